Context: an optimization exercise on an open-source flow, tuned for small area, a short achievable clock period and few clock cycles. The choices shown serve that exercise and are no tape-out recipe.
Where RTL was checked, it was by simulation tests only, not by an equivalence proof against the original.
The runs stand in the order in which they began. Some may have run side by side, so a run need not build on the results above it, and the first need not be the original design.
The series may have gaps, and a smaller design here may also do less where the tests do not look.
For runs 1 to 4, only the layout was checked, not whether the RTL still works.
No activity file was given, so power comes from the tool's default toggle rates.

--- flow/design.v ---
module PC
	#(parameter PC_width = 32)
(clk, rst_n, pc_in, pc_write, pc_out);
	input clk, rst_n, pc_write;
	input [PC_width-1:0] pc_in;
	output reg[PC_width-1:0] pc_out;
	always@(posedge clk or negedge rst_n) begin
		if(!rst_n)
			pc_out <= 0;
		else if(pc_write == 1'b1)
			pc_out <= pc_in;
		else
			pc_out <= pc_out;
	end
endmodule
module IFID
	#(parameter PC_width = 32, inst_width = 32, num_width = 5)
(clk, rst_n, flush, hazard, PC_in, PC4_in, inst_in,rd_num1_in, rd_num2_in, wr_num_in,
PC_out, PC4_out, inst_out, rd_num1_out, rd_num2_out, wr_num_out);
	input clk, rst_n, flush, hazard;
	input [PC_width-1:0] PC_in, PC4_in;
	input [inst_width-1:0] inst_in;
	input [num_width-1:0] rd_num1_in, rd_num2_in, wr_num_in;
	output reg [PC_width-1:0] PC_out, PC4_out;
	output reg [inst_width-1:0] inst_out;
	output reg [num_width-1:0] rd_num1_out, rd_num2_out, wr_num_out;
	wire zero = ~rst_n | flush;
	always@(posedge clk) begin
		if(zero) begin
			PC_out <= 0;
			PC4_out <= 0;
			inst_out <= 0;
			rd_num1_out <= 0;
			rd_num2_out <= 0;
			wr_num_out <= 0;
		end else if(hazard) begin
			PC_out <= PC_out;
			PC4_out <= PC4_out;
			inst_out <= inst_out;
			rd_num1_out <= rd_num1_out;
			rd_num2_out <= rd_num2_out;
			wr_num_out <= wr_num_out;
		end else begin
			PC_out <= PC_in;
			PC4_out <= PC4_in;
			inst_out <= inst_in;
			rd_num1_out <= rd_num1_in;
			rd_num2_out <= rd_num2_in;
			wr_num_out <= wr_num_in;
		end
	end
endmodule
module regnumDecoder
	#(parameter inst_width = 32, num_width = 5)
(instruction, rs1, rs2, rd);
	input [inst_width-1:0] instruction;
	output [num_width-1:0] rs1, rs2, rd;
	assign rs1 = instruction[19:15];
	assign rs2 = instruction[24:20];
	assign rd = instruction[11:7];
endmodule
module regFile
	#(parameter reg_num = 32, reg_addrwidth = 5, reg_dwidth = 32)
(rst_n, clk, rd_num1, rd_num2, rd_data1, rd_data2, wr_num, wr_data, wr_en);
	input clk, rst_n;
	input [reg_addrwidth-1:0] rd_num1, rd_num2;
	output [reg_dwidth-1:0] rd_data1, rd_data2;
	input [reg_addrwidth-1:0] wr_num;
	input [reg_dwidth-1:0] wr_data;
	input wr_en;
	reg [reg_dwidth-1:0] registers [0:reg_num-1];
	assign rd_data1 = registers[rd_num1];
	assign rd_data2 = registers[rd_num2];
	always@(negedge clk or negedge rst_n) begin : write_to_reg
		integer i;
		if(!rst_n) begin	 
			for(i=0; i<reg_num; i=i+1)
				registers[i] <= 0;
		end else begin
			if(wr_en) begin
				if(wr_num == 0)
					registers[wr_num] <= 0;
				else
					registers[wr_num] <= wr_data;
			end else
				registers[wr_num] <= registers[wr_num];
		end
	end
endmodule
module control
	#(parameter inst_width = 32, inst_op_width = 17)
(inst_in, AB_relation, 
read1_src, reg_write, ALU_src, comp_unsigned, ALU_out, sb_w,
memory_rd, memory_wr, lb_w, reg_wr_src, PC_src);
	input [inst_width-1:0] inst_in;
	input AB_relation;
	output reg read1_src;   
	output reg reg_write;   
	output reg ALU_src;   
	output reg comp_unsigned;   
	output reg ALU_out;   
	output reg sb_w;   
	output reg memory_rd;   
	output reg memory_wr;   
	output reg lb_w;   
	output reg [1:0] reg_wr_src;   
	output reg [1:0] PC_src;   
	wire[inst_op_width-1:0] operation;
	assign operation = {inst_in[6:0], inst_in[14:12], inst_in[31:25]};
	always@(operation) begin
		casex(operation)
			17'b0110111_xxx_xxxxxxx: read1_src <= 1'b1;
			default: read1_src <= 1'b0;
		endcase
	end
	always@(operation) begin
		casex(operation)
			17'b0110011_000_0000000, 17'b0110011_000_0100000, 17'b0110011_111_0000000, 17'b0110011_110_0000000, 17'b0110011_100_0000000, 17'b0110011_010_0000000, 17'b0110011_011_0000000, 17'b0110011_101_0100000,
			17'b0110011_101_0000000, 17'b0110011_001_0000000, 17'b0010011_000_xxxxxxx, 17'b0010011_111_xxxxxxx, 17'b0010011_110_xxxxxxx, 17'b0010011_100_xxxxxxx, 17'b0010011_010_xxxxxxx, 17'b0010011_011_xxxxxxx,
			17'b0010011_101_0100000, 17'b0010011_101_0000000, 17'b0010011_001_0000000, 17'b1100111_000_xxxxxxx, 17'b0000011_010_xxxxxxx, 17'b0000011_000_xxxxxxx, 17'b0110111_xxx_xxxxxxx, 17'b1101111_xxx_xxxxxxx:
			reg_write <= 1'b1;
			default: reg_write <= 1'b0;
		endcase
	end
	always@(operation) begin
		casex(operation)
			17'b0010011_000_xxxxxxx, 17'b0010011_111_xxxxxxx, 17'b0010011_110_xxxxxxx, 17'b0010011_100_xxxxxxx, 17'b0010011_010_xxxxxxx, 17'b0010011_011_xxxxxxx, 17'b0010011_101_0100000, 
			17'b0010011_101_0000000, 17'b0010011_001_0000000, 17'b1100111_000_xxxxxxx, 17'b0000011_010_xxxxxxx, 17'b0000011_000_xxxxxxx, 17'b0110111_xxx_xxxxxxx, 17'b0100011_000_xxxxxxx, 17'b0100011_010_xxxxxxx:
			ALU_src <= 1'b1;
			default: ALU_src <= 1'b0;
		endcase
	end
	always@(operation) begin
		casex(operation)
			17'b0110011_011_0000000, 17'b0010011_011_xxxxxxx, 17'b1100011_110_xxxxxxx, 17'b1100011_111_xxxxxxx:
			comp_unsigned <= 1'b1;
			default: comp_unsigned <= 1'b0;
		endcase
	end
	always@(operation) begin
		casex(operation)
			17'b0110011_010_0000000, 17'b0110011_011_0000000, 17'b0010011_010_xxxxxxx, 17'b0010011_011_xxxxxxx, 17'b1100011_100_xxxxxxx, 17'b1100011_101_xxxxxxx, 17'b1100011_110_xxxxxxx, 17'b1100011_111_xxxxxxx:
			 ALU_out <= 1'b1;
			default: ALU_out <= 1'b0;
		endcase
	end
	always@(operation) begin
		casex(operation)
			17'b0100011_000_xxxxxxx: sb_w <= 1'b1;
			default: sb_w <= 1'b0;
		endcase
	end
	always@(operation) begin
		casex(operation)
			17'b0000011_000_xxxxxxx, 17'b0000011_010_xxxxxxx: memory_rd <= 1'b1;
			default: memory_rd <= 1'b0;
		endcase
	end
	always@(operation) begin
		casex(operation)
			17'b0100011_000_xxxxxxx, 17'b0100011_010_xxxxxxx: memory_wr <= 1'b1;
			default: memory_wr <= 1'b0;
		endcase
	end
	always@(operation) begin
		casex(operation)
			17'b0000011_000_xxxxxxx: lb_w <= 1'b1;
			default: lb_w <= 1'b0;
		endcase
	end
	always@(operation) begin
		casex(operation)
			17'b1100111_000_xxxxxxx, 17'b1101111_xxx_xxxxxxx: reg_wr_src <= 2'b11;
			17'b0000011_010_xxxxxxx, 17'b0000011_000_xxxxxxx: reg_wr_src <= 2'b10;
			default: reg_wr_src <= 2'b00;
		endcase
	end
	always@(operation, AB_relation) begin
		casex(operation)
			17'b1100111_000_xxxxxxx: PC_src <= 2'b10;
			17'b0010111_xxx_xxxxxxx, 17'b1101111_xxx_xxxxxxx: PC_src <= 2'b11;
			17'b1100011_000_xxxxxxx, 17'b1100011_001_xxxxxxx, 17'b1100011_100_xxxxxxx, 17'b1100011_110_xxxxxxx: begin  
			if(AB_relation == 1'b1)
				PC_src <= 2'b11;
			else
				PC_src <= 2'b00;
			end
			17'b1100011_101_xxxxxxx, 17'b1100011_111_xxxxxxx: begin  
			if(AB_relation == 1'b1)
				PC_src <= 2'b00;
			else
				PC_src <= 2'b11;
			end
			default:  PC_src <= 2'b00;
		endcase
	end
endmodule
module ALUctl
	#(parameter inst_width = 32, ALUop_width=4, inst_op_width=17)
(inst_in, ALUop_out);
	input [inst_width-1:0] inst_in;
	output reg[ALUop_width-1:0] ALUop_out;
	wire[inst_op_width-1:0] operation;
	assign operation = {inst_in[6:0], inst_in[14:12], inst_in[31:25]};
	always@(operation) begin
		casex(operation)
			17'b0110011_000_0000000, 17'b0010011_000_xxxxxxx, 17'b1100111_000_xxxxxxx, 17'b0000011_010_xxxxxxx, 17'b0000011_000_xxxxxxx, 17'b0110111_xxx_xxxxxxx, 17'b0100011_010_xxxxxxx, 17'b0100011_000_xxxxxxx: ALUop_out <= 4'b100x;
			17'b0110011_000_0100000: ALUop_out <= 4'b110x;
			17'b0110011_111_0000000, 17'b0010011_111_xxxxxxx: ALUop_out <= 4'b0011;
			17'b0110011_110_0000000, 17'b0010011_110_xxxxxxx: ALUop_out <= 4'b0001;
			17'b0110011_100_0000000, 17'b0010011_100_xxxxxxx: ALUop_out <= 4'b0111;
			17'b0110011_101_0100000, 17'b0010011_101_0100000: ALUop_out <= 4'b1111;
			17'b0110011_101_0000000, 17'b0010011_101_0000000: ALUop_out <= 4'b1110;
			17'b0110011_001_0000000, 17'b0010011_001_0000000: ALUop_out <= 4'b101x;
			17'b1100011_000_xxxxxxx: ALUop_out <= 4'b0010;
			17'b1100011_001_xxxxxxx: ALUop_out <= 4'b0000;
			default: ALUop_out <= 0;
		endcase
	end
endmodule
module immGen
	#(parameter inst_width = 32, imm_width = 32)
(inst_in, imm_out);
	input [inst_width-1:0] inst_in;
	output reg[imm_width-1:0] imm_out;
	reg [2:0] inst_type;
	always@(inst_in[6:0]) begin
		case(inst_in[6:0])
			7'b0110011: inst_type <= 3'b000;
			7'b0010011, 7'b1100111, 7'b0000011: inst_type <= 3'b001;
			7'b0010111, 7'b0110111: inst_type <= 3'b010;
			7'b1101111: inst_type <= 3'b011;
			7'b1100011: inst_type <= 3'b100;
			7'b0100011: inst_type <= 3'b101;
			default: inst_type <= 3'b000; 
		endcase
	end
	always@(inst_type, inst_in) begin
		case(inst_type)
			3'd0: imm_out <= 0;
			3'd1: imm_out <= {{20{inst_in[31]}}, inst_in[31:20]};
			3'd2: imm_out <= {inst_in[31:12], 12'b0};
			3'd3: imm_out <= {{11{inst_in[31]}}, inst_in[31], inst_in[19:12], inst_in[20], inst_in[30:21], 1'b0};
			3'd4: imm_out <= {{19{inst_in[31]}}, inst_in[31], inst_in[7], inst_in[30:25], inst_in[11:8] , 1'b0};
			3'd5: imm_out <= {{20{inst_in[31]}}, inst_in[31:25], inst_in[11:7]};
		default: imm_out <= 0;
		endcase
	end
endmodule
module hazardDetect
	#(parameter num_width = 5)
(ID_rs1, ID_rs2, EX_rd, EX_memread, hazard);
	input [num_width-1:0] ID_rs1, ID_rs2, EX_rd;   
	input EX_memread;   
	output reg hazard;
	always@(ID_rs1, ID_rs2, EX_rd, EX_memread) begin
		if(EX_memread == 1'b1 && (EX_rd == ID_rs1 || EX_rd == ID_rs2))
			hazard <= 1'b1;
		else
			hazard <= 1'b0;
	end
endmodule
module IDEX
	#(parameter PC_width = 32, inst_width = 32, num_width = 5, operand_width = 32, ALUop_width = 4)
( 
clk, rst_n, flush, rd_after_ld, PC_in, PC4_in, inst_in, rd_num1_in, rd_num2_in, wr_num_in,
rs1_in, rs2_in, imm_in, ALUop_in, ALUsrc_in, comp_unsigned_in, ALU_out_in, sb_w_in, memory_rd_in, memory_wr_in, lb_w_in,
reg_write_in, reg_wr_src_in,
PC_out, PC4_out, inst_out, rd_num1_out, rd_num2_out, wr_num_out,
rs1_out, rs2_out, imm_out, ALUop_out, ALUsrc_out ,comp_unsigned_out, ALU_out_out, sb_w_out, memory_rd_out, memory_wr_out, lb_w_out,
reg_write_out, reg_wr_src_out
);
	input clk, rst_n, flush, rd_after_ld;
	input [PC_width-1:0] PC_in, PC4_in;
	input [inst_width-1:0] inst_in;
	input [num_width-1:0] rd_num1_in, rd_num2_in, wr_num_in;
	input [operand_width-1:0] rs1_in, rs2_in, imm_in;
	input [ALUop_width-1:0] ALUop_in;
	input ALUsrc_in, comp_unsigned_in, ALU_out_in, sb_w_in, memory_rd_in, memory_wr_in, lb_w_in,
	      reg_write_in;
	input [1:0] reg_wr_src_in;
	output reg [PC_width-1:0] PC_out, PC4_out;
	output reg [inst_width-1:0] inst_out;
	output reg [num_width-1:0] rd_num1_out, rd_num2_out, wr_num_out;
	output reg [operand_width-1:0] rs1_out, rs2_out, imm_out;
	output reg [ALUop_width-1:0] ALUop_out;
	output reg ALUsrc_out, comp_unsigned_out, ALU_out_out, sb_w_out, memory_rd_out, memory_wr_out, lb_w_out,
	      reg_write_out;
	output reg [1:0] reg_wr_src_out;
	wire zero = ~rst_n | flush | rd_after_ld;
	always@(posedge clk) begin
		if(zero) begin
			PC_out <= 0;
			PC4_out <= 0;
			inst_out <= 0;
			rd_num1_out <= 0;
			rd_num2_out <= 0;
			wr_num_out <= 0;
			rs1_out <= 0;
			rs2_out <= 0;
			imm_out <= 0;
			ALUop_out <= 0;
			ALUsrc_out <= 0;
			comp_unsigned_out <= 0; 
			ALU_out_out <= 0; 
			sb_w_out <= 0; 
			memory_rd_out <= 0;
			memory_wr_out <= 0; 
			lb_w_out <= 0;
	      reg_write_out <= 0;
			reg_wr_src_out <= 0;
		end else begin
			PC_out <= PC_in;
			PC4_out <= PC4_in;
			inst_out <= inst_in;
			rd_num1_out <= rd_num1_in;
			rd_num2_out <= rd_num2_in;
			wr_num_out <= wr_num_in;
			rs1_out <= rs1_in;
			rs2_out <= rs2_in;
			imm_out <= imm_in;
			ALUop_out <= ALUop_in;
			ALUsrc_out <= ALUsrc_in;
			comp_unsigned_out <= comp_unsigned_in;
			ALU_out_out <= ALU_out_in;
			sb_w_out <= sb_w_in;
			memory_rd_out <= memory_rd_in;
			memory_wr_out <= memory_wr_in;
			lb_w_out <= lb_w_in;
	      reg_write_out <= reg_write_in;
			reg_wr_src_out <= reg_wr_src_in;
		end
	end
endmodule
module foward
	#(parameter num_width = 5)
(EX_rs1, EX_rs2, MEM_rd, MEM_regwr, WB_rd, WB_regwr, EX_rs1src, EX_rs2src);
	input [num_width-1:0] EX_rs1, EX_rs2, MEM_rd, WB_rd;
	input MEM_regwr, WB_regwr;   
	output reg [1:0] EX_rs1src, EX_rs2src;   
	always@(EX_rs1, EX_rs2, MEM_rd, MEM_regwr, WB_rd, WB_regwr) begin
		if(MEM_rd == EX_rs1 && EX_rs1 != 0 && MEM_regwr == 1'b1) begin
			if(MEM_regwr == 1'b1)
				EX_rs1src <= 2'b10;
			else
				EX_rs1src <= 2'b00;
		end else if(WB_rd == EX_rs1 && EX_rs1 != 0) begin
			if(WB_regwr == 1'b1)
				EX_rs1src <= 2'b11;
			else
				EX_rs1src <= 2'b00;
		end else
			EX_rs1src <= 2'b00;
		if(MEM_rd == EX_rs2 && EX_rs2 != 0 && MEM_regwr == 1'b1) begin
			if(MEM_regwr == 1'b1)
				EX_rs2src <= 2'b10;
			else
				EX_rs2src <= 2'b00;
		end else if(WB_rd == EX_rs2 && EX_rs2 != 0) begin
			if(WB_regwr == 1'b1)
				EX_rs2src <= 2'b11;
			else
				EX_rs2src <= 2'b00;
		end else
			EX_rs2src <= 2'b00;
	end
endmodule
module mul2t1
	#(parameter data_width = 32)
(d1_in, d2_in, sel_in, d_out);
	input [data_width-1:0] d1_in, d2_in;
	input sel_in;   
	output reg [data_width-1:0] d_out;
	always@(d1_in, d2_in, sel_in) begin
		if(sel_in)
			d_out <= d2_in;
		else
			d_out <= d1_in;
	end
endmodule
module mul3t1
	#(parameter data_width = 32)
(d1_in, d2_in, d3_in, sel_in, d_out);
	input [data_width-1:0] d1_in, d2_in, d3_in;
	input [1:0] sel_in;   
	output reg [data_width-1:0] d_out;
	always@(d1_in, d2_in, d3_in, sel_in) begin
		case(sel_in)
			2'b00: d_out <= d1_in;
			2'b10: d_out <= d2_in;
			2'b11: d_out <= d3_in;
			default: d_out <= d1_in;
		endcase
	end
endmodule
module ALU
	#(parameter opcode_width = 4, Sa_width = 5, operand_width = 32)
(ALUop, Sa, A, B, C, V);
	input [opcode_width-1:0] ALUop;
	input [Sa_width-1:0] Sa;
	input signed [operand_width-1:0] A, B;
	output V;
	output reg signed [operand_width-1:0] C;
	assign V = ((ALUop[opcode_width-1:opcode_width-3] == 3'b100 || ALUop[opcode_width-1:opcode_width-3] == 3'b110) && 
	(A[operand_width-1] == B[operand_width-1]) && (A[operand_width-1] != C[operand_width-1]))?1'b1:1'b0;
	always@(ALUop, A, B, Sa) begin
		casex(ALUop)
			4'b0001: C <= A | B;
			4'b0101: C <= ~(A | B);
			4'b0011: C <= A & B;
			4'b0111: C <= A ^ B;
			4'b0010: C <= (A==B)?{{(operand_width-1){1'd0}}, 1'b1}:{{(operand_width-1){1'd0}}, 1'b0};
			4'b0000: C <= (A==B)?{{(operand_width-1){1'd0}}, 1'b0}:{{(operand_width-1){1'd0}}, 1'b1};
			4'b0100: C <= (A<=0)?{{(operand_width-1){1'd0}}, 1'b1}:{{(operand_width-1){1'd0}}, 1'b0};
			4'b0110: C <= (A<=0)?{{(operand_width-1){1'd0}}, 1'b0}:{{(operand_width-1){1'd0}}, 1'b1};
			4'b100x: C <= A + B;
			4'b110x: C <= A - B;
			4'b101x: C <= A << Sa;
			4'b1110: C <= A >> Sa;
			4'b1111: C <= A >>> Sa;
			default C <= {operand_width{1'b0}};
		endcase
	end
endmodule
module ALUSaGen
	#(parameter operand_width = 32, Sa_width = 5)
(ALU_src_in, Sa_out);
	input [operand_width-1:0] ALU_src_in;
	output [Sa_width-1:0] Sa_out;
	assign Sa_out = ALU_src_in[Sa_width-1:0];
endmodule
module comparator
	#(parameter in_width = 32, out_width = 32)
(comp_A, comp_B, comp_unsigned, C);
	input [in_width-1:0] comp_A, comp_B;
	input comp_unsigned;
	output reg [out_width-1:0] C;
	reg [in_width-1:0] A, B;
	always@(comp_A, comp_B, comp_unsigned) begin
		if(comp_unsigned) begin
			if($unsigned(comp_A) < $unsigned(comp_B))
				C <= 1;
			else
				C <= 0;
		end else begin
			if($signed(comp_A) < $signed(comp_B))
				C <= 1;
			else
				C <= 0;
		end
	end
endmodule
module LSBextract
	#(parameter in_dwidth = 32)
(data_input, lsb);
	input [in_dwidth-1:0] data_input;
	output lsb;
	assign lsb = data_input[0];
endmodule
module branchHandler
	#(parameter inst_width = 32, inst_op_width = 17)
(inst_in, AB_relation, PC_src, flush);
	input [inst_width-1:0] inst_in;
	input AB_relation;
	output reg [1:0] PC_src;
	output reg flush;
	wire[inst_op_width-1:0] operation;
	assign operation = {inst_in[6:0], inst_in[14:12], inst_in[31:25]};
	always@(operation, AB_relation) begin
		casex(operation)
			17'b1100111_000_xxxxxxx: PC_src <= 2'b10;
			17'b0010111_xxx_xxxxxxx, 17'b1101111_xxx_xxxxxxx: PC_src <= 2'b11;
			17'b1100011_000_xxxxxxx, 17'b1100011_001_xxxxxxx, 17'b1100011_100_xxxxxxx, 17'b1100011_110_xxxxxxx: begin  
			if(AB_relation == 1'b1)
				PC_src <= 2'b11;
			else
				PC_src <= 2'b00;
			end
			17'b1100011_101_xxxxxxx, 17'b1100011_111_xxxxxxx: begin  
			if(AB_relation == 1'b1)
				PC_src <= 2'b00;
			else
				PC_src <= 2'b11;
			end
			default:  PC_src <= 2'b00;
		endcase
	end
	always@(PC_src) begin
		if(PC_src == 2'b00)
			flush <= 1'b0;
		else
			flush <= 1'b1;
	end
endmodule
module adder
	#(parameter operand_width = 32)
(PC_in, offset_in, C);
	input signed [operand_width-1:0] PC_in, offset_in;
	output reg signed [operand_width-1:0] C;
	always@(PC_in, offset_in) C <= PC_in + offset_in;
endmodule
module EXMEM
	#(parameter PC_width = 32, num_width = 5, operand_width = 32, ALUop_width = 4)
( 
clk, rst_n, PC4_in, wr_num_in, rs2_in, sb_w_in, 
memory_rd_in, memory_wr_in, lb_w_in, reg_write_in, reg_wr_src_in,
ALU_result_in,
wr_num_out, rs2_out, sb_w_out, memory_rd_out, memory_wr_out, lb_w_out,
reg_write_out, reg_wr_src_out,
ALU_result_out
);
	input clk, rst_n;
	input [PC_width-1:0] PC4_in;
	input [num_width-1:0] wr_num_in;
	input [operand_width-1:0] rs2_in, ALU_result_in;
	input sb_w_in, memory_rd_in, memory_wr_in, lb_w_in, reg_write_in;
	input [1:0] reg_wr_src_in;
	output reg [num_width-1:0] wr_num_out;
	output reg [operand_width-1:0] rs2_out, ALU_result_out;
	output reg sb_w_out, memory_rd_out, memory_wr_out, lb_w_out, reg_write_out;
	output reg [1:0] reg_wr_src_out;
	always@(posedge clk) begin
		if(!rst_n) begin
			wr_num_out <= 0;
			rs2_out <= 0;
			ALU_result_out <= 0;
			sb_w_out <= 0; 
			memory_rd_out <= 0;
			memory_wr_out <= 0; 
			lb_w_out <= 0;
	      reg_write_out <= 0;
			reg_wr_src_out <= 0;
		end else begin
			wr_num_out <= wr_num_in;
			sb_w_out <= sb_w_in;
			memory_rd_out <= memory_rd_in;
			memory_wr_out <= memory_wr_in;
			lb_w_out <= lb_w_in;
	      reg_write_out <= reg_write_in;
			reg_wr_src_out <= reg_wr_src_in;
			rs2_out <= rs2_in;
			if(reg_wr_src_in == 2'b11)
				ALU_result_out <= PC4_in;
			else
				ALU_result_out <= ALU_result_in;
		end
	end
endmodule
module dataModifier
	#(parameter mem_dwidth = 32)
(data_in, lb_w, data_out);
	input [mem_dwidth-1:0] data_in;
	input lb_w;
	output reg [mem_dwidth-1:0] data_out;
	always@(data_in, lb_w) begin
		if(lb_w)
			data_out <= {24'b0, data_in[31:24]};
		else
			data_out <= data_in;
	end
endmodule
module MEMWB
	#(parameter num_width = 5, operand_width = 32, ALUop_width = 4)
( 
clk, rst_n, wr_num_in, reg_write_in, reg_wr_src_in,
ALU_result_in, memory_data_in,
wr_num_out, reg_write_out, wr_data_out
);
	input clk, rst_n;
	input [num_width-1:0] wr_num_in;
	input [operand_width-1:0] ALU_result_in, memory_data_in;
	input reg_write_in;
	input [1:0] reg_wr_src_in;
	output reg [num_width-1:0] wr_num_out;
	output reg [operand_width-1:0] wr_data_out;
	output reg reg_write_out;
	always@(posedge clk) begin
		if(!rst_n) begin
			wr_num_out <= 0;
			wr_data_out <= 0;
	      reg_write_out <= 0;
		end else begin
			wr_num_out <= wr_num_in;
	      reg_write_out <= reg_write_in;
			if(reg_wr_src_in == 2'b10)
				wr_data_out <= memory_data_in;
			else
				wr_data_out <= ALU_result_in;
		end
	end
endmodule
module pipeline(
	clk,
	rst_n,
	imem_addr,
	imem_rdata,
	dmem_addr,
	dmem_wdata,
	dmem_we,
	dmem_byte,
	dmem_rdata
);
input wire	clk;
input wire	rst_n;
output wire	[31:0] imem_addr;
input wire	[31:0] imem_rdata;
output wire	[31:0] dmem_addr;
output wire	[31:0] dmem_wdata;
output wire	dmem_we;
output wire	dmem_byte;
input wire	[31:0] dmem_rdata;
wire	[31:0] const_4 = 32'd4;
wire	[4:0] zero = 5'd0;
wire	[3:0] EX_ALUop;
wire	EX_ALUout;
wire	[31:0] EX_ALUresult;
wire	EX_comp;
wire	EX_flush;
wire	EX_lbw;
wire	EX_memread;
wire	EX_memwr;
wire	[31:0] EX_PC4;
wire	[31:0] EX_PCimm;
wire	[1:0] EX_PCsrc;
wire	[4:0] EX_rdnum1;
wire	[4:0] EX_rdnum2;
wire	EX_regwr;
wire	[1:0] EX_regwsrc;
wire	EX_sbw;
wire	[4:0] EX_wrnum;
wire	[1:0] foward_A;
wire	[1:0] foward_B;
wire	hazard;
wire	[31:0] ID_inst;
wire	[31:0] ID_PC4_;
wire	[31:0] ID_PC_;
wire	[4:0] ID_rnum1;
wire	[4:0] ID_rnum2;
wire	[4:0] ID_wrnum;
wire	[31:0] MEM_ALUresult;
wire	MEM_regwr;
wire	[1:0] MEM_regwsrc;
wire	[4:0] MEM_wrnum;
wire	WB_regwr;
wire	[31:0] WB_wrdata;
wire	[4:0] WB_wrnum;
wire	SYNTHESIZED_WIRE_0;
wire	[31:0] SYNTHESIZED_WIRE_1;
wire	[31:0] SYNTHESIZED_WIRE_52;
wire	SYNTHESIZED_WIRE_3;
wire	SYNTHESIZED_WIRE_4;
wire	SYNTHESIZED_WIRE_5;
wire	SYNTHESIZED_WIRE_6;
wire	SYNTHESIZED_WIRE_7;
wire	SYNTHESIZED_WIRE_8;
wire	SYNTHESIZED_WIRE_9;
wire	SYNTHESIZED_WIRE_10;
wire	SYNTHESIZED_WIRE_11;
wire	[3:0] SYNTHESIZED_WIRE_12;
wire	[31:0] SYNTHESIZED_WIRE_13;
wire	[1:0] SYNTHESIZED_WIRE_14;
wire	[31:0] SYNTHESIZED_WIRE_15;
wire	[31:0] SYNTHESIZED_WIRE_16;
wire	[31:0] SYNTHESIZED_WIRE_53;
wire	[31:0] SYNTHESIZED_WIRE_54;
wire	[4:0] SYNTHESIZED_WIRE_19;
wire	SYNTHESIZED_WIRE_20;
wire	[31:0] SYNTHESIZED_WIRE_21;
wire	[31:0] SYNTHESIZED_WIRE_55;
wire	[31:0] SYNTHESIZED_WIRE_25;
wire	[31:0] SYNTHESIZED_WIRE_56;
wire	[31:0] SYNTHESIZED_WIRE_57;
wire	[4:0] SYNTHESIZED_WIRE_29;
wire	[4:0] SYNTHESIZED_WIRE_30;
wire	[4:0] SYNTHESIZED_WIRE_31;
wire	[31:0] SYNTHESIZED_WIRE_33;
wire	[31:0] SYNTHESIZED_WIRE_34;
wire	SYNTHESIZED_WIRE_35;
wire	[31:0] SYNTHESIZED_WIRE_58;
wire	[31:0] SYNTHESIZED_WIRE_38;
wire	[31:0] SYNTHESIZED_WIRE_39;
wire	SYNTHESIZED_WIRE_42;
wire	SYNTHESIZED_WIRE_43;
wire	SYNTHESIZED_WIRE_44;
wire	[31:0] SYNTHESIZED_WIRE_45;
wire	SYNTHESIZED_WIRE_46;
wire	[31:0] SYNTHESIZED_WIRE_47;
wire	[31:0] SYNTHESIZED_WIRE_48;
wire	[4:0] SYNTHESIZED_WIRE_51;
PC	b2v_inst(
	.clk(clk),
	.rst_n(rst_n),
	.pc_write(SYNTHESIZED_WIRE_0),
	.pc_in(SYNTHESIZED_WIRE_1),
	.pc_out(SYNTHESIZED_WIRE_52));
	defparam	b2v_inst.PC_width = 32;
assign	imem_addr = SYNTHESIZED_WIRE_52;
assign	SYNTHESIZED_WIRE_56 = imem_rdata;
mul2t1	b2v_inst10(
	.sel_in(SYNTHESIZED_WIRE_3),
	.d1_in(ID_rnum1),
	.d2_in(zero),
	.d_out(SYNTHESIZED_WIRE_51));
	defparam	b2v_inst10.data_width = 5;
ALUctl	b2v_inst11(
	.inst_in(ID_inst),
	.ALUop_out(SYNTHESIZED_WIRE_12));
	defparam	b2v_inst11.ALUop_width = 4;
	defparam	b2v_inst11.inst_op_width = 17;
	defparam	b2v_inst11.inst_width = 32;
control	b2v_inst12(
	.inst_in(ID_inst),
	.read1_src(SYNTHESIZED_WIRE_3),
	.reg_write(SYNTHESIZED_WIRE_11),
	.ALU_src(SYNTHESIZED_WIRE_4),
	.comp_unsigned(SYNTHESIZED_WIRE_5),
	.ALU_out(SYNTHESIZED_WIRE_6),
	.sb_w(SYNTHESIZED_WIRE_7),
	.memory_rd(SYNTHESIZED_WIRE_8),
	.memory_wr(SYNTHESIZED_WIRE_9),
	.lb_w(SYNTHESIZED_WIRE_10),
	.reg_wr_src(SYNTHESIZED_WIRE_14));
	defparam	b2v_inst12.inst_op_width = 17;
	defparam	b2v_inst12.inst_width = 32;
IDEX	b2v_inst14(
	.clk(clk),
	.rst_n(rst_n),
	.flush(EX_flush),
	.rd_after_ld(hazard),
	.ALUsrc_in(SYNTHESIZED_WIRE_4),
	.comp_unsigned_in(SYNTHESIZED_WIRE_5),
	.ALU_out_in(SYNTHESIZED_WIRE_6),
	.sb_w_in(SYNTHESIZED_WIRE_7),
	.memory_rd_in(SYNTHESIZED_WIRE_8),
	.memory_wr_in(SYNTHESIZED_WIRE_9),
	.lb_w_in(SYNTHESIZED_WIRE_10),
	.reg_write_in(SYNTHESIZED_WIRE_11),
	.ALUop_in(SYNTHESIZED_WIRE_12),
	.imm_in(SYNTHESIZED_WIRE_13),
	.inst_in(ID_inst),
	.PC4_in(ID_PC4_),
	.PC_in(ID_PC_),
	.rd_num1_in(SYNTHESIZED_WIRE_51),
	.rd_num2_in(ID_rnum2),
	.reg_wr_src_in(SYNTHESIZED_WIRE_14),
	.rs1_in(SYNTHESIZED_WIRE_15),
	.rs2_in(SYNTHESIZED_WIRE_16),
	.wr_num_in(ID_wrnum),
	.ALUsrc_out(SYNTHESIZED_WIRE_35),
	.comp_unsigned_out(EX_comp),
	.ALU_out_out(EX_ALUout),
	.sb_w_out(EX_sbw),
	.memory_rd_out(EX_memread),
	.memory_wr_out(EX_memwr),
	.lb_w_out(EX_lbw),
	.reg_write_out(EX_regwr),
	.ALUop_out(EX_ALUop),
	.imm_out(SYNTHESIZED_WIRE_55),
	.inst_out(SYNTHESIZED_WIRE_21),
	.PC4_out(EX_PC4),
	.PC_out(SYNTHESIZED_WIRE_25),
	.rd_num1_out(EX_rdnum1),
	.rd_num2_out(EX_rdnum2),
	.reg_wr_src_out(EX_regwsrc),
	.rs1_out(SYNTHESIZED_WIRE_34),
	.rs2_out(SYNTHESIZED_WIRE_33),
	.wr_num_out(EX_wrnum));
	defparam	b2v_inst14.ALUop_width = 4;
	defparam	b2v_inst14.inst_width = 32;
	defparam	b2v_inst14.num_width = 5;
	defparam	b2v_inst14.operand_width = 32;
	defparam	b2v_inst14.PC_width = 32;
ALU	b2v_inst15(
	.A(SYNTHESIZED_WIRE_53),
	.ALUop(EX_ALUop),
	.B(SYNTHESIZED_WIRE_54),
	.Sa(SYNTHESIZED_WIRE_19),
	.C(SYNTHESIZED_WIRE_38));
	defparam	b2v_inst15.opcode_width = 4;
	defparam	b2v_inst15.operand_width = 32;
	defparam	b2v_inst15.Sa_width = 5;
branchHandler	b2v_inst16(
	.AB_relation(SYNTHESIZED_WIRE_20),
	.inst_in(SYNTHESIZED_WIRE_21),
	.flush(EX_flush),
	.PC_src(EX_PCsrc));
	defparam	b2v_inst16.inst_op_width = 17;
	defparam	b2v_inst16.inst_width = 32;
comparator	b2v_inst17(
	.comp_unsigned(EX_comp),
	.comp_A(SYNTHESIZED_WIRE_53),
	.comp_B(SYNTHESIZED_WIRE_54),
	.C(SYNTHESIZED_WIRE_39));
	defparam	b2v_inst17.in_width = 32;
	defparam	b2v_inst17.out_width = 32;
adder	b2v_inst18(
	.offset_in(SYNTHESIZED_WIRE_55),
	.PC_in(SYNTHESIZED_WIRE_25),
	.C(EX_PCimm));
	defparam	b2v_inst18.operand_width = 32;
LSBextract	b2v_inst19(
	.data_input(EX_ALUresult),
	.lsb(SYNTHESIZED_WIRE_20));
	defparam	b2v_inst19.in_dwidth = 32;
IFID	b2v_inst2(
	.clk(clk),
	.rst_n(rst_n),
	.flush(EX_flush),
	.hazard(hazard),
	.inst_in(SYNTHESIZED_WIRE_56),
	.PC4_in(SYNTHESIZED_WIRE_57),
	.PC_in(SYNTHESIZED_WIRE_52),
	.rd_num1_in(SYNTHESIZED_WIRE_29),
	.rd_num2_in(SYNTHESIZED_WIRE_30),
	.wr_num_in(SYNTHESIZED_WIRE_31),
	.inst_out(ID_inst),
	.PC4_out(ID_PC4_),
	.PC_out(ID_PC_),
	.rd_num1_out(ID_rnum1),
	.rd_num2_out(ID_rnum2),
	.wr_num_out(ID_wrnum));
	defparam	b2v_inst2.inst_width = 32;
	defparam	b2v_inst2.num_width = 5;
	defparam	b2v_inst2.PC_width = 32;
ALUSaGen	b2v_inst20(
	.ALU_src_in(SYNTHESIZED_WIRE_54),
	.Sa_out(SYNTHESIZED_WIRE_19));
	defparam	b2v_inst20.operand_width = 32;
	defparam	b2v_inst20.Sa_width = 5;
mul3t1	b2v_inst22(
	.d1_in(SYNTHESIZED_WIRE_33),
	.d2_in(MEM_ALUresult),
	.d3_in(WB_wrdata),
	.sel_in(foward_B),
	.d_out(SYNTHESIZED_WIRE_58));
	defparam	b2v_inst22.data_width = 32;
mul3t1	b2v_inst23(
	.d1_in(SYNTHESIZED_WIRE_34),
	.d2_in(MEM_ALUresult),
	.d3_in(WB_wrdata),
	.sel_in(foward_A),
	.d_out(SYNTHESIZED_WIRE_53));
	defparam	b2v_inst23.data_width = 32;
mul2t1	b2v_inst24(
	.sel_in(SYNTHESIZED_WIRE_35),
	.d1_in(SYNTHESIZED_WIRE_58),
	.d2_in(SYNTHESIZED_WIRE_55),
	.d_out(SYNTHESIZED_WIRE_54));
	defparam	b2v_inst24.data_width = 32;
mul2t1	b2v_inst25(
	.sel_in(EX_ALUout),
	.d1_in(SYNTHESIZED_WIRE_38),
	.d2_in(SYNTHESIZED_WIRE_39),
	.d_out(EX_ALUresult));
	defparam	b2v_inst25.data_width = 32;
EXMEM	b2v_inst26(
	.clk(clk),
	.rst_n(rst_n),
	.sb_w_in(EX_sbw),
	.memory_rd_in(EX_memread),
	.memory_wr_in(EX_memwr),
	.lb_w_in(EX_lbw),
	.reg_write_in(EX_regwr),
	.ALU_result_in(EX_ALUresult),
	.PC4_in(EX_PC4),
	.reg_wr_src_in(EX_regwsrc),
	.rs2_in(SYNTHESIZED_WIRE_58),
	.wr_num_in(EX_wrnum),
	.sb_w_out(SYNTHESIZED_WIRE_42),
	.memory_rd_out(SYNTHESIZED_WIRE_43),
	.memory_wr_out(SYNTHESIZED_WIRE_44),
	.lb_w_out(SYNTHESIZED_WIRE_46),
	.reg_write_out(MEM_regwr),
	.ALU_result_out(MEM_ALUresult),
	.reg_wr_src_out(MEM_regwsrc),
	.rs2_out(SYNTHESIZED_WIRE_45),
	.wr_num_out(MEM_wrnum));
	defparam	b2v_inst26.ALUop_width = 4;
	defparam	b2v_inst26.num_width = 5;
	defparam	b2v_inst26.operand_width = 32;
	defparam	b2v_inst26.PC_width = 32;
mul3t1	b2v_inst27(
	.d1_in(SYNTHESIZED_WIRE_57),
	.d2_in(EX_ALUresult),
	.d3_in(EX_PCimm),
	.sel_in(EX_PCsrc),
	.d_out(SYNTHESIZED_WIRE_1));
	defparam	b2v_inst27.data_width = 32;
assign	dmem_addr = MEM_ALUresult;
assign	dmem_wdata = SYNTHESIZED_WIRE_45;
assign	dmem_we = SYNTHESIZED_WIRE_44;
assign	dmem_byte = SYNTHESIZED_WIRE_42;
assign	SYNTHESIZED_WIRE_47 = (SYNTHESIZED_WIRE_43 && !SYNTHESIZED_WIRE_44) ? dmem_rdata : 32'd0;
dataModifier	b2v_inst29(
	.lb_w(SYNTHESIZED_WIRE_46),
	.data_in(SYNTHESIZED_WIRE_47),
	.data_out(SYNTHESIZED_WIRE_48));
	defparam	b2v_inst29.mem_dwidth = 32;
MEMWB	b2v_inst30(
	.clk(clk),
	.rst_n(rst_n),
	.reg_write_in(MEM_regwr),
	.ALU_result_in(MEM_ALUresult),
	.memory_data_in(SYNTHESIZED_WIRE_48),
	.reg_wr_src_in(MEM_regwsrc),
	.wr_num_in(MEM_wrnum),
	.reg_write_out(WB_regwr),
	.wr_data_out(WB_wrdata),
	.wr_num_out(WB_wrnum));
	defparam	b2v_inst30.ALUop_width = 4;
	defparam	b2v_inst30.num_width = 5;
	defparam	b2v_inst30.operand_width = 32;
foward	b2v_inst31(
	.MEM_regwr(MEM_regwr),
	.WB_regwr(WB_regwr),
	.EX_rs1(EX_rdnum1),
	.EX_rs2(EX_rdnum2),
	.MEM_rd(MEM_wrnum),
	.WB_rd(WB_wrnum),
	.EX_rs1src(foward_A),
	.EX_rs2src(foward_B));
	defparam	b2v_inst31.num_width = 5;
hazardDetect	b2v_inst32(
	.EX_memread(EX_memread),
	.EX_rd(EX_wrnum),
	.ID_rs1(ID_rnum1),
	.ID_rs2(ID_rnum2),
	.hazard(hazard));
	defparam	b2v_inst32.num_width = 5;
assign	SYNTHESIZED_WIRE_0 =  ~hazard;
regnumDecoder	b2v_inst6(
	.instruction(SYNTHESIZED_WIRE_56),
	.rd(SYNTHESIZED_WIRE_31),
	.rs1(SYNTHESIZED_WIRE_29),
	.rs2(SYNTHESIZED_WIRE_30));
	defparam	b2v_inst6.inst_width = 32;
	defparam	b2v_inst6.num_width = 5;
adder	b2v_inst7(
	.offset_in(const_4),
	.PC_in(SYNTHESIZED_WIRE_52),
	.C(SYNTHESIZED_WIRE_57));
	defparam	b2v_inst7.operand_width = 32;
regFile	b2v_inst8(
	.rst_n(rst_n),
	.clk(clk),
	.wr_en(WB_regwr),
	.rd_num1(SYNTHESIZED_WIRE_51),
	.rd_num2(ID_rnum2),
	.wr_data(WB_wrdata),
	.wr_num(WB_wrnum),
	.rd_data1(SYNTHESIZED_WIRE_15),
	.rd_data2(SYNTHESIZED_WIRE_16));
	defparam	b2v_inst8.reg_addrwidth = 5;
	defparam	b2v_inst8.reg_dwidth = 32;
	defparam	b2v_inst8.reg_num = 32;
immGen	b2v_inst9(
	.inst_in(ID_inst),
	.imm_out(SYNTHESIZED_WIRE_13));
	defparam	b2v_inst9.imm_width = 32;
	defparam	b2v_inst9.inst_width = 32;
endmodule
--- flow/run.sh ---
#!/bin/bash
# synth_recipe.tcl (not shown) runs the flow's synth.tcl, then flattens the netlist and writes it again
# the make line also repeats each setting of config.mk as NAME=value (left out here)
make -C /OpenROAD-flow-scripts/flow DESIGN_CONFIG=/design/flow/config.mk WORK_HOME=/design/flow/orfs CLKGATE_MAP_FILE= SYNTH_SCRIPT=/design/flow/synth_recipe.tcl finish
--- flow/config.mk ---
export PLATFORM = sky130hd
export DESIGN_NAME = pipeline
export DESIGN_NICKNAME = pipeline
export VERILOG_FILES = /design/flow/design.v
export SDC_FILE = /design/flow/constraint.sdc
export NUM_CORES = 8
export LEC_CHECK = 0
export CAP_MARGIN = 20
export CELL_PAD_IN_SITES_DETAIL_PLACEMENT = 2
export CELL_PAD_IN_SITES_GLOBAL_PLACEMENT = 2
export CORE_MARGIN = 2
export CORE_UTILIZATION = 35
export SLEW_MARGIN = 20
--- flow/constraint.sdc ---
create_clock -name core_clock -period 10.0 [get_ports {clk}]
set_input_delay 2.0000 -clock core_clock [delete_from_list [all_inputs] [get_ports {clk}]]
set_output_delay 2.0000 -clock core_clock [all_outputs]
set_load 0.01 [all_outputs]
==> reports/results.tsv, run 1 <==
stage	metric	value	unit
status	status	no timing/DRC/antenna violations	
detailed_routing	Wirelength per Cell	47.6	µm
synthesis	mux contribution to synthesized area	1.82	%
timing	Post-Route Setup TNS	0	ns
timing	RSZ-0062 raised after global routing	false	
placement	Cell Area, Placed	88400	µm²
synthesis	Mapped Avg Cell Area	8.53	µm²
synthesis	synthesized instance count	9553	
synthesis	Post-synth ARST share	72.3	%
grt	number of global-route vias before repair	93300	
synthesis	Yosys warnings	20	
die	Ports	164	
detailed_routing	WL met3	76.6	mm
critical_path	endpoint type of the worst setup path	flip-flop	
detailed_routing	vias	95800	
synthesis	Post-Synth Adder-Cell Area	2.19	%
die	Die ar.	237000	µm²
critical_path	Reg2Reg Setup Slack	0.53	ns
final_layout	P&R area growth vs syn	16.3	%
die	Initial Util	35.1	%
die	Die Y	487	µm
synthesis	synth unique cells	105	
synthesis	xor and xnor area share after synthesis	1.29	%
pwr	maximum vdd drop	141	µV
timing	worst slew pin tran	1.43	ns
final_layout	Layout Nets	9645	
die	core area	232000	µm²
pwr	leakage power	37.6	nW
synthesis	Post-synth top flop	dfrtn_1	
placement	PortBufs	163	
final_layout	most common cell after layout, fill and taps aside	nand2_1	
final_layout	layout cells sized above 1	10.9	%
final_layout	final non-filler cell total	12700	
placement	Detailed Place HPWL	395	mm
synthesis	#FFs+latches synth	1461	
grt	global-route wire length before repair	817	mm
detailed_routing	Final ANT Viol Nets	0	
detailed_routing	met2 WL post-DR	246	mm
detailed_routing	total wire length	605	mm
grt	antenna violations before repair	68	
synthesis	Mapped Area	81500	µm²
min_path	worst min-delay path class	reg -> reg	
critical_path	critical path startpoint category	flip-flop	
clocking	clk sinks	1461	
timing	final hold violation count	0	
synthesis	Synth area leader	dfrtn_1	
placement	dpl cells	12300	
synthesis	largest family of logic cells by synthesized area	compound AO/OA/AOI/OAI gates	
detailed_routing	Vias/cell	7.54	
pwr	pwr/cell area	157	nW/µm²
clocking	Reg clk slew, reported paths	0.06	ns
synthesis	Post-Syn Nets	9760	
detailed_routing	DR top layer	met5	
synthesis	compound-cell area share of the yosys netlist	30.8	%
critical_path	CP Data Required Time	5.75	ns
pwr	Tot Pwr	14.9	mW
timing	Worst slew margin	4.69	%
detailed_routing	Met1 Routed Length	222	mm
final_layout	most frequent cells in the layout	nand2_1, o21ai_0, dfrtn_1	
grt	largest net degree at the start of global routing	89	
clocking	CTS tree	done	
clocking	cts repair resizes	0	
detailed_routing	DRC viols	0	
timing	Worst Skew	0.121	ns
grt	GR Util All Layers	49.7	%
clocking	Hold-fix buffers, CTS	0	
die	num rows	177	
clocking	H-tree levels	4	
clocking	Root Driver	clkbuf_16	
synthesis	sequential element share of the synthesized area	42.4	%
clocking	Clk Latency, worst-skew pair	0.88	ns
die	Chip Width	487	µm
synthesis	Yosys top cell area share	31.4	%
synthesis	post-synthesis simple-gate area fraction	16.6	%
flow_run	max-cap violation count	0	
final_layout	Final Instance Area	94800	µm²
critical_path	Arr. time, crit path	5.22	ns
detailed_routing	drt pass-1 iters	14	
synthesis	most area-consuming cells after synthesis	dfrtn_1, dfxtp_1, o21ai_0, nand2_1, a22oi_1	
synthesis	Post-synth EDFFs	0	
clocking	postcts setup bufs	0	
placement	RePlAce Congestion	1.04	
clocking	clock buffer count from CTS	171	
timing	endpoints failing setup	0	
grt	Congestion Overflow GR	0	
detailed_routing	Starting DRT DRC Count	14400	
critical_path	Setup CP Type	reg -> reg	
critical_path	worst-path fanout max	31	
clocking	clock buffer depth	3	
timing	Slew Limit Fails	0	
flip-flops by register name, summed over array words and instances (netlist names), 20 cells and up:
name	flops
b2v_inst2.PC_out	32
b2v_inst26.rs2_out	32
b2v_inst30.wr_data_out	32
b2v_inst14.rs2_out	32
b2v_inst2.inst_out	20
b2v_inst14.imm_out	32
b2v_inst8.registers	1024
b2v_inst14.PC_out	32
b2v_inst14.PC4_out	30
b2v_inst.pc_out	32
b2v_inst26.ALU_result_out	32
b2v_inst14.rs1_out	32
b2v_inst2.PC4_out	30
final timing paths:
path / startpoint / end / cells past startpoint
hold / removal: b2v_inst2.PC_out[28] / b2v_inst14.PC_out[28] / 1
setup / recovery: b2v_inst30.wr_num_out[3] / b2v_inst8.registers[24][19] / 11
hold reg to reg: b2v_inst2.PC_out[28] / b2v_inst14.PC_out[28] / 1
setup reg to reg: b2v_inst30.wr_num_out[3] / b2v_inst8.registers[24][19] / 11
max in group asynchronous: rst_n / b2v_inst8.registers[23][19] / 2
min in group asynchronous: rst_n / b2v_inst.pc_out[29] / 3
per-stage QoR:
step	hold slack [ns]	setup WS, ns	utilization (%)
5_1_grt	0.470	0.487	40.8
4_1_cts	0.428	0.785	40.7
3_3_place_gp	0.433	0.982	38.1
2_1_floorplan	0.412	2.21	-
6_report	0.425	0.530	40.9
3_5_place_dp	0.445	0.920	38.1
area by class of cell:
| cell class | count | area (µm²) |
|---|---|---|
| fillers | 25300 | 137000 |
| well taps | 3043 | 3810 |
| multi-input cells | 7079 | 44300 |
| clock buffers | 243 | 5060 |
| inverters | 115 | 432 |
| clock inverters | 71 | 907 |
| repair buffers | 610 | 5620 |
| diodes | 84 | 210 |
| flip-flops and latches | 1461 | 34500 |
synth_stat cells (40+ instances only):
master / instances
nand2_1: 1484
o21ai_0: 1261
dfrtn_1: 1024
clkbuf_1: 735
a22oi_1: 639
a221oi_1: 454
nor2_1: 442
a22o_1: 438
dfxtp_1: 405
a21oi_1: 350
nand3_1: 235
nand4_1: 205
nor3_1: 164
and2_1: 146
ha_1: 138
inv_1: 107
mux2i_1: 101
nor2b_1: 95
buf_2: 80
xnor2_1: 80
a211oi_1: 69
buf_1: 60
a31oi_1: 58
nor4_1: 44
nand2b_1: 40
o32ai_1: 40
xor2_1: 40
worst max-delay path: stages, from the launching register on:
cell and delay, ns:
dfxtp_1 0.68, or3b_2 0.63, nor2_4 1.05, buf_4 0.55, a22o_1 0.24, a221oi_1 0.06, nand4_1 0.13, nor3_1 0.05
nor3_1 0.26, a21oi_2 0.06, buf_4 0.27, o21ai_0 0.29
logic make-up (layout without fill, tap and decap cells):
group,count (synthesis),after routing
buffers and inverters,1013,1039
multiplexers,137,137
AND/OR/NAND/NOR,2992,2992
XOR/XNOR,120,120
adder cells (fa/ha/maj),141,141
flip-flops,1461,1461
other,0,84
AO/OA/AOI/OAI,3689,3689
routing by layer:
| metal | track usage [%] | vias up |
|---|---|---|
| met4 | 38.8 | 50 |
| met2 | 69.9 | 8535 |
| li1 | - | 35500 |
| met3 | 21.6 | 3245 |
| met5 | 1.12 | - |
| met1 | 59.0 | 48500 |
power breakdown:
group          leakage (nW)  switching (mW)  internal, mW
sequential             17.9           0.294          6.10
combinational          16.7            1.23         0.492
clock                  2.93            2.86          3.93
total                  37.6            4.38          10.5
==> inputs of run 2 (changes only) <==
==> flow/design.v (replaced) <==
module pipeline (
	input  wire        clk,
	input  wire        rst_n,
	output wire [31:0] imem_addr,
	input  wire [31:0] imem_rdata,
	output reg  [31:0] dmem_addr,
	output reg  [31:0] dmem_wdata,
	output reg         dmem_we,
	output reg         dmem_byte,
	input  wire [31:0] dmem_rdata
);
	reg  [31:0] pc;
	reg         e_wen, e_load, e_store, e_br, e_jalr, e_link, e_pred;
	reg         e_alu, e_sub, e_sra, e_byte;
	reg  [2:0]  e_f3;
	reg  [4:0]  e_rd;
	reg  [31:0] e_a, e_b, e_aux;
	reg         w_wen, w_load, w_lb;
	reg  [4:0]  w_rd;
	reg  [31:0] rf [1:31];
	assign imem_addr = pc;
	wire [31:0] inst = imem_rdata;
	wire [4:0]  rs1 = inst[19:15];
	wire [4:0]  rs2 = inst[24:20];
	wire [4:0]  rd  = inst[11:7];
	wire [2:0]  f3  = inst[14:12];
	wire d_jal   = inst[3];
	wire d_jalr  = inst[6] & inst[2] & ~inst[3];
	wire d_br    = inst[6] & ~inst[2];
	wire d_lui   = ~inst[6] & inst[2];
	wire d_load  = ~inst[5] & ~inst[4];
	wire d_store = ~inst[6] & inst[5] & ~inst[4];
	wire d_opimm = ~inst[5] & inst[4];
	wire d_op    = inst[5] & inst[4] & ~inst[2];
	wire d_use1  = ~d_lui & ~d_jal;
	wire d_use2  = d_op | d_br | d_store;
	wire d_wr    = d_op | d_opimm | d_load | d_lui | d_jal | d_jalr;
	wire d_wen   = d_wr & (rd != 5'd0);
	wire d_alu   = d_op | d_opimm;
	wire d_sub   = d_br | (d_alu & ~f3[2] & f3[1]) | (d_op & inst[30] & (f3 == 3'b000));
	wire [31:0] e_bx  = e_b ^ {32{e_sub}};
	wire [31:0] e_sum = e_a + e_bx + {31'd0, e_sub};
	wire        e_sd  = e_a[31] ^ e_b[31];
	wire        e_lt  = e_sd ? e_a[31] : e_sum[31];
	wire        e_ltu = e_sd ? e_b[31] : e_sum[31];
	wire        e_eq  = (e_a == e_b);
	wire [2:0]  e_rsel = e_alu ? e_f3 : 3'b000;
	wire        e_left = ~e_f3[2];
	wire [4:0]  e_sh   = e_b[4:0];
	reg  [31:0] e_srev;
	integer k;
	always @(*) for (k = 0; k < 32; k = k + 1) e_srev[k] = e_a[31 - k];
	wire [31:0] e_sin  = e_left ? e_srev : e_a;
	wire        e_fill = e_sra & e_a[31] & ~e_left;
	wire [31:0] e_sr   = $signed({e_fill, e_sin}) >>> e_sh;
	reg  [31:0] e_srr;
	always @(*) for (k = 0; k < 32; k = k + 1) e_srr[k] = e_sr[31 - k];
	wire [31:0] e_shift = e_left ? e_srr : e_sr;
	reg  [31:0] e_alu_out;
	always @(*) begin
		case (e_rsel)
			3'b000: e_alu_out = e_sum;
			3'b001: e_alu_out = e_shift;
			3'b010: e_alu_out = {31'd0, e_lt};
			3'b011: e_alu_out = {31'd0, e_ltu};
			3'b100: e_alu_out = e_a ^ e_b;
			3'b101: e_alu_out = e_shift;
			3'b110: e_alu_out = e_a | e_b;
			default: e_alu_out = e_a & e_b;
		endcase
	end
	wire [31:0] e_res = e_link ? e_aux : e_alu_out;
	wire e_cond  = e_f3[2] ? (e_f3[1] ? e_ltu : e_lt) : e_eq;
	wire e_taken = e_cond ^ e_f3[0];
	wire redirect = e_jalr | (e_br & (e_taken ^ e_pred));
	wire [31:0] e_target = e_jalr ? {e_sum[31:1], 1'b0} : e_aux;
	wire [31:0] w_data = w_load ? (w_lb ? {24'd0, dmem_rdata[31:24]} : dmem_rdata) : dmem_addr;
	wire fe1 = e_wen & (e_rd == rs1);
	wire fw1 = w_wen & (w_rd == rs1);
	wire fe2 = e_wen & (e_rd == rs2);
	wire fw2 = w_wen & (w_rd == rs2);
	wire [31:0] rf1 = (rs1 == 5'd0) ? 32'd0 : rf[rs1];
	wire [31:0] rf2 = (rs2 == 5'd0) ? 32'd0 : rf[rs2];
	wire [31:0] rs1v = fe1 ? e_res : fw1 ? w_data : rf1;
	wire [31:0] rs2v = fe2 ? e_res : fw2 ? w_data : rf2;
	wire stall = e_load & e_wen & ((d_use1 & (e_rd == rs1)) | (d_use2 & (e_rd == rs2)));
	wire go    = ~redirect & ~stall;
	wire [31:0] imm_b_op = d_lui ? {inst[31:12], 12'd0}
	                             : {{20{inst[31]}}, inst[31:25], d_store ? inst[11:7] : inst[24:20]};
	wire [31:0] imm_jb = d_jal ? {{12{inst[31]}}, inst[19:12], inst[20], inst[30:21], 1'b0}
	                           : {{20{inst[31]}}, inst[7], inst[30:25], inst[11:8], 1'b0};
	wire [31:0] pc_tgt = pc + imm_jb;
	wire [31:0] pc_4   = pc + 32'd4;
	wire        d_pred = d_jal | (d_br & inst[31]);
	always @(posedge clk or negedge rst_n) begin
		if (!rst_n) begin
			pc <= 32'd0;
			e_wen <= 1'b0; e_load <= 1'b0; e_store <= 1'b0; e_br <= 1'b0; e_jalr <= 1'b0;
			dmem_we <= 1'b0; w_wen <= 1'b0;
		end else begin
			if (redirect)    pc <= e_target;
			else if (!stall) pc <= d_pred ? pc_tgt : pc_4;
			e_wen   <= go & d_wen;
			e_load  <= go & d_load;
			e_store <= go & d_store;
			e_br    <= go & d_br;
			e_jalr  <= go & d_jalr;
			dmem_we <= e_store;
			w_wen   <= e_wen;
		end
	end
	always @(posedge clk) begin
		e_link <= d_jal | d_jalr;
		e_pred <= d_pred;
		e_alu  <= d_alu;
		e_sub  <= d_sub;
		e_sra  <= inst[30];
		e_byte <= ~f3[1];
		e_f3   <= f3;
		e_rd   <= rd;
		e_a    <= d_lui ? 32'd0 : rs1v;
		e_b    <= (d_op | d_br) ? rs2v : imm_b_op;
		e_aux  <= d_store ? rs2v : (d_br & ~inst[31]) ? pc_tgt : pc_4;
		dmem_addr  <= e_res;
		dmem_wdata <= e_aux;
		dmem_byte  <= e_byte;
		w_rd   <= e_rd;
		w_load <= e_load;
		w_lb   <= e_byte;
		if (w_wen) rf[w_rd] <= w_data;
	end
endmodule
==> run 2 against run 1 <==
Still clean; non-clock buffer count shrank 305; via count shrank 55%; routed wire length shrank 56%; clock-buffer cell count shrank 64; synthesized cell count shrank 54%; setup slack gained 3.3 ns; synthesized area shrank 21%; critical path depth grew 2; die area shrank 21%.
==> reports/results.tsv, run 2 <==
stage	metric	value	unit	change
synthesis	Yosys warnings	1		-95%
detailed_routing	vias	43400		-55%
synthesis	synth unique cells	82		-22%
die	Chip Width	432	µm	-11%
detailed_routing	DRC viols	0		unchanged
pwr	leakage power	24.9	nW	-34%
clocking	H-tree levels	4		unchanged
timing	period utilisation layout	61.5	%	
synthesis	Mapped Avg Cell Area	14.5	µm²	+70%
detailed_routing	Final ANT Viol Nets	0		unchanged
status	status	no timing/DRC/antenna violations		
placement	Cell Area, Placed	69000	µm²	-22%
placement	RePlAce Congestion	0.879		-15%
clocking	clock buffer depth	3		unchanged
critical_path	R2R cell count	13		+2
critical_path	FF-to-FF Start	e_b[3]		
synthesis	Synth area leader	edfxtp_1		
detailed_routing	Met1 Routed Length	106	mm	-52%
critical_path	worst-path fanout max	64		+110%
critical_path	endpoint of the worst register-to-register path	pc[9]		
synthesis	sequential element share of the synthesized area	53.6	%	+11 points
timing	final setup margin	3.85	ns	+3.32 ns
placement	PortBufs	161		-1.2%
final_layout	Filler Cells Inserted	17800		-30%
grt	largest net degree at the start of global routing	122		+37%
clocking	Root Driver	clkbuf_16		
synthesis	synthesized instance count	4423		-54%
die	Die ar.	187000	µm²	-21%
synthesis	commonest cells in the netlist	edfxtp_1, mux4_2, nor2_1		
placement	dpl cells	6782		-45%
critical_path	endpoint type of the worst setup path	flip-flop		
critical_path	critical path startpoint category	flip-flop		
clocking	Hold-fix buffers, CTS	0		unchanged
synthesis	#FFs+latches synth	1212		-17%
critical_path	Reg2Reg Setup Slack	3.85	ns	+3.32 ns
clocking	CTS tree	done		
timing	endpoints failing setup	0		unchanged
detailed_routing	DR top layer	met5		
grt	antenna violations before repair	15		-78%
synthesis	Mapped Area	64100	µm²	-21%
critical_path	CP Data Required Time	10.72	ns	+4.97 ns
detailed_routing	met2 WL post-DR	133	mm	-46%
die	num rows	157		-11%
critical_path	Setup crit start	e_b[3]		
timing	Slew Limit Fails	0		unchanged
final_layout	Layout Nets	4734		-51%
critical_path	Arr. time, crit path	6.87	ns	+1.65 ns
die	Ports	164		unchanged
timing	worst slew pin tran	1.20	ns	-0.227 ns
die	Die Y	432	µm	-11%
clocking	clock buffer count from CTS	141		-18%
pwr	maximum vdd drop	156	µV	+11%
timing	fin crit period	6.15	ns	
synthesis	Post-synth ARST share	3.22	%	-69 points
flow_run	max-cap violation count	0		unchanged
min_path	worst min-delay path class	reg -> reg		
synthesis	Yosys top cell area share	46.4	%	+15 points
clocking	Clk Latency, worst-skew pair	0.83	ns	-0.05 ns
detailed_routing	Starting DRT DRC Count	3868		-73%
synthesis	most frequent cell after synthesis	edfxtp_1		
clocking	Reg clk slew, reported paths	0.06	ns	about the same
clocking	postcts setup bufs	0		unchanged
synthesis	Post-synth top flop	edfxtp_1		
final_layout	most common cell after layout, fill and taps aside	edfxtp_1		
final_layout	Final Instance Area	73700	µm²	-22%
die	core area	182000	µm²	-21%
final_layout	most frequent cells in the layout	edfxtp_1, mux4_2, nor2_1		
final_layout	largest reg by FF count	rf		
detailed_routing	total wire length	265	mm	-56%
detailed_routing	Wirelength per Cell	37.7	µm	-21%
detailed_routing	drt pass-1 iters	5		-9
final_layout	final non-filler cell total	7042		-45%
detailed_routing	WL met3	13.5	mm	-82%
placement	Detailed Place HPWL	173	mm	-56%
final_layout	P&R area growth vs syn	14.9	%	
grt	Congestion Overflow GR	0		unchanged
synthesis	Post-synth EDFFs	992		+992
timing	final hold violation count	0		unchanged
placement	pre-CTS WS	3.26	ns	+2.34 ns
pwr	pwr/cell area	230	nW/µm²	+47%
die	Initial Util	35.1	%	about the same
critical_path	Worst Setup EP	pc[9]		
timing	Worst slew margin	17.8	%	+13 points
clocking	cts repair resizes	0		unchanged
critical_path	Setup CP Type	reg -> reg		
timing	Max Freq	163	MHz	
detailed_routing	Vias/cell	6.16		-18%
grt	number of global-route vias before repair	46100		-51%
synthesis	most area-consuming cells after synthesis	edfxtp_1, mux4_2, dfxtp_1, mux2i_1, ha_1		
clocking	clk sinks	1212		-17%
final_layout	max reg flops	992		-3.1%
timing	Worst Skew	0.0639	ns	-0.0572 ns
timing	Post-Route Setup TNS	0	ns	unchanged
synthesis	Post-Syn Nets	4616		-53%
grt	global-route wire length before repair	370	mm	-55%
grt	GR Util All Layers	28.4	%	-21 points
final_layout	layout cells sized above 1	24.1	%	+13 points
timing	RSZ-0062 raised after global routing	false		
[run 2: cell types whose count changed in the layout (fill, tap and decap cells not counted), moves of 436 or more]
| cell | previous run | this run |
|---|---|---|
| a221oi_1 | 450 | 14 |
| a22oi_1 | 639 | 2 |
| dfrtn_1 | 1024 | 0 |
| edfxtp_1 | 0 | 992 |
| mux4_2 | 6 | 633 |
| nand2_1 | 1455 | 229 |
| o21ai_0 | 1241 | 186 |
[run 2: power by group]
part           total (mW)  internal [mW]  switching [mW]
clock network        5.28           2.99            2.29
registers            6.90           6.27           0.626
logic                4.80           1.74            3.06
[run 2: per-stage QoR]
stage / hold slack [ns] / util (%) / power, mW
6_report: 0.341 / 40.4 / 17.0
4_1_cts: 0.344 / 40.4 / 17.1
5_1_grt: 0.360 / 40.4 / 17.6
3_3_place_gp: 0.315 / 37.8 / 11.7
2_1_floorplan: 0.310 / - / 9.30
3_5_place_dp: 0.331 / 37.8 / 11.8
[run 2: worst min path at each step]
stage,startpoint,end,slack [ns],cells past startpoint
global placement,e_byte,w_lb,0.32,0
detailed placement,e_byte,w_lb,0.33,0
finish,e_byte,w_lb,0.34,0
global route,e_byte,w_lb,0.36,0
CTS,e_byte,w_lb,0.34,0
floorplan,e_byte,w_lb,0.31,0
[run 2: final cells by class]
type | count | area, µm² | share of cell area (%)
diodes | 7 | 17.5 | 0.0238
clock buffers | 179 | 3770 | 5.12
clock inverters | 73 | 890 | 1.21
inverters | 132 | 495 | 0.672
multi-input cells | 2749 | 28400 | 38.5
flip-flops and latches | 1212 | 34400 | 46.7
well taps | 2385 | 2980 | 4.05
repair buffers | 305 | 2760 | 3.74
[run 2: per-layer routing]
metal	track usage, %	vias up
met4	12.4	4
met1	35.8	23700
met2	48.6	1399
li1	-	17900
met5	0	-
met3	4.00	422
[run 2: critical path: stages (launching register included)]
cell and delay (ns):
dfxtp_1 0.31, buf_4 0.23, inv_1 0.73, ha_1 0.41
nor4_1 0.60, nand4_1 0.17, nor3_1 0.42, nor2_1 0.12
nor4_2 0.71, mux2i_4 0.33, buf_4 0.61, or3_2 0.83
a211oi_1 0.15, a211o_1 0.32
[run 2: cell families (layout without fill, tap and decap cells)]
kind of cell	Yosys count	after routing	synth area share, %
adders and majority gates	127	127	2.50
and+or+nand+nor	830	830	5.79
AOI/OAI and AO/OA	815	815	7.88
other	0	7	0
muxes	841	841	25.5
buffers and inverters	462	689	2.82
xor gates and xnor gates	136	136	1.86
DFF	1212	1212	53.6
==> inputs of run 3 (changes only) <==
--- a/flow/config.mk
+++ b/flow/config.mk
@@ -12,2 +12,3 @@
 export CORE_UTILIZATION = 35
+export SETUP_SLACK_MARGIN = 5
 export SLEW_MARGIN = 20
==> run 3 against run 2 <==
Via count fell by 0.13%; clock skew rose by 0.010 ns; critical path type unchanged; combinational power rose by 2%; largest cell class unchanged; still clean on timing, DRC and antenna.
==> reports/results.tsv, run 3 <==
stage	metric	value	unit	change
detailed_routing	Starting DRT DRC Count	4024		+4.0%
die	num rows	157		unchanged
final_layout	Filler Cells Inserted	17800		+0.10%
die	Die ar.	187000	µm²	unchanged
synthesis	Post-Syn Nets	4616		unchanged
synthesis	sequential element share of the synthesized area	53.6	%	unchanged
synthesis	Synth area leader	edfxtp_1		
detailed_routing	DRC viols	0		unchanged
synthesis	Post-synth EDFFs	992		unchanged
critical_path	Setup CP Type	reg -> reg		
clocking	CTS tree	done		
synthesis	#FFs+latches synth	1212		unchanged
pwr	leakage power	25.1	nW	+0.55%
synthesis	Yosys warnings	1		unchanged
final_layout	max reg flops	992		unchanged
min_path	worst min-delay path class	reg -> reg		
clocking	clock buffer count from CTS	141		unchanged
timing	WHS	0.339	ns	-0.00198 ns
die	Die Y	432	µm	unchanged
detailed_routing	Vias/cell	6.14		-0.35%
detailed_routing	Wirelength per Cell	37.5	µm	-0.57%
timing	final hold violation count	0		unchanged
clocking	Hold-fix buffers, CTS	0		unchanged
timing	endpoints failing setup	0		unchanged
detailed_routing	drt pass-1 iters	5		unchanged
flow_run	max-cap violation count	0		unchanged
clocking	H-tree levels	4		unchanged
final_layout	largest reg by FF count	rf		
critical_path	CP Data Required Time	10.54	ns	-0.18 ns
critical_path	critical path startpoint category	flip-flop		
timing	Post-Route Setup TNS	0	ns	unchanged
die	Chip Width	432	µm	unchanged
synthesis	synth unique cells	82		unchanged
synthesis	Yosys top cell area share	46.4	%	unchanged
timing	worst slew pin tran	1.23	ns	+0.0317 ns
clocking	Reg clk slew, reported paths	0.06	ns	about the same
synthesis	most frequent cell after synthesis	edfxtp_1		
final_layout	layout cells sized above 1	25.2	%	+1.1 points
final_layout	P&R area growth vs syn	15.7	%	
critical_path	worst-path fanout max	44		-31%
timing	fin crit period	4.99	ns	-1.17 ns
placement	Detailed Place HPWL	174	mm	+0.79%
grt	number of global-route vias before repair	46400		+0.64%
die	core area	182000	µm²	unchanged
detailed_routing	Final ANT Viol Nets	0		unchanged
synthesis	Post-synth top flop	edfxtp_1		
timing	period utilisation layout	49.9	%	-12 points
detailed_routing	vias	43400		-0.13%
placement	PortBufs	161		unchanged
placement	RePlAce Congestion	0.891		+1.3%
synthesis	Post-synth ARST share	3.22	%	unchanged
detailed_routing	total wire length	264	mm	-0.35%
timing	Slew Limit Fails	0		unchanged
grt	Congestion Overflow GR	0		unchanged
die	Ports	164		unchanged
final_layout	most frequent cells in the layout	edfxtp_1, mux4_2, nor2_1		
clocking	Clk Latency, worst-skew pair	0.81	ns	-0.02 ns
grt	GR Util All Layers	28.2	%	-0.12 points
synthesis	Mapped Area	64100	µm²	unchanged
synthesis	Mapped Avg Cell Area	14.5	µm²	unchanged
timing	Worst slew margin	17.4	%	-0.46 points
clocking	Root Driver	clkbuf_16		
clocking	clock buffer depth	3		unchanged
synthesis	commonest cells in the netlist	edfxtp_1, mux4_2, nor2_1		
synthesis	synthesized instance count	4423		unchanged
grt	largest net degree at the start of global routing	90		-26%
status	status	no timing/DRC/antenna violations		
critical_path	Arr. time, crit path	5.53	ns	-1.34 ns
die	Initial Util	35.1	%	unchanged
grt	global-route wire length before repair	369	mm	-0.31%
timing	Max Freq	201	MHz	+23%
pwr	maximum vdd drop	145	µV	-7.0%
synthesis	most area-consuming cells after synthesis	edfxtp_1, mux4_2, dfxtp_1, mux2i_1, ha_1		
pwr	pwr/cell area	229	nW/µm²	-0.45%
timing	Worst Skew	0.0741	ns	+0.0103 ns
timing	RSZ-0062 raised after global routing	true		
final_layout	most common cell after layout, fill and taps aside	edfxtp_1		
clocking	clk sinks	1212		unchanged
final_layout	Layout Nets	4756		+0.46%
critical_path	endpoint type of the worst setup path	flip-flop		
grt	antenna violations before repair	13		-2
## run 3: cell types whose count changed in the layout (fill, tap and decap cells not counted), sizes merged
| cell | delta |
|---|---|
| clkdlybuf4s50 | -4 |
| clkinv | -1 |
| bufinv | -1 |
| clkbuf | +3 |
| dlymetal6s2s | +1 |
| inv | -3 |
| clkinvlp | +4 |
| diode | -6 |
| buf | +20 |
| dlygate4sd2 | +3 |
## run 3: layout make-up
type | instances | area [µm²] | area share, %
well taps | 2385 | 2980 | 4.02
flip-flops and latches | 1212 | 34400 | 46.4
multi-input cells | 2749 | 28600 | 38.6
clock inverters | 71 | 851 | 1.15
repair buffers | 326 | 3070 | 4.14
repair inverters | 1 | 5.00 | 0.00675
diodes | 1 | 2.50 | 0.00337
inverters | 132 | 503 | 0.678
clock buffers | 181 | 3740 | 5.04
## run 3: what timing repair did
action	4_1_cts	5_1_grt
pin swaps	10	1
cloned	1	0
resized for setup	50	33
buffers inserted	11	2
endpoints found under the setup margin	101	66
## run 3: final timing paths
| check | startpoint | to | slack, ns | cells past startpoint |
|---|---|---|---|---|
| max | e_f3[2] | e_b[3] | 5.01 | 10 |
| min | e_byte | w_lb | 0.34 | 0 |
| max reg2reg | e_f3[2] | e_b[3] | 5.01 | 10 |
| min reg2reg | e_byte | w_lb | 0.34 | 0 |
| max in group asynchronous | rst_n | e_jalr | 8.15 | 2 |
| min in group asynchronous | rst_n | pc[29] | 1.33 | 2 |
## run 3: cells by family (layout without fill, tap and decap cells)
| logic type | count (synthesis) | count (layout) | share of synthesized area [%] |
|---|---|---|---|
| flops | 1212 | 1212 | 53.6 |
| mux | 841 | 841 | 25.5 |
| simple gates | 830 | 830 | 5.79 |
| compound gates | 815 | 815 | 7.88 |
| buf+inv | 462 | 711 | 2.82 |
| xor+xnor | 136 | 136 | 1.86 |
| fa+ha+maj | 127 | 127 | 2.50 |
| other cells | 0 | 1 | 0 |
## run 3: worst max-delay path, stage by stage, from the launching register on
cell      delay, ns
dfxtp_2        0.64
buf_8          0.41
mux4_2         0.64
mux2_2         0.32
mux4_2         0.51
o211ai_1       0.19
a21oi_1        0.09
o22ai_1        0.45
o21ai_0        0.52
mux2i_2        0.53
o21ai_0        0.34
## run 3: report_power, final
part | leakage, nW | switching [mW] | internal [mW]
sequential | 11.0 | 0.637 | 6.27
combinational | 11.9 | 3.09 | 1.81
clock | 2.21 | 2.26 | 2.94
## run 3: routing by layer
layer | share of wire, % | vias to the layer above | global-route usage [%]
met5 | 0.016 | - | 0
met1 | 40 | 23600 | 35.7
met3 | 4.6 | 420 | 3.50
met4 | 4.7 | 6 | 12.1
met2 | 51 | 1426 | 48.7
li1 | - | 17900 | -
## run 3: per-stage QoR
step | utilization [%] | cell area (µm²) | instances | worst slack, ns | power, mW
final | 40.7 | 74200 | 7058 | 5.01 | 17.0
after global routing | 40.7 | 74200 | 7057 | 4.88 | 17.6
after CTS | 40.6 | 74000 | 7055 | 4.74 | 17.1
after detailed placement | 37.9 | 69100 | 6791 | 3.61 | 11.8
after global placement | 37.9 | 69100 | 6790 | 3.62 | 11.7
after floorplan | - | 64400 | 4423 | 4.83 | 9.34
==> inputs of run 4 (changes only) <==
--- a/flow/config.mk
+++ b/flow/config.mk
@@ -8,6 +8,6 @@
 export CAP_MARGIN = 20
-export CELL_PAD_IN_SITES_DETAIL_PLACEMENT = 2
-export CELL_PAD_IN_SITES_GLOBAL_PLACEMENT = 2
+export CELL_PAD_IN_SITES_DETAIL_PLACEMENT = 1
+export CELL_PAD_IN_SITES_GLOBAL_PLACEMENT = 1
 export CORE_MARGIN = 2
-export CORE_UTILIZATION = 35
+export CORE_UTILIZATION = 55
 export SETUP_SLACK_MARGIN = 5
==> run 4 against run 3 <==
Critical path depth decreased by 2; synthesized area unchanged; non-clock buffer count decreased by 26; first-iteration DRC count increased by 43%; sequential share of layout area increased by 1.1 points; setup slack got worse by 0.095 ns; sequential cell count unchanged.
==> reports/results.tsv, run 4 <==
stage	metric	value	unit	change
critical_path	critical path startpoint category	primary input		
synthesis	Post-Syn Nets	4616		unchanged
critical_path	CP bufs+invs	2		+1
synthesis	Mapped Avg Cell Area	14.5	µm²	unchanged
critical_path	endpoint type of the worst setup path	flip-flop		
synthesis	synthesized instance count	4423		unchanged
critical_path	CP peak stage delay	0.72	ns	+0.08 ns
min_path	worst min-delay path class	reg -> reg		
timing	RSZ-0062 raised after global routing	false		
synthesis	most frequent cell after synthesis	edfxtp_1		
timing	WHS	0.329	ns	-0.0101 ns
grt	antenna violations before repair	17		+4
timing	Post-Route Setup TNS	0	ns	unchanged
critical_path	Setup CP Type	in -> reg		
critical_path	crit-path most repeated cell	o21ai_0		
placement	pre-CTS WS	3.59	ns	-0.0235 ns
critical_path	CP Data Required Time	10.58	ns	+0.04 ns
detailed_routing	Wirelength per Cell	38.6	µm	+2.9%
critical_path	Critical-path top delay cell	buf_4		
timing	period utilisation layout	50.8	%	+0.95 points
synthesis	Synth area leader	edfxtp_1		
clocking	Clk Latency, worst-skew pair	0.77	ns	-0.04 ns
placement	Detailed Place HPWL	152	mm	-13%
final_layout	largest reg by FF count	rf		
final_layout	register area	34400	µm²	about the same
detailed_routing	Starting DRT DRC Count	5756		+43%
final_layout	Layout Nets	4719		-0.78%
grt	GR Util All Layers	39.9	%	+12 points
critical_path	worst-path fanout max	88		+100%
clocking	clock buffer count from CTS	131		-7.1%
grt	global-route wire length before repair	338	mm	-8.4%
timing	final hold violation count	0		unchanged
grt	largest net degree at the start of global routing	93		+3.3%
final_layout	most common cell after layout, fill and taps aside	edfxtp_1		
status	status	no timing/DRC/antenna violations		
timing	Slew Limit Fails	0		unchanged
die	Chip Width	345	µm	-20%
detailed_routing	total wire length	238	mm	-10%
die	core area	116000	µm²	-36%
timing	worst slew pin tran	1.30	ns	+0.0702 ns
synthesis	most area-consuming cells after synthesis	edfxtp_1, mux4_2, dfxtp_1, mux2i_1, ha_1		
synthesis	Yosys warnings	1		unchanged
synthesis	synth unique cells	82		unchanged
timing	Worst slew margin	12.4	%	-5.0 points
die	Ports	164		unchanged
pwr	leakage power	24.8	nW	-0.99%
detailed_routing	Vias/cell	7.29		+19%
pwr	maximum vdd drop	182	µV	+25%
clocking	clk sinks	1212		unchanged
synthesis	commonest cells in the netlist	edfxtp_1, mux4_2, nor2_1		
synthesis	Yosys top cell area share	46.4	%	unchanged
die	Die Y	345	µm	-20%
pwr	pwr/cell area	227	nW/µm²	-1.2%
critical_path	delay-heaviest family, CP	multiplexers		
detailed_routing	drt pass-1 iters	5		unchanged
grt	number of global-route vias before repair	45800		-1.2%
final_layout	layout cells sized above 1	24.4	%	-0.76 points
final_layout	P&R area growth vs syn	13.0	%	
clocking	Reg clk slew, reported paths	0.06	ns	about the same
synthesis	Post-synth top flop	edfxtp_1		
critical_path	Arr. time, crit path	5.66	ns	+0.13 ns
die	num rows	125		-20%
timing	Worst Skew	0.0440	ns	-0.0301 ns
final_layout	max reg flops	992		unchanged
detailed_routing	DRC viols	0		unchanged
synthesis	sequential element share of the synthesized area	53.6	%	unchanged
timing	fin crit period	5.08	ns	+0.0950 ns
placement	PortBufs	161		unchanged
detailed_routing	Final ANT Viol Nets	0		unchanged
clocking	Hold-fix buffers, CTS	0		unchanged
grt	Congestion Overflow GR	0		unchanged
detailed_routing	vias	45000		+3.7%
synthesis	#FFs+latches synth	1212		unchanged
flow_run	max-cap violation count	0		unchanged
die	Initial Util	55.3	%	+20 points
final_layout	multi-input logic area	28600	µm²	-0.28%
clocking	H-tree levels	4		unchanged
timing	final setup margin	4.92	ns	-0.0950 ns
timing	endpoints failing setup	0		unchanged
final_layout	most frequent cells in the layout	edfxtp_1, mux4_2, nor2_1		
clocking	CTS tree	done		
synthesis	Post-synth ARST share	3.22	%	unchanged
critical_path	critical path, cell by cell	buf_12 -> buf_4 -> mux4_2 -> mux4_2 -> mux2i_1 -> o21ai_0 -> o21ai_0 -> o21ai_0		
placement	RePlAce Congestion	1.07		+20%
timing	Max Freq	197	MHz	-1.9%
synthesis	Post-synth EDFFs	992		unchanged
clocking	Root Driver	clkbuf_16		
die	Die ar.	119000	µm²	-36%
clocking	clock buffer depth	3		unchanged
final_layout	Filler Cells Inserted	10600		-41%
synthesis	Mapped Area	64100	µm²	unchanged
==> run 4: cell counts after synthesis <==
No cell type changed its count.
==> run 4: repair_timing <==
| action | CTS | global route |
|---|---|---|
| pin swaps | 1 | 4 |
| endpoints found under the setup margin | 62 | 48 |
| setup buffers | 0 | 3 |
| gates resized for setup | 21 | 41 |
| cloned | 1 | 1 |
==> run 4: metrics by stage <==
stage,instance area [µm²],util [%],power [mW],cells
detailed placement,67900,58.6,11.5,5912
floorplan,64400,-,9.34,4423
CTS,72300,62.4,16.3,6154
global placement,67900,58.6,11.4,5912
finish,72500,62.5,16.4,6165
global route,72500,62.5,16.9,6161
==> run 4: cell type report <==
class,instances,share of cell area [%]
clock buffers,170,5.01
inverters,132,0.689
clock inverters,71,0.858
well taps,1524,2.63
diodes,7,0.0242
repair buffers,300,3.92
multi-input cells,2749,39.4
flip-flops and latches,1212,47.5
==> run 4: kinds of logic (layout without fill, tap and decap cells) <==
group | after synthesis | count (layout) | share of synthesized area, %
AOI/OAI and AO/OA | 815 | 815 | 7.88
and+or+nand+nor | 830 | 830 | 5.79
buffers and inverters | 462 | 673 | 2.82
DFF | 1212 | 1212 | 53.6
xor gates and xnor gates | 136 | 136 | 1.86
other | 0 | 7 | 0
muxes | 841 | 841 | 25.5
adders and majority gates | 127 | 127 | 2.50
==> run 4: per-layer routing <==
layer	GRT usage, %	vias to the layer above	routed length [µm]
met3	9.48	651	25000
li1	-	17900	-
met4	21.2	12	14100
met2	62.4	2904	112000
met1	52.1	23500	86600
met5	0	-	66
==> run 4: final timing paths <==
| check | start | endpoint | slack [ns] | cells past startpoint |
|---|---|---|---|---|
| max in group asynchronous | rst_n | e_jalr | 8.17 | 2 |
| min in group asynchronous | rst_n | pc[6] | 1.35 | 2 |
| worst min-delay path | e_byte | w_lb | 0.33 | 0 |
| worst max register to register | e_b[0] | e_b[30] | 5.10 | 13 |
| worst max-delay path | imem_rdata[21] | e_b[12] | 4.92 | 8 |
| worst min register to register | e_byte | w_lb | 0.33 | 0 |
==> run 4: report_power, final <==
part / switching, mW / internal [mW] / total, mW
combinational: 2.99 / 1.77 / 4.75
clock: 2.12 / 2.72 / 4.84
sequential: 0.551 / 6.27 / 6.82
total: 5.66 / 10.8 / 16.4
==> inputs of run 5 (changes only) <==
--- a/flow/design.v
+++ b/flow/design.v
@@ -81,4 +81,12 @@
 	wire fw2 = w_wen & (w_rd == rs2);
-	wire [31:0] rf1 = (rs1 == 5'd0) ? 32'd0 : rf[rs1];
-	wire [31:0] rf2 = (rs2 == 5'd0) ? 32'd0 : rf[rs2];
+	reg  [31:0] rf1, rf2;
+	integer r;
+	always @(*) begin
+		rf1 = 32'd0;
+		rf2 = 32'd0;
+		for (r = 1; r < 32; r = r + 1) begin
+			rf1 = rf1 | (rf[r] & {32{rs1 == r}});
+			rf2 = rf2 | (rf[r] & {32{rs2 == r}});
+		end
+	end
 	wire [31:0] rs1v = fe1 ? e_res : fw1 ? w_data : rf1;
--- a/flow/config.mk
+++ b/flow/config.mk
@@ -8,6 +8,6 @@
 export CAP_MARGIN = 20
-export CELL_PAD_IN_SITES_DETAIL_PLACEMENT = 1
-export CELL_PAD_IN_SITES_GLOBAL_PLACEMENT = 1
+export CELL_PAD_IN_SITES_DETAIL_PLACEMENT = 2
+export CELL_PAD_IN_SITES_GLOBAL_PLACEMENT = 2
 export CORE_MARGIN = 2
-export CORE_UTILIZATION = 55
+export CORE_UTILIZATION = 35
 export SETUP_SLACK_MARGIN = 5
==> run 5 against run 4 <==
Via count is 22% higher; critical path depth up 4; clock power is 15% higher; hold slack improved by 0.0040 ns; final cell count up 24%; synthesized area is 7.3% lower; clock-buffer cell count up 6; setup slack got worse by 0.018 ns; sequential cell count did not move; global-route usage is 2.0 points higher; clock skew rose by 0.012 ns.
==> reports/results.tsv, run 5 <==
stage	metric	value	unit	change
detailed_routing	total wire length	372	mm	+57%
pwr	Tot Pwr	17.3	mW	+5.6%
timing	Worst Skew	0.0561	ns	+0.0121 ns
die	Die ar.	173000	µm²	+45%
grt	number of global-route vias before repair	54200		+18%
critical_path	endpoint type of the worst setup path	flip-flop		
critical_path	critical path startpoint category	primary input		
critical_path	Arr. time, crit path	5.84	ns	+0.18 ns
pwr	pwr/cell area	245	nW/µm²	+7.9%
synthesis	sequential element share of the synthesized area	57.8	%	+4.2 points
clocking	H-tree levels	4		unchanged
critical_path	critical path, cell by cell	clkdlybuf4s50_1 -> buf_4 -> nand3_1 -> nor2_4 -> buf_4 -> buf_4 -> a22o_1 -> a221oi_1 -> nand4_1 -> o22ai_1 -> mux2_2 -> nor2_1		
grt	Congestion Overflow GR	0		unchanged
synthesis	Post-synth EDFFs	992		unchanged
grt	antenna violations before repair	16		-1
synthesis	Post-Syn Nets	5255		+14%
min_path	worst hold path cell count	0		unchanged
status	status	no timing/DRC/antenna violations		
flow_run	max-cap violation count	0		unchanged
grt	Top Usage Layer GRT	met2		
detailed_routing	drt pass-1 iters	9		+4
clocking	Root Driver	clkbuf_16		
timing	Post-Route Setup TNS	0	ns	unchanged
placement	Cell Area, Placed	65400	µm²	-3.7%
timing	final setup margin	4.90	ns	-0.0175 ns
synthesis	Mapped Area	59500	µm²	-7.3%
timing	Worst slew margin	18.8	%	+6.4 points
synthesis	Mapped Avg Cell Area	11.8	µm²	-19%
placement	RePlAce Congestion	0.927		-14%
timing	endpoints failing setup	0		unchanged
pwr	Int Pwr	11.0	mW	+2.5%
timing	worst slew pin tran	1.22	ns	-0.0821 ns
timing	period utilisation layout	51.0	%	+0.18 points
die	Die Y	416	µm	+20%
critical_path	CP Data Required Time	10.74	ns	+0.16 ns
final_layout	layout cells sized above 1	15.1	%	-9.4 points
final_layout	most frequent cells in the layout	edfxtp_1, a22oi_1, nand2_1		
pwr	combinational share of power	28.0	%	-1.0 points
final_layout	final non-filler cell total	7626		+24%
die	Initial Util	35.2	%	-20 points
synthesis	#FFs+latches synth	1212		unchanged
detailed_routing	Vias/cell	7.20		-1.2%
synthesis	synth unique cells	91		+11%
synthesis	most frequent cell after synthesis	edfxtp_1		
timing	Max Freq	196	MHz	-0.34%
timing	RSZ-0062 raised after global routing	false		
critical_path	Setup CP Type	in -> reg		
pwr	maximum vdd drop	198	µV	+8.9%
final_layout	Filler Cells Inserted	17100		+62%
critical_path	endpoint of the worst register-to-register path	e_aux[9]		
grt	GRT met1 Usage	50.7	%	-1.4 points
clocking	Reg clk slew, reported paths	0.06	ns	about the same
critical_path	CP bufs+invs	4		+2
synthesis	most area-consuming cells after synthesis	edfxtp_1, a22oi_1, dfxtp_1, ha_1, nand2_1		
synthesis	Synth area leader	edfxtp_1		
detailed_routing	Starting DRT DRC Count	9196		+60%
clocking	Clk Latency, worst-skew pair	0.85	ns	+0.08 ns
critical_path	worst-path fanout max	18		-80%
final_layout	largest reg by FF count	rf		
grt	met2 Use GR	65.3	%	+2.9 points
die	Chip Width	416	µm	+20%
synthesis	Yosys warnings	1		unchanged
critical_path	CP peak stage delay	0.62	ns	-0.10 ns
min_path	worst min-delay path class	reg -> reg		
grt	met3 Resource Use GR	10.9	%	+1.5 points
grt	global-route wire length before repair	494	mm	+46%
detailed_routing	Final ANT Viol Nets	0		unchanged
critical_path	FF-to-FF Start	e_sub		
clocking	clk sinks	1212		unchanged
min_path	WHS Endpoint	w_lb		
pwr	Seq pwr share	39.9	%	-1.7 points
clocking	clock buffer depth	3		unchanged
pwr	leakage power	24.5	nW	-1.3%
detailed_routing	vias	54900		+22%
pwr	sw frac	36.4	%	+1.9 points
final_layout	most common cell after layout, fill and taps aside	edfxtp_1		
placement	PortBufs	161		unchanged
synthesis	Post-synth top flop	edfxtp_1		
grt	GR Util All Layers	41.9	%	+2.0 points
timing	fin crit period	5.10	ns	+0.0175 ns
clocking	Hold-fix buffers, CTS	0		unchanged
pwr	NetSw	6.31	mW	+12%
timing	final hold violation count	0		unchanged
final_layout	Layout Nets	5472		+16%
critical_path	crit-path most repeated cell	buf_4		
placement	Detailed Place HPWL	233	mm	+53%
critical_path	Reg2Reg Setup Slack	5.15	ns	+0.05 ns
final_layout	Final Instance Area	70900	µm²	-2.1%
critical_path	R2R cell count	12		-1
synthesis	Yosys top cell area share	50.1	%	+3.6 points
die	Ports	164		unchanged
die	core area	169000	µm²	+46%
pwr	Clock Power Share	32.1	%	+2.6 points
die	num rows	151		+21%
timing	Slew Limit Fails	0		unchanged
detailed_routing	Wirelength per Cell	48.8	µm	+27%
grt	largest net degree at the start of global routing	47		-49%
synthesis	Post-synth ARST share	3.22	%	unchanged
placement	dpl cells	7322		+24%
final_layout	max reg flops	992		unchanged
critical_path	delay-heaviest family, CP	buffers and inverters		
synthesis	commonest cells in the netlist	edfxtp_1, a22oi_1, nand2_1		
synthesis	synthesized instance count	5062		+14%
clocking	clock buffer count from CTS	143		+9.2%
placement	pre-CTS WS	2.87	ns	-0.722 ns
clocking	CTS tree	done		
min_path	Hold Path Origin	e_byte		
critical_path	Critical-path top delay cell	buf_4		
detailed_routing	DRC viols	0		unchanged
final_layout	P&R area growth vs syn	19.2	%	
[run 5: cell count changes in the layout (fill, tap and decap cells not counted), moves of 64 or more]
cell and change:
mux4_2 -581, a221oi_1 +144, a22o_1 +123, buf_4 +123, a22oi_1 +650, nor2_1 -69
nand2_1 +143, nand4_1 +104, a21oi_1 -71, a222oi_1 +64, mux2i_1 -125, nand3_1 +127
[run 5: stage by stage]
stage	hold WS, ns	utilization, %
final	0.332	41.9
after global routing	0.346	41.9
after CTS	0.336	41.7
after detailed placement	0.314	38.7
after global placement	0.316	38.7
after floorplan	0.310	-
[run 5: logic make-up (layout without fill, tap and decap cells)]
logic type	after synthesis	count (layout)	share of synthesized area (%)
DFF	1212	1212	57.8
and+or+nand+nor	1258	1258	9.86
other	0	12	0
buffers and inverters	504	838	3.32
xor gates and xnor gates	135	135	1.99
adders and majority gates	127	127	2.70
AOI/OAI and AO/OA	1701	1701	21.1
muxes	125	125	3.25
[run 5: worst reg2reg max path, delay by kind of cell, from the launching register on]
family,cells,cell delay [ns]
compound gates,5,1.68
flops,1,0.32
xor+xnor,1,0.16
fa+ha+maj,1,0.37
simple gates,4,1.82
buf+inv,1,0.39
[run 5: metal layers]
layer  up-vias  share of wire [%]
met2      4332                 45
met1     28600                 35
li1      20700                  -
met4         8                8.6
met3      1242                 11
met5         -              0.012
[run 5: area by class of cell]
cell class	instances	area [µm²]	area share (%)
sequential	1212	34400	48.5
multi-input combinational	3346	24300	34.3
timing repair buffer	438	3940	5.55
clock buffer	176	3820	5.39
tap	2218	2780	3.91
clock inverter	86	1100	1.55
inverter	138	523	0.737
antenna	12	30.0	0.0423
[run 5: timing repair]
item,in CTS,in global routing
pin swaps,7,10
resized for setup,71,41
buffers inserted,12,16
endpoints found under the setup margin,133,67
[run 5: worst max path at each step]
stage,start,endpoint,slack [ns],depth (start not counted)
2_1_floorplan,imem_rdata[3],pc[28],4.99,15
3_3_place_gp,imem_rdata[24],e_b[0],3.02,11
3_5_place_dp,imem_rdata[24],e_b[0],2.87,11
4_1_cts,imem_rdata[20],e_b[0],4.85,11
5_1_grt,imem_rdata[31],pc[28],5.00,15
6_report,imem_rdata[16],e_a[6],4.90,12
[run 5: power by group through the flow]
stage / Sequential [mW] / Combinational [mW] / Clock [mW]
6_report: 6.92 / 4.86 / 5.56
5_1_grt: 6.93 / 5.07 / 5.77
3_5_place_dp: 7.02 / 4.67 / 0
4_1_cts: 6.91 / 4.73 / 5.59
2_1_floorplan: 6.75 / 2.31 / 0
3_3_place_gp: 7.01 / 4.59 / 0
Testbench counts for the RTL of run 5, summed over its fixed seeds: cycles 89,122.
==> inputs of run 6 (changes only) <==
--- a/flow/design.v
+++ b/flow/design.v
@@ -12,3 +12,3 @@
 	reg  [31:0] pc;
-	reg         e_wen, e_load, e_store, e_br, e_jalr, e_link, e_pred;
+	reg         e_wen, e_load, e_store, e_br, e_jalr, e_link, e_pred, e_jal4;
 	reg         e_alu, e_sub, e_sra, e_byte;
@@ -97,10 +97,13 @@
 	                             : {{20{inst[31]}}, inst[31:25], d_store ? inst[11:7] : inst[24:20]};
-	wire [31:0] imm_jb = d_jal ? {{12{inst[31]}}, inst[19:12], inst[20], inst[30:21], 1'b0}
-	                           : {{20{inst[31]}}, inst[7], inst[30:25], inst[11:8], 1'b0};
-	wire [31:0] pc_tgt = pc + imm_jb;
+	wire [31:0] imm_pc = d_jal  ? {{12{inst[31]}}, inst[19:12], inst[20], inst[30:21], 1'b0}
+	                   : d_jalr ? {{20{inst[31]}}, inst[31:20]}
+	                   :          {{20{inst[31]}}, inst[7], inst[30:25], inst[11:8], 1'b0};
+	wire [31:0] pc_tgt = pc + imm_pc;
 	wire [31:0] pc_4   = pc + 32'd4;
-	wire        d_pred = d_jal | (d_br & inst[31]);
+	wire        d_jalr_k = d_jalr & e_jal4 & (e_rd == rs1);
+	wire        d_pred = d_jal | (d_br & inst[31]) | d_jalr_k;
+	wire        d_jal4 = d_jal & (inst[31:12] == 20'h00400);
 	always @(posedge clk or negedge rst_n) begin
 		if (!rst_n) begin
-			pc <= 32'd0;
+			pc <= 32'd0; e_jal4 <= 1'b0;
 			e_wen <= 1'b0; e_load <= 1'b0; e_store <= 1'b0; e_br <= 1'b0; e_jalr <= 1'b0;
@@ -109,3 +112,3 @@
 			if (redirect)    pc <= e_target;
-			else if (!stall) pc <= d_pred ? pc_tgt : pc_4;
+			else if (!stall) pc <= d_pred ? {pc_tgt[31:1], pc_tgt[0] & ~d_jalr} : pc_4;
 			e_wen   <= go & d_wen;
@@ -114,3 +117,4 @@
 			e_br    <= go & d_br;
-			e_jalr  <= go & d_jalr;
+			e_jalr  <= go & d_jalr & ~d_jalr_k;
+			e_jal4  <= go & d_jal4 & d_wen;
 			dmem_we <= e_store;
==> flow/flow/run.sh (new file) <==
#!/bin/bash
set -euo pipefail
export SETUP_SLACK_MARGIN=5.5
export BUFFER_PORTS_ARGS="-buffer_cell sky130_fd_sc_hd__buf_2"
bash standard.sh > standard_flow.log 2>&1
==> flow/standard.sh (new file) <==
#!/bin/bash
# synth_recipe.tcl (not shown) runs the flow's synth.tcl, then flattens the netlist and writes it again
# the make line also repeats each setting of config.mk as NAME=value (left out here)
make -C /OpenROAD-flow-scripts/flow DESIGN_CONFIG=/design/flow/config.mk WORK_HOME=/design/flow/orfs CLKGATE_MAP_FILE= SYNTH_SCRIPT=/design/flow/synth_recipe.tcl "${@:-finish}"
--- a/flow/config.mk
+++ b/flow/config.mk
@@ -12,3 +12,4 @@
 export CORE_UTILIZATION = 35
-export SETUP_SLACK_MARGIN = 5
+export CTS_CLUSTER_DIAMETER = 100
+export CTS_CLUSTER_SIZE = 24
 export SLEW_MARGIN = 20
removed: flow/run.sh
==> run 6 against run 5 <==
Critical endpoint is now e_a[20]; total power down 12%; sequential power barely moved; non-clock buffer count increased by 73; highest routed layer unchanged; register-to-register slack improved by 0.37 ns; clock-buffer cell count decreased by 97; synthesized area up 0.58%; die area is 0.57% higher.
==> reports/results.tsv, run 6 <==
stage	metric	value	unit	change
status	status	no timing/DRC/antenna violations		
grt	largest net degree at the start of global routing	54		+15%
grt	number of global-route vias before repair	53800		-0.72%
grt	global-route wire length before repair	486	mm	-1.5%
clocking	Reg clk slew, reported paths	0.10	ns	+0.04 ns
critical_path	Worst Setup EP	e_a[20]		
synthesis	Yosys warnings	1		unchanged
pwr	NetSw	6.09	mW	-3.5%
die	Chip Width	417	µm	+0.29%
placement	pre-CTS WS	3.84	ns	+0.972 ns
synthesis	Post-synth ARST share	3.30	%	+0.080 points
final_layout	most frequent cells in the layout	edfxtp_1, a22oi_1, nand2_1		
critical_path	Setup crit start	imem_rdata[17]		
synthesis	#FFs+latches synth	1213		+0.083%
timing	WHS	0.353	ns	+0.0206 ns
final_layout	Layout Nets	5494		+0.40%
clocking	Clk Latency, worst-skew pair	0.73	ns	-0.12 ns
timing	worst slew pin tran	1.22	ns	+0.000907 ns
synthesis	Mapped Avg Cell Area	11.7	µm²	-0.21%
synthesis	Post-synth EDFFs	992		unchanged
clocking	CTS tree	done		
final_layout	max reg flops	992		unchanged
detailed_routing	Vias/cell	7.22		+0.30%
final_layout	post-layout util	40.6	%	-1.3 points
timing	Worst Skew	0.0612	ns	+0.00516 ns
synthesis	Synth area leader	edfxtp_1		
clocking	Hold-fix buffers, CTS	0		unchanged
timing	Worst slew margin	18.7	%	-0.061 points
synthesis	synthesized instance count	5102		+0.79%
grt	GR Util All Layers	40.9	%	-0.98 points
clocking	clock buffer count from CTS	66		-54%
critical_path	CP Data Required Time	10.63	ns	-0.11 ns
critical_path	endpoint type of the worst setup path	flip-flop		
critical_path	endpoint of the worst register-to-register path	e_b[11]		
critical_path	critical path startpoint category	primary input		
final_layout	most common cell after layout, fill and taps aside	edfxtp_1		
placement	RePlAce Congestion	0.938		+1.2%
synthesis	most area-consuming cells after synthesis	edfxtp_1, a22oi_1, dfxtp_1, ha_1, nand2_1		
timing	fin crit period	4.70	ns	-0.395 ns
critical_path	Setup CP Type	in -> reg		
pwr	Seq pwr share	45.2	%	+5.3 points
placement	dpl cells	7335		+0.18%
pwr	Clock Power Share	20.8	%	-11 points
final_layout	P&R area growth vs syn	15.3	%	
grt	antenna violations before repair	20		+4
synthesis	Mapped Area	59800	µm²	+0.58%
critical_path	Arr. time, crit path	5.33	ns	-0.51 ns
synthesis	Yosys top cell area share	49.8	%	-0.29 points
synthesis	most frequent cell after synthesis	edfxtp_1		
timing	final setup margin	5.30	ns	+0.395 ns
detailed_routing	total wire length	368	mm	-1.1%
timing	final hold violation count	0		unchanged
detailed_routing	Starting DRT DRC Count	8574		-6.8%
timing	endpoints failing setup	0		unchanged
timing	period utilisation layout	47.0	%	-4.0 points
detailed_routing	Wirelength per Cell	48.7	µm	-0.16%
placement	Detailed Place HPWL	227	mm	-2.4%
synthesis	sequential element share of the synthesized area	57.5	%	-0.29 points
detailed_routing	vias	54600		-0.67%
die	Initial Util	35.3	%	+0.085 points
critical_path	R2R cell count	13		+1
final_layout	final non-filler cell total	7552		-0.97%
die	Die Y	417	µm	+0.29%
flow_run	max-cap violation count	0		unchanged
die	num rows	151		unchanged
placement	PortBufs	161		unchanged
synthesis	synth unique cells	99		+8.8%
final_layout	layout cells sized above 1	18.4	%	+3.3 points
critical_path	Reg2Reg Setup Slack	5.52	ns	+0.37 ns
synthesis	commonest cells in the netlist	edfxtp_1, a22oi_1, nand2_1		
final_layout	register area	34400	µm²	about the same
die	Die ar.	174000	µm²	+0.57%
clocking	clk sinks	1213		+0.083%
pwr	leakage power	23.7	nW	-3.3%
detailed_routing	Final ANT Viol Nets	0		unchanged
detailed_routing	DRC viols	0		unchanged
critical_path	worst-path fanout max	19		+1
pwr	pwr/cell area	222	nW/µm²	-9.3%
synthesis	Post-Syn Nets	5296		+0.78%
final_layout	multi-input logic area	25300	µm²	+4.1%
timing	Max Freq	213	MHz	+8.4%
grt	Congestion Overflow GR	0		unchanged
die	Ports	164		unchanged
synthesis	Post-synth top flop	edfxtp_1		
pwr	combinational share of power	34.0	%	+6.0 points
detailed_routing	drt pass-1 iters	10		+1
clocking	H-tree levels	3		-1
pwr	Int Pwr	9.21	mW	-17%
min_path	worst min-delay path class	reg -> reg		
clocking	clock buffer depth	3		unchanged
die	core area	170000	µm²	+0.34%
clocking	Root Driver	clkbuf_16		
pwr	maximum vdd drop	145	µV	-27%
timing	RSZ-0062 raised after global routing	true		
final_layout	largest reg by FF count	rf		
timing	Post-Route Setup TNS	0	ns	unchanged
critical_path	FF-to-FF Start	e_sub		
pwr	sw frac	39.8	%	+3.4 points
timing	Slew Limit Fails	0		unchanged
final_layout	Filler Cells Inserted	17300		+1.2%
run 6: cell count changes after synthesis, sizes merged, moves of 10 or more:
| cell | previous run | this run |
|---|---|---|
| a22o | 126 | 138 |
| a22oi | 654 | 627 |
| or3 | 21 | 11 |
| o31ai | 12 | 23 |
| a21oi | 196 | 225 |
| clkbuf | 299 | 311 |
| nand2b | 14 | 32 |
| o22ai | 29 | 39 |
| nand3 | 176 | 149 |
| a211oi | 18 | 43 |
| nand2 | 376 | 357 |
| a221oi | 161 | 144 |
| nor3 | 89 | 76 |
| o221ai | 27 | 45 |
run 6: repair_timing:
item | 4_1_cts | 5_1_grt
gates cloned | 1 | 1
endpoints found under the hold margin | 0 | 0
resized for setup | 151 | 120
setup endpoints to repair | 141 | 103
pin swaps | 49 | 43
buffers inserted | 67 | 45
run 6: routing by layer:
metal	vias to the layer above	part of all wire (%)	GRT usage, %
met5	-	0.080	0
met4	20	8.2	27.0
met3	1176	10	9.51
met2	4012	45	65.0
met1	28600	36	49.8
li1	20700	-	-
run 6: cells by family after synthesis:
group | share of synthesized area (%)
compound gates | 21.5
xor+xnor | 2.06
fa+ha+maj | 2.70
buf+inv | 3.48
flops | 57.5
mux | 3.15
simple gates | 9.61
run 6: critical path, cell delays in order:
cell and delay, ns:
clkbuf_4 0.21, or3_1 0.61, nor2_4 0.68, buf_4 0.63, a221oi_1 0.24, nand4_1 0.18
nor3_1 0.08, nand2_1 0.17, o211ai_1 0.25, a21oi_1 0.22
run 6: stage by stage:
step | total power [mW] | instance area, µm²
finish | 15.3 | 69000
global route | 15.7 | 68900
CTS | 15.0 | 67900
detailed placement | 11.6 | 64700
global placement | 11.5 | 64700
floorplan | 9.15 | 60000
run 6: how the worst min path moves through the flow:
stage | start | end | depth (start not counted) | slack [ns]
after detailed placement | e_byte | w_lb | 0 | 0.34
after global routing | e_byte | w_lb | 0 | 0.36
after global placement | e_byte | w_lb | 0 | 0.31
after floorplan | e_byte | w_lb | 0 | 0.31
after CTS | e_byte | w_lb | 0 | 0.36
final | e_byte | w_lb | 0 | 0.35
run 6: cell type report:
cell class                 count  share of cell area, %
antenna                        8                 0.0290
clock buffer                  79                   2.52
clock inverter                15                  0.368
inverter                     147                  0.811
multi-input combinational   3361                   36.7
sequential                  1213                   49.9
tap                         2218                   4.02
timing repair buffer         511                   5.61
run 6: power groups by stage:
stage	sequential, mW	combinational, mW	clock [mW]
global route	6.93	5.43	3.32
global placement	7.01	4.53	0
finish	6.92	5.20	3.18
floorplan	6.74	2.41	0
detailed placement	7.01	4.62	0
CTS	6.90	4.86	3.19
Testbench counts for the RTL of run 6, summed over its fixed seeds: cycles 86,713.
==> inputs of run 7 (changes only) <==
--- a/flow/design.v
+++ b/flow/design.v
@@ -97,5 +97,8 @@
 	                             : {{20{inst[31]}}, inst[31:25], d_store ? inst[11:7] : inst[24:20]};
-	wire [31:0] imm_pc = d_jal  ? {{12{inst[31]}}, inst[19:12], inst[20], inst[30:21], 1'b0}
-	                   : d_jalr ? {{20{inst[31]}}, inst[31:20]}
-	                   :          {{20{inst[31]}}, inst[7], inst[30:25], inst[11:8], 1'b0};
+	wire [31:0] imm_pc = {{12{inst[31]}},
+	                      inst[3] ? inst[19:12] : {8{inst[31]}},
+	                      inst[3] ? inst[20] : inst[2] ? inst[31] : inst[7],
+	                      inst[30:25],
+	                      inst[2] ? inst[24:21] : inst[11:8],
+	                      inst[2] & ~inst[3] & inst[20]};
 	wire [31:0] pc_tgt = pc + imm_pc;
@@ -103,2 +106,3 @@
 	wire        d_jalr_k = d_jalr & e_jal4 & (e_rd == rs1);
+	wire        d_br4  = (inst[31:25] == 7'd0) & (inst[11:7] == 5'b00100);
 	wire        d_pred = d_jal | (d_br & inst[31]) | d_jalr_k;
@@ -116,3 +120,3 @@
 			e_store <= go & d_store;
-			e_br    <= go & d_br;
+			e_br    <= go & d_br & ~d_br4;
 			e_jalr  <= go & d_jalr & ~d_jalr_k;
==> run 7 against run 6 <==
Total power decreased by 1.5%; register-to-register slack lost 0.03 ns; synthesized cell count increased by 2.4%; sequential power barely moved; maximum frequency rose by 2.7%; sequential share of layout area barely moved; first-iteration DRC count rose by 7.6%; setup slack improved by 0.12 ns; core utilization fell by 0.45 points; via count grew 1.3%; design area is essentially flat; routed wire length is 0.86% higher; critical path type unchanged.
==> reports/results.tsv, run 7 <==
stage	metric	value	unit	change
critical_path	delay-heaviest family, CP	compound AO/OA/AOI/OAI gates		
pwr	maximum vdd drop	160	µV	+11%
min_path	worst min-delay path class	reg -> reg		
detailed_routing	Starting DRT DRC Count	9229		+7.6%
critical_path	critical path, cell by cell	buf_4 -> nand3b_1 -> buf_4 -> nor2_4 -> buf_6 -> a22oi_1 -> nand3_1 -> nor3_1 -> nand3_1 -> o211ai_1 -> o21a_1 -> o21ai_0		
detailed_routing	Vias/cell	7.15		-1.0%
die	Die ar.	176000	µm²	+0.94%
final_layout	most frequent cells in the layout	edfxtp_1, a22oi_1, nand2_1		
timing	RSZ-0062 raised after global routing	true		
critical_path	CP bufs+invs	3		+1
pwr	leakage power	24.3	nW	+2.6%
die	Ports	164		unchanged
timing	period utilisation layout	45.8	%	-1.2 points
placement	dpl cells	7555		+3.0%
placement	PortBufs	161		unchanged
flow_run	max-cap violation count	0		unchanged
synthesis	Yosys top cell area share	49.3	%	-0.47 points
synthesis	Post-synth ARST share	3.30	%	unchanged
synthesis	compound-cell area share of the yosys netlist	20.9	%	-0.55 points
synthesis	mux contribution to synthesized area	3.51	%	+0.36 points
timing	fin crit period	4.58	ns	-0.123 ns
final_layout	Filler Cells Inserted	17700		+2.0%
synthesis	commonest cells in the netlist	edfxtp_1, a22oi_1, nand2_1		
final_layout	largest reg by FF count	rf		
clocking	Hold-fix buffers, CTS	0		unchanged
die	core area	172000	µm²	+1.1%
critical_path	Setup CP Type	in -> reg		
final_layout	register area	34400	µm²	about the same
synthesis	most frequent cell after synthesis	edfxtp_1		
clocking	H-tree levels	3		unchanged
detailed_routing	Wirelength per Cell	48.0	µm	-1.5%
timing	Max Freq	218	MHz	+2.7%
final_layout	layout cells sized above 1	17.2	%	-1.3 points
clocking	clock buffer count from CTS	66		unchanged
die	num rows	152		+0.66%
critical_path	Critical-path top delay cell	nor2_4		
synthesis	Yosys warnings	1		unchanged
pwr	pwr/cell area	219	nW/µm²	-1.5%
status	status	no timing/DRC/antenna violations		
synthesis	sequential element share of the synthesized area	57.0	%	-0.54 points
timing	worst slew pin tran	1.23	ns	+0.00738 ns
timing	Worst Skew	0.0703	ns	+0.00909 ns
final_layout	post-layout util	40.2	%	-0.45 points
detailed_routing	total wire length	371	mm	+0.86%
synthesis	Mapped Avg Cell Area	11.6	µm²	-1.4%
synthesis	post-synthesis simple-gate area fraction	10.7	%	+1.1 points
die	Initial Util	35.2	%	-0.057 points
die	Die Y	419	µm	+0.47%
clocking	Reg clk slew, reported paths	0.10	ns	about the same
clocking	CTS tree	done		
placement	RePlAce Congestion	0.968		+3.2%
grt	number of global-route vias before repair	54700		+1.6%
final_layout	Layout Nets	5582		+1.6%
synthesis	most area-consuming cells after synthesis	edfxtp_1, a22oi_1, dfxtp_1, nand2_1, ha_1		
synthesis	Post-synth EDFFs	992		unchanged
clocking	Clk Latency, worst-skew pair	0.76	ns	+0.03 ns
critical_path	CP Data Required Time	10.66	ns	+0.03 ns
synthesis	xor and xnor area share after synthesis	1.93	%	-0.13 points
timing	Post-Route Setup TNS	0	ns	unchanged
timing	Slew Limit Fails	0		unchanged
critical_path	endpoint type of the worst setup path	flip-flop		
critical_path	critical path startpoint category	primary input		
timing	final setup margin	5.42	ns	+0.123 ns
synthesis	Post-Synth Adder-Cell Area	2.68	%	-0.025 points
critical_path	worst-path fanout max	23		+4
critical_path	Arr. time, crit path	5.24	ns	-0.09 ns
timing	final hold violation count	0		unchanged
synthesis	#FFs+latches synth	1213		unchanged
grt	largest net degree at the start of global routing	56		+3.7%
detailed_routing	drt pass-1 iters	10		unchanged
final_layout	P&R area growth vs syn	14.2	%	
synthesis	largest family of logic cells by synthesized area	compound AO/OA/AOI/OAI gates		
final_layout	most common cell after layout, fill and taps aside	edfxtp_1		
final_layout	max reg flops	992		unchanged
critical_path	CP peak stage delay	0.56	ns	-0.12 ns
pwr	Tot Pwr	15.1	mW	-1.5%
detailed_routing	Final ANT Viol Nets	0		unchanged
detailed_routing	vias	55300		+1.3%
grt	GR Util All Layers	41.3	%	+0.36 points
timing	Worst slew margin	18.2	%	-0.49 points
timing	endpoints failing setup	0		unchanged
clocking	clk sinks	1213		unchanged
grt	antenna violations before repair	26		+30%
synthesis	synth unique cells	99		unchanged
placement	Detailed Place HPWL	231	mm	+1.6%
die	Chip Width	419	µm	+0.47%
synthesis	Synth area leader	edfxtp_1		
detailed_routing	DRC viols	0		unchanged
placement	pre-CTS WS	3.84	ns	-0.00285 ns
grt	global-route wire length before repair	493	mm	+1.4%
synthesis	Mapped Area	60400	µm²	+0.95%
final_layout	final non-filler cell total	7733		+2.4%
synthesis	synthesized instance count	5224		+2.4%
clocking	Root Driver	clkbuf_16		
clocking	clock buffer depth	3		unchanged
synthesis	Post-Syn Nets	5418		+2.3%
grt	Congestion Overflow GR	0		unchanged
synthesis	Post-synth top flop	edfxtp_1		
final_layout	multi-input logic area	25600	µm²	+1.2%
run 7: repair_timing:
action / in CTS / in global routing
setup buffers: 59 / 15
pin swaps: 37 / 16
gates resized for setup: 147 / 63
hold endpoints to repair: 0 / 0
setup endpoints to repair: 132 / 85
run 7: logic make-up after synthesis:
| logic type | count (synthesis) |
|---|---|
| and+or+nand+nor | 1387 |
| muxes | 132 |
| buffers and inverters | 501 |
| xor gates and xnor gates | 133 |
| adders and majority gates | 128 |
| AOI/OAI and AO/OA | 1730 |
| DFF | 1213 |
run 7: final timing paths:
path	startpoint	to	slack (ns)	cells past startpoint
max in group asynchronous	rst_n	pc[21]	8.16	2
hold / removal	e_byte	w_lb	0.35	0
setup reg to reg	e_f3[2]	e_b[12]	5.49	10
hold reg to reg	e_byte	w_lb	0.35	0
setup / recovery	imem_rdata[22]	e_b[2]	5.42	12
min in group asynchronous	rst_n	w_wen	1.38	2
run 7: routing by layer:
metal  track usage, %  up-vias  share of wire (%)
met4             24.9       24                7.6
met1             51.3    29100                 36
met5                0        -              0.045
met2             64.7     4014                 45
met3             10.3     1122                 11
li1                 -    21000                  -
run 7: area by class of cell:
cell class	count	area share (%)
sequential	1213	49.9
tap	2310	4.19
antenna	12	0.0436
clock buffer	76	2.51
clock inverter	15	0.376
inverter	138	0.766
timing repair buffer	459	5.02
multi-input combinational	3510	37.2
run 7: where the power goes:
group	switching [mW]	internal [mW]
sequential	0.663	6.28
clock	1.90	1.29
combinational	3.39	1.54
total	5.95	9.12
run 7: stage by stage:
| step | hold WS [ns] | instance area (µm²) |
|---|---|---|
| 3_5_place_dp | 0.314 | 65400 |
| 4_1_cts | 0.348 | 68500 |
| 2_1_floorplan | 0.310 | 60500 |
| 6_report | 0.347 | 69000 |
| 5_1_grt | 0.360 | 68900 |
| 3_3_place_gp | 0.315 | 65400 |
Testbench counts for the RTL of run 7, summed over its fixed seeds: cycles 86,161.
==> inputs of run 8 (changes only) <==
--- a/flow/design.v
+++ b/flow/design.v
@@ -128,3 +128,3 @@
 	always @(posedge clk) begin
-		e_link <= d_jal | d_jalr;
+		e_link <= d_jal | d_jalr | d_lui;
 		e_pred <= d_pred;
@@ -136,5 +136,5 @@
 		e_rd   <= rd;
-		e_a    <= d_lui ? 32'd0 : rs1v;
+		e_a    <= rs1v;
 		e_b    <= (d_op | d_br) ? rs2v : imm_b_op;
-		e_aux  <= d_store ? rs2v : (d_br & ~inst[31]) ? pc_tgt : pc_4;
+		e_aux  <= d_store ? rs2v : d_lui ? {inst[31:12], 12'd0} : (d_br & ~inst[31]) ? pc_tgt : pc_4;
 		dmem_addr  <= e_res;
==> run 8 against run 7 <==
Sequential share of layout area rose by 0.76 points; non-clock buffer count fell by 11; final cell count down 3.7%; critical endpoint is now e_a[3]; largest power group unchanged.
==> reports/results.tsv, run 8 <==
stage	metric	value	unit	change
grt	number of global-route vias before repair	53600		-2.0%
grt	GR Util All Layers	40.9	%	-0.36 points
die	Ports	164		unchanged
synthesis	Post-synth ARST share	3.30	%	unchanged
final_layout	Filler Cells Inserted	17300		-2.1%
synthesis	Synth area leader	edfxtp_1		
critical_path	critical path startpoint category	primary input		
placement	PortBufs	161		unchanged
detailed_routing	drt pass-1 iters	8		-2
pwr	sw frac	38.9	%	-0.58 points
critical_path	worst-path fanout max	15		-35%
placement	RePlAce Congestion	0.908		-6.2%
timing	RSZ-0062 raised after global routing	true		
timing	fin crit period	4.58	ns	-0.00194 ns
final_layout	max reg flops	992		unchanged
detailed_routing	DRC viols	0		unchanged
synthesis	synth unique cells	81		-18%
synthesis	Post-Syn Nets	5241		-3.3%
detailed_routing	Wirelength per Cell	48.9	µm	+1.9%
grt	Congestion Overflow GR	0		unchanged
die	Die Y	417	µm	-0.65%
clocking	clk sinks	1213		unchanged
clocking	CTS tree	done		
synthesis	Post-synth EDFFs	992		unchanged
final_layout	P&R area growth vs syn	14.0	%	
status	status	no timing/DRC/antenna violations		
placement	Detailed Place HPWL	225	mm	-2.4%
timing	endpoints failing setup	0		unchanged
clocking	H-tree levels	3		unchanged
timing	Worst Skew	0.0718	ns	+0.00149 ns
timing	Max Freq	218	MHz	about the same
final_layout	layout cells sized above 1	17.2	%	about the same
grt	largest net degree at the start of global routing	58		+3.6%
critical_path	Arr. time, crit path	5.25	ns	about the same
critical_path	endpoint type of the worst setup path	flip-flop		
final_layout	most common cell after layout, fill and taps aside	edfxtp_1		
timing	period utilisation layout	45.8	%	about the same
synthesis	Yosys top cell area share	50.0	%	+0.65 points
clocking	clock buffer depth	3		unchanged
synthesis	most area-consuming cells after synthesis	edfxtp_1, a22oi_1, dfxtp_1, ha_1, mux4_2		
clocking	Reg clk slew, reported paths	0.09	ns	about the same
die	Chip Width	417	µm	-0.65%
timing	worst slew pin tran	1.21	ns	-0.0125 ns
clocking	clock buffer count from CTS	66		unchanged
pwr	NetSw	5.74	mW	-3.6%
final_layout	largest reg by FF count	rf		
synthesis	Mapped Area	59600	µm²	-1.3%
final_layout	Layout Nets	5395		-3.4%
critical_path	Setup CP Type	in -> reg		
detailed_routing	Final ANT Viol Nets	0		unchanged
timing	Worst slew margin	19.1	%	+0.83 points
grt	antenna violations before repair	16		-38%
min_path	worst min-delay path class	reg -> reg		
synthesis	Post-synth top flop	edfxtp_1		
detailed_routing	vias	53900		-2.5%
synthesis	most frequent cell after synthesis	edfxtp_1		
detailed_routing	Vias/cell	7.24		+1.2%
die	core area	169000	µm²	-1.3%
pwr	Int Pwr	9.01	mW	-1.2%
pwr	combinational share of power	31.8	%	-0.9 points
grt	global-route wire length before repair	484	mm	-2.0%
synthesis	synthesized instance count	5047		-3.4%
clocking	Root Driver	clkbuf_16		
detailed_routing	total wire length	364	mm	-1.8%
pwr	maximum vdd drop	183	µV	+14%
timing	Post-Route Setup TNS	0	ns	unchanged
final_layout	most frequent cells in the layout	edfxtp_1, a22oi_1, nand2_1		
die	Initial Util	35.2	%	about the same
synthesis	sequential element share of the synthesized area	57.7	%	+0.76 points
clocking	Clk Latency, worst-skew pair	0.79	ns	+0.03 ns
min_path	Hold Path Origin	e_byte		
critical_path	FF-to-FF Start	e_f3[2]		
pwr	Clock Power Share	21.7	%	+0.5 points
pwr	Tot Pwr	14.8	mW	-2.1%
detailed_routing	Starting DRT DRC Count	8870		-3.9%
critical_path	Setup crit start	imem_rdata[18]		
pwr	leakage power	23.7	nW	-2.7%
timing	Slew Limit Fails	0		unchanged
die	num rows	151		-0.66%
die	Die ar.	174000	µm²	-1.3%
timing	final hold violation count	0		unchanged
critical_path	CP Data Required Time	10.67	ns	about the same
synthesis	Mapped Avg Cell Area	11.8	µm²	+2.2%
synthesis	commonest cells in the netlist	edfxtp_1, a22oi_1, nand2_1		
pwr	pwr/cell area	217	nW/µm²	-0.62%
synthesis	Yosys warnings	1		unchanged
pwr	Seq pwr share	46.5	%	+0.4 points
flow_run	max-cap violation count	0		unchanged
synthesis	#FFs+latches synth	1213		unchanged
[run 8: changes by cell type after synthesis, moves of 19 or more]
cell | previous run | this run
a221oi_1 | 35 | 120
o21ai_0 | 175 | 194
mux2i_1 | 37 | 71
a22o_1 | 39 | 109
nand4_1 | 63 | 123
clkbuf_1 | 283 | 311
and3_1 | 55 | 31
a22oi_1 | 831 | 690
nand2_1 | 495 | 334
inv_1 | 133 | 153
nor4_1 | 62 | 28
a31oi_1 | 40 | 20
o22ai_1 | 15 | 36
[run 8: final timing paths]
kind / slack, ns / to / cells past startpoint
setup / recovery: 5.42 / e_a[3] / 12
hold / removal: 0.35 / w_lb / 0
setup reg to reg: 5.61 / e_b[30] / 11
hold reg to reg: 0.35 / w_lb / 0
max in group asynchronous: 8.13 / e_jalr / 2
min in group asynchronous: 1.36 / pc[18] / 2
[run 8: kinds of logic (layout without fill, tap and decap cells)]
| kind of cell | count (synthesis) | count (layout) | synth area share [%] |
|---|---|---|---|
| buffers and inverters | 519 | 695 | 3.34 |
| flip-flops | 1213 | 1213 | 57.7 |
| AND/OR/NAND/NOR | 1172 | 1173 | 9.23 |
| adder cells (fa/ha/maj) | 128 | 128 | 2.71 |
| other | 0 | 6 | 0 |
| multiplexers | 164 | 164 | 4.02 |
| AO/OA/AOI/OAI | 1716 | 1716 | 21.0 |
| XOR/XNOR | 135 | 135 | 1.98 |
[run 8: power groups by stage]
stage | combinational (mW) | sequential, mW | clock, mW
floorplan | 2.40 | 6.69 | 0
global placement | 4.34 | 6.96 | 0
detailed placement | 4.42 | 6.96 | 0
CTS | 4.53 | 6.85 | 3.22
global route | 4.93 | 6.87 | 3.35
finish | 4.69 | 6.86 | 3.20
[run 8: timing repair]
action	in CTS	in global routing
hold buffers	0	0
buffers inserted	52	9
pin swaps	35	10
cloned	1	0
setup endpoints to repair	134	87
gates resized for setup	106	78
[run 8: cell type report]
class,instances,area [µm²],area share [%]
Tap cell,2218,2780,4.09
Antenna cell,6,15.0,0.0221
Clock buffer,76,1710,2.52
Sequential cell,1213,34400,50.7
Clock inverter,15,258,0.379
Inverter,156,597,0.879
Timing Repair Buffer,448,3350,4.93
Multi-Input combinational cell,3316,24800,36.5
[run 8: through the flow]
step                hold WS [ns]  cells  util [%]  setup slack [ns]  instance area [µm²]
CTS                        0.351   7433      39.9              5.41                67500
global route               0.358   7442      40.1              5.45                67900
floorplan                  0.310   5047         -              5.15                59700
detailed placement         0.322   7289      38.2              3.66                64600
global placement           0.315   7286      38.1              3.68                64600
finish                     0.349   7448      40.1              5.42                67900
[run 8: layer usage]
| layer | global-route usage, % | vias up | part of all wire (%) |
|---|---|---|---|
| met1 | 49.8 | 28400 | 36 |
| li1 | - | 20400 | - |
| met5 | 0 | - | 0.024 |
| met2 | 65.6 | 3957 | 45 |
| met4 | 25.3 | 14 | 7.8 |
| met3 | 9.74 | 1152 | 11 |
[run 8: worst max-delay path: stages]
cell and delay, ns:
clkbuf_4 0.31, or3b_2 0.62, nor2_4 0.47, buf_6 0.41, buf_4 0.43, a22o_1 0.22, a221oi_1 0.05, nand3_1 0.10
nor2_1 0.07, nand4_1 0.13, o22ai_2 0.19, mux2i_1 0.20
Testbench counts for the RTL of run 8, summed over its fixed seeds: cycles 86,161.
==> inputs of run 9 (changes only) <==
==> flow/flow/run.sh (replaced) <==
#!/bin/bash
set -euo pipefail
export SETUP_SLACK_MARGIN=5.75
export BUFFER_PORTS_ARGS="-buffer_cell sky130_fd_sc_hd__buf_2"
bash standard.sh > standard_flow.log 2>&1
==> run 9 against run 8 <==
Non-clock buffer count increased by 60; die area unchanged; via count increased by 0.51%; maximum frequency increased by 6.4%; register-to-register slack improved by 0.24 ns; sequential share of layout area decreased by 0.89 points; sequential cell count unchanged; hold slack got worse by 0.0073 ns; total power increased by 2.2%; synthesized area unchanged.
==> reports/results.tsv, run 9 <==
stage	metric	value	unit	change
synthesis	commonest cells in the netlist	edfxtp_1, a22oi_1, nand2_1		
placement	RePlAce Congestion	0.912		+0.48%
synthesis	most area-consuming cells after synthesis	edfxtp_1, a22oi_1, dfxtp_1, ha_1, mux4_2		
synthesis	Mapped Area	59600	µm²	unchanged
critical_path	critical path, cell by cell	buf_8 -> or3b_4 -> nor2_4 -> buf_4 -> buf_4 -> a222oi_1 -> nand3_1 -> nor3_2 -> nand3_1 -> o211ai_1 -> o21ai_2 -> a21o_1		
synthesis	post-synthesis simple-gate area fraction	9.23	%	unchanged
timing	fin crit period	4.31	ns	-0.273 ns
critical_path	worst-path fanout max	14		-1
die	Chip Width	417	µm	unchanged
die	Die Y	417	µm	unchanged
detailed_routing	vias	54200		+0.51%
pwr	maximum vdd drop	124	µV	-32%
placement	Cell Area, Placed	64500	µm²	-0.18%
synthesis	Post-Syn Nets	5241		unchanged
placement	Detailed Place HPWL	222	mm	-1.4%
grt	global-route wire length before repair	484	mm	about the same
timing	Post-Route Setup TNS	0	ns	unchanged
critical_path	Arr. time, crit path	4.92	ns	-0.33 ns
clocking	Root Driver	clkbuf_16		
timing	period utilisation layout	43.1	%	-2.7 points
timing	Worst slew margin	18.1	%	-1.0 points
final_layout	layout cells sized above 1	19.2	%	+2.1 points
min_path	worst min-delay path class	reg -> reg		
pwr	pwr/cell area	218	nW/µm²	+0.34%
synthesis	Yosys warnings	1		unchanged
final_layout	final non-filler cell total	7514		+0.89%
synthesis	Post-synth EDFFs	992		unchanged
clocking	clock buffer depth	3		unchanged
detailed_routing	Wirelength per Cell	48.4	µm	-1.2%
synthesis	most frequent cell after synthesis	edfxtp_1		
timing	Max Freq	232	MHz	+6.4%
clocking	Reg clk slew, reported paths	0.10	ns	about the same
timing	final setup margin	5.69	ns	+0.273 ns
critical_path	delay-heaviest family, CP	compound AO/OA/AOI/OAI gates		
flow_run	max-cap violation count	0		unchanged
synthesis	synthesized instance count	5047		unchanged
synthesis	compound-cell area share of the yosys netlist	21.0	%	unchanged
grt	antenna violations before repair	20		+4
synthesis	#FFs+latches synth	1213		unchanged
detailed_routing	Final ANT Viol Nets	0		unchanged
timing	endpoints failing setup	0		unchanged
clocking	clock buffer count from CTS	66		unchanged
final_layout	most frequent cells in the layout	edfxtp_1, a22oi_1, nand2_1		
synthesis	Yosys top cell area share	50.0	%	unchanged
timing	WHS	0.341	ns	-0.00731 ns
final_layout	post-layout util	40.8	%	+0.73 points
synthesis	Synth area leader	edfxtp_1		
final_layout	P&R area growth vs syn	16.0	%	
final_layout	Final Instance Area	69100	µm²	+1.8%
detailed_routing	DRC viols	0		unchanged
die	Die ar.	174000	µm²	unchanged
die	num rows	151		unchanged
final_layout	Filler Cells Inserted	17200		-0.35%
synthesis	Post-synth ARST share	3.30	%	unchanged
synthesis	sequential element share of the synthesized area	57.7	%	unchanged
clocking	Clk Latency, worst-skew pair	0.77	ns	-0.02 ns
critical_path	critical path startpoint category	primary input		
final_layout	max reg flops	992		unchanged
synthesis	mux contribution to synthesized area	4.02	%	unchanged
critical_path	Setup CP Type	in -> reg		
die	core area	169000	µm²	unchanged
clocking	clk sinks	1213		unchanged
timing	RSZ-0062 raised after global routing	true		
critical_path	Critical-path top delay cell	o211ai_1		
synthesis	Post-Synth Adder-Cell Area	2.71	%	unchanged
synthesis	xor and xnor area share after synthesis	1.98	%	unchanged
critical_path	CP peak stage delay	0.41	ns	-0.21 ns
grt	Congestion Overflow GR	0		unchanged
die	Ports	164		unchanged
timing	worst slew pin tran	1.23	ns	+0.0150 ns
critical_path	endpoint type of the worst setup path	flip-flop		
pwr	leakage power	24.2	nW	+2.4%
detailed_routing	total wire length	363	mm	-0.31%
synthesis	largest family of logic cells by synthesized area	compound AO/OA/AOI/OAI gates		
grt	largest net degree at the start of global routing	65		+12%
die	Initial Util	35.2	%	unchanged
critical_path	CP bufs+invs	3		unchanged
detailed_routing	drt pass-1 iters	8		unchanged
synthesis	synth unique cells	81		unchanged
critical_path	CP Data Required Time	10.61	ns	-0.06 ns
timing	final hold violation count	0		unchanged
grt	number of global-route vias before repair	54000		+0.68%
final_layout	largest reg by FF count	rf		
placement	pre-CTS WS	3.83	ns	+0.165 ns
status	status	no timing/DRC/antenna violations		
detailed_routing	Starting DRT DRC Count	8702		-1.9%
final_layout	most common cell after layout, fill and taps aside	edfxtp_1		
clocking	CTS tree	done		
grt	GR Util All Layers	40.7	%	-0.25 points
synthesis	Post-synth top flop	edfxtp_1		
timing	Worst Skew	0.0552	ns	-0.0166 ns
final_layout	Layout Nets	5455		+1.1%
pwr	Tot Pwr	15.1	mW	+2.2%
timing	Slew Limit Fails	0		unchanged
placement	dpl cells	7287		-0.027%
placement	PortBufs	161		unchanged
clocking	H-tree levels	3		unchanged
detailed_routing	Vias/cell	7.21		-0.37%
synthesis	Mapped Avg Cell Area	11.8	µm²	unchanged
## run 9: power by group
part | total (mW) | switching (mW) | internal, mW
logic | 5.00 | 3.32 | 1.67
clock network | 3.21 | 1.93 | 1.29
registers | 6.86 | 0.630 | 6.23
## run 9: timing repair
action	CTS	global route
pin swaps	51	44
resized for setup	207	122
hold buffers	0	0
endpoints found under the setup margin	141	99
gates cloned	3	4
buffers inserted	92	25
## run 9: cells by family after synthesis
| family | Yosys count |
|---|---|
| buffers and inverters | 519 |
| adders and majority gates | 128 |
| DFF | 1213 |
| AOI/OAI and AO/OA | 1716 |
| muxes | 164 |
| and+or+nand+nor | 1172 |
| xor gates and xnor gates | 135 |
## run 9: worst reg2reg max path: stages (launching register included)
cell,delay (ns)
dfxtp_1,0.82
ha_1,0.46
nand4_1,0.22
o22ai_1,0.12
a21oi_1,0.30
o221ai_2,0.21
or4_4,0.56
nand3_4,0.14
buf_4,0.15
mux2_4,0.32
buf_4,0.22
and3_1,0.20
a211oi_1,0.20
o21ai_0,0.11
## run 9: final timing paths
| check | endpoint | start | depth (start not counted) | slack (ns) |
|---|---|---|---|---|
| worst max-delay path | e_b[5] | imem_rdata[22] | 12 | 5.69 |
| worst min-delay path | w_lb | e_byte | 0 | 0.34 |
| worst max register to register | pc[14] | e_a[16] | 13 | 5.85 |
| worst min register to register | w_lb | e_byte | 0 | 0.34 |
| max in group asynchronous | e_jalr | rst_n | 2 | 8.12 |
| min in group asynchronous | pc[29] | rst_n | 2 | 1.37 |
## run 9: routing by layer
metal	part of all wire (%)	vias to the layer above	track usage (%)	wire [µm]
met2	46	3950	65.3	166000
met5	0.029	-	0	106
met3	10	1181	8.92	37600
li1	-	20600	-	-
met1	36	28500	49.9	131000
met4	7.6	16	25.1	27800
## run 9: area by class of cell
cell class	count	area, µm²	area share (%)
repair buffers	508	4120	5.96
inverters	156	593	0.858
clock buffers	75	1710	2.47
flip-flops and latches	1213	34400	49.8
multi-input cells	3316	25200	36.5
clock inverters	19	297	0.429
diodes	9	22.5	0.0326
well taps	2218	2780	4.01

what the ideal ports hide:
In the flow no input, the clock included, has a driving cell. The finished layouts below were timed again as built, in two steps.
Step 1, drivers: a clkbuf_16 drives clk and a buf_2 each remaining input, both assumed.
Step 2 moves the port delays by t, midway between the first and last clock arrival at a register: inputs arrive t later, outputs are due t later. That takes back most of the time a late clock gives input paths.
a / b / c = ideal / step 1 / step 2; a / b = the first two.
run | t, ns | setup WS [ns] | hold slack, ns | slew at the worst register clock pin (ns) | worst slew at a driven data input, ns
run 2 | 0.886 | 3.847 / 3.847 / 3.193 | 0.341 / 0.341 / 0.341 | 0.07 / 0.07 | 0.06
run 3 | 0.861 | 5.013 / 5.013 / 4.318 | 0.339 / 0.339 / 0.339 | 0.07 / 0.07 | 0.08
run 4 | 0.829 | 4.918 / 4.939 / 4.110 | 0.329 / 0.329 / 0.329 | 0.07 / 0.07 | 0.12
run 5 | 0.904 | 4.901 / 4.964 / 4.060 | 0.332 / 0.332 / 0.332 | 0.07 / 0.07 | 0.10
run 6 | 0.789 | 5.296 / 5.360 / 4.570 | 0.353 / 0.353 / 0.353 | 0.11 / 0.11 | 0.08
run 7 | 0.813 | 5.419 / 5.478 / 4.665 | 0.347 / 0.347 / 0.347 | 0.11 / 0.11 | 0.08
run 8 | 0.841 | 5.421 / 5.481 / 4.640 | 0.349 / 0.349 / 0.349 | 0.11 / 0.11 | 0.08
run 9 | 0.836 | 5.695 / 5.656 / 4.821 | 0.341 / 0.341 / 0.341 | 0.11 / 0.11 | 0.17
After both steps setup and hold are still met in every run listed. For run 9, which loses most, drivers alone change the setup slack by -0.039 ns; drivers and shift together by -0.874 ns.
